From an optimization exercise on the open Yosys and OpenROAD flow, aimed at small area; shortcuts taken in it are not production practice. RTL that was checked went through simulation tests only; none was proved equivalent to the original. Order is by start time. A run may have started before the one above it ended, and the first run may already hold edits. Some runs may be left out. An edit can pass the tests and still lose a function that they never use. The RTL of runs 1, 4 and 5 was laid out without a check of its function. Power is estimated from default activity; no workload was simulated.

==> design/flow/design.v <==
module DRAM32XN #(parameter data_width = 20)
                 (
                  DATA_IN,
                  ADDRESS,
                  ADDRESS_DP,
                  WRITE_EN,
                  CLK,
                  RST,
                  O_DATA_OUT,
                  O_DATA_OUT_DP);
input [data_width-1:0]DATA_IN;
input [3:0] ADDRESS;
input [3:0] ADDRESS_DP;
input WRITE_EN;
input CLK;
input RST;
output [data_width-1:0]O_DATA_OUT_DP;
output [data_width-1:0]O_DATA_OUT;
reg [data_width-1:0] mem [0:15];
integer i;
always @ (posedge CLK) begin
  if(RST) begin
    for(i = 0; i < 16; i = i + 1)
      mem[i] <= {data_width{1'b0}};
  end else if(WRITE_EN)
    mem[ADDRESS] <= DATA_IN;
end
assign O_DATA_OUT    = mem[ADDRESS];
assign O_DATA_OUT_DP = mem[ADDRESS_DP];
endmodule
`timescale 1 ns / 1ps
module chnlbond (
  input  wire       clk,
  input  wire       rst,
  input  wire [9:0] rawdata,
  input  wire       iamvld,
  input  wire       other_ch0_vld,
  input  wire       other_ch1_vld,
  input  wire       other_ch0_rdy,
  input  wire       other_ch1_rdy,
  output reg        iamrdy,
  output reg [9:0]  sdata
);
  localparam CTRLTOKEN0 = 10'b1101010100;
  localparam CTRLTOKEN1 = 10'b0010101011;
  localparam CTRLTOKEN2 = 10'b0101010100;
  localparam CTRLTOKEN3 = 10'b1010101011;
  wire rawdata_vld;
  assign rawdata_vld = other_ch0_vld & other_ch1_vld & iamvld;
  reg [3:0] wa, ra;
  reg we;
  always @ (posedge clk) begin
    we <= rawdata_vld;
  end
  always @ (posedge clk) begin
    if(rawdata_vld)
      wa <= wa + 1'b1;
    else
      wa <= 4'h0;
  end
  wire [9:0] dpfo_dout;
  DRAM32XN #(.data_width(10))
  cbfifo_i (
         .DATA_IN(rawdata),
         .ADDRESS(wa),
         .ADDRESS_DP(ra),
         .WRITE_EN(we),
         .CLK(clk),
         .RST(rst),
         .O_DATA_OUT(),
         .O_DATA_OUT_DP(dpfo_dout));
  always @ (posedge clk) begin
    sdata <= dpfo_dout;
  end
  reg rcvd_ctkn, rcvd_ctkn_q;  
  reg blnkbgn;  
  always @ (posedge clk) begin
    rcvd_ctkn <= ((sdata == CTRLTOKEN0) || (sdata == CTRLTOKEN1) || (sdata == CTRLTOKEN2) || (sdata == CTRLTOKEN3));
    rcvd_ctkn_q <= rcvd_ctkn;
    blnkbgn <= !rcvd_ctkn_q & rcvd_ctkn;
  end
  wire next_blnkbgn;
  reg skip_line;
  always @ (posedge clk) begin
    if(!rawdata_vld)
      skip_line <= 1'b0;
    else if(blnkbgn)
      skip_line <= 1'b1;
  end
  assign next_blnkbgn = skip_line & blnkbgn;
  always @ (posedge clk) begin
    if(!rawdata_vld)
      iamrdy <= 1'b0;
    else if(next_blnkbgn)
      iamrdy <= 1'b1;
  end
  reg rawdata_vld_q;
  reg rawdata_vld_rising;
  always @ (posedge clk) begin
    rawdata_vld_q <= rawdata_vld;
    rawdata_vld_rising <= rawdata_vld & !rawdata_vld_q;
  end
  reg ra_en;
  always @ (posedge clk) begin
    if(rst)
      ra_en <= 1'b0;
    else if(rawdata_vld_rising || (other_ch0_rdy & other_ch1_rdy & iamrdy))
      ra_en <= 1'b1;
    else if(next_blnkbgn && !(other_ch0_rdy & other_ch1_rdy & iamrdy))
      ra_en <= 1'b0;
  end
  always @ (posedge clk) begin
    if(!rawdata_vld)
      ra <= 4'h0;
    else if(ra_en)
      ra <= ra + 1'b1;
  end
endmodule
`timescale 1 ns / 1ps
module phasealign # (
   parameter CTKNCNTWD   = 4,     
   parameter SRCHTIMERWD = 23     
)
(
   input  wire       rst,
   input  wire       clk,
   input  wire [9:0] sdata,       
   input  wire       psdone,
   input  wire       dcm_ovflw,
   output reg        found_vld_openeye,
   output reg        psen,        
   output reg        psincdec,    
   output reg        psaligned,   
   output reg        psalgnerr
);  
  localparam CTRLTOKEN0 = 10'b1101010100;
  localparam CTRLTOKEN1 = 10'b0010101011;
  localparam CTRLTOKEN2 = 10'b0101010100;
  localparam CTRLTOKEN3 = 10'b1010101011;
  reg rcvd_ctkn, rcvd_ctkn_q;  
  reg blnkbgn;  
  reg [9:0] sdata_q;
  wire tkn0, tkn1, tkn2, tkn3;
  reg tkn0_q, tkn1_q, tkn2_q, tkn3_q;
  assign tkn0 = (sdata_q == CTRLTOKEN0) ? 1'b1 : 1'b0;
  assign tkn1 = (sdata_q == CTRLTOKEN1) ? 1'b1 : 1'b0;
  assign tkn2 = (sdata_q == CTRLTOKEN2) ? 1'b1 : 1'b0;
  assign tkn3 = (sdata_q == CTRLTOKEN3) ? 1'b1 : 1'b0;
  always @ (posedge clk) begin
   tkn0_q <= tkn0;
   tkn1_q <= tkn1;
   tkn2_q <= tkn2;
   tkn3_q <= tkn3;
  end
  always @ (posedge clk) begin
    sdata_q <= sdata;
    rcvd_ctkn <= (tkn0_q || tkn1_q || tkn2_q || tkn3_q);
    rcvd_ctkn_q <= rcvd_ctkn;
    blnkbgn <= !rcvd_ctkn_q & rcvd_ctkn;
  end
  reg [(SRCHTIMERWD-1):0] ctkn_srh_timer;
  reg ctkn_srh_rst;
  always @ (posedge clk) begin
    if (ctkn_srh_rst)
      ctkn_srh_timer <= {SRCHTIMERWD{1'b0}};
    else
      ctkn_srh_timer <= ctkn_srh_timer + 1'b1; 
  end
  reg ctkn_srh_tout;
  always @ (posedge clk) begin
    ctkn_srh_tout <= (ctkn_srh_timer == {SRCHTIMERWD{1'b1}});
  end
  reg [(CTKNCNTWD-1):0] ctkn_counter;
  reg ctkn_cnt_rst;
  always @ (posedge clk) begin
    if(ctkn_cnt_rst)
      ctkn_counter <= {CTKNCNTWD{1'b0}};
    else
      ctkn_counter <= ctkn_counter + 1'b1;
  end
  reg ctkn_cnt_tout;
  always @ (posedge clk) begin
    ctkn_cnt_tout <= (ctkn_counter == {CTKNCNTWD{1'b1}});
  end
  reg init_phs_done;  
  reg [9:0] ps_cnt;
  reg psinc_cnt_en, psdec_cnt_en;
  always @ (posedge clk) begin
    if(rst)
      ps_cnt <= 10'h0;
    else if(psen && psinc_cnt_en)
      ps_cnt <= ps_cnt + 1'b1;
    else if(psen && psdec_cnt_en && init_phs_done)
      ps_cnt <= ps_cnt - 1'b1;
  end
  reg ps_cnt_full;
  always @ (posedge clk) begin
    ps_cnt_full <= ps_cnt[9];
  end
  reg [9:0] openeye_bgn, jtrzone_bgn;
  reg psdec_cnt_end;
  always @ (posedge clk) begin
    psdec_cnt_end <= (ps_cnt == ((openeye_bgn + jtrzone_bgn) >> 1));
  end
  reg found_jtrzone;
  reg [3:0] openeye_counter;  
  localparam OPENEYE_CNTER_RST  = 4'b0000;
  localparam OPENEYE_CNTER_FULL = 4'b0100;
  reg [13:0] cstate;   
  reg [13:0] nstate;
  localparam INITDEC     = 14'b1 << 0;   
  localparam TESTDEC     = 14'b1 << 1;
  localparam INITDECDONE = 14'b1 << 2;  
  localparam IDLE        = 14'b1 << 3;  
  localparam PSINC       = 14'b1 << 4;   
  localparam PSINCDONE   = 14'b1 << 5;   
  localparam TESTOVFLW   = 14'b1 << 6;  
  localparam PSDEC       = 14'b1 << 7;   
  localparam PSDECDONE   = 14'b1 << 8;   
  localparam RCVDCTKN    = 14'b1 << 9;   
  localparam EYEOPENS    = 14'b1 << 10;   
  localparam JTRZONE     = 14'b1 << 11;   
  localparam PSALGND     = 14'b1 << 12;  
  localparam PSALGNERR   = 14'b1 << 13;  
  always @ (posedge clk) begin
    if (rst)
      cstate <= INITDEC; 
    else
      cstate <= nstate;
  end  
  always @ (*) begin
    case (cstate)
      INITDEC: begin
         nstate = TESTDEC;
      end
      TESTDEC: begin
         nstate = INITDECDONE;
      end
      INITDECDONE: begin
        if(psdone)
          nstate = (dcm_ovflw) ? IDLE : INITDEC;
        else
          nstate = INITDECDONE;
      end
      IDLE: begin
        if(blnkbgn)
          nstate = RCVDCTKN;
        else
          if(ctkn_srh_tout)
            nstate = JTRZONE;
          else
            nstate = (ps_cnt_full) ? PSALGNERR : IDLE;
      end
      RCVDCTKN: begin
        if(rcvd_ctkn)
          nstate = (ctkn_cnt_tout) ? EYEOPENS : RCVDCTKN;
        else
          nstate = IDLE;
      end
      EYEOPENS: begin
        nstate = PSINC;
      end 
      JTRZONE: begin
        if(!found_vld_openeye)
          nstate = PSINC;
        else
          nstate = PSDEC;
      end
      PSINC: begin  
        nstate = PSINCDONE;
      end
      PSINCDONE: begin  
        if(psdone)
          nstate = TESTOVFLW; 
        else
          nstate = PSINCDONE;
      end
      TESTOVFLW: begin
         nstate = (dcm_ovflw) ? PSALGNERR : IDLE;
      end
      PSDEC: begin
        nstate = PSDECDONE;
      end
      PSDECDONE: begin
        if(psdone)
          nstate = (psdec_cnt_end) ? PSALGND : PSDEC;
        else
          nstate = PSDECDONE;
      end
      PSALGND: begin   
        nstate = PSALGND;
      end
      PSALGNERR: begin  
        nstate = PSALGNERR;
      end
      default: begin
        nstate = INITDEC;
      end
    endcase
  end
  reg [9:0] last_openeye_pos;
  always @ (posedge clk) begin
    if(rst) begin
      psen               <= 1'b0;  
      psincdec           <= 1'b0;  
      init_phs_done      <= 1'b0;
      psinc_cnt_en       <= 1'b0;  
      psdec_cnt_en       <= 1'b0;  
      openeye_bgn        <= 10'h0;  
      jtrzone_bgn        <= 10'h0;  
      last_openeye_pos   <= 10'h0;
      found_vld_openeye  <= 1'b0;  
      found_jtrzone      <= 1'b0;  
      psalgnerr          <= 1'b0;  
      openeye_counter    <= OPENEYE_CNTER_RST;
      psaligned          <= 1'b0;  
      ctkn_srh_rst       <= 1'b1;  
      ctkn_cnt_rst       <= 1'b1;  
    end else begin
      case (cstate)
        INITDEC: begin
          if(!dcm_ovflw) begin
            psen               <= 1'b1;
            psincdec           <= 1'b0;
          end else begin
            psen               <= 1'b0;
            psincdec           <= 1'b0;
          end
          init_phs_done      <= 1'b0;
        end
        TESTDEC: begin
          psen               <= 1'b0;
          psincdec           <= 1'b0;
          init_phs_done      <= 1'b0;
        end
        INITDECDONE: begin
          psen               <= 1'b0;
          psincdec           <= 1'b0;
          init_phs_done      <= 1'b0;
        end
        IDLE: begin
          psen               <= 1'b0;
          psincdec           <= 1'b1;
          init_phs_done      <= 1'b1;
          psinc_cnt_en       <= 1'b0;  
          psdec_cnt_en       <= 1'b0;  
          psalgnerr          <= 1'b0;  
          psaligned          <= 1'b0;
          ctkn_srh_rst       <= 1'b0;
          ctkn_cnt_rst       <= 1'b1;
        end
        RCVDCTKN: begin
          psen               <= 1'b0;
          psincdec           <= 1'b1;
          psinc_cnt_en       <= 1'b0;  
          psdec_cnt_en       <= 1'b0;  
          psalgnerr          <= 1'b0;  
          psaligned          <= 1'b0;
          ctkn_srh_rst       <= 1'b0;
          ctkn_cnt_rst       <= 1'b0;
        end
        PSINC: begin
          psen               <= 1'b1;
          psincdec           <= 1'b1;
          psinc_cnt_en       <= 1'b1;  
          psdec_cnt_en       <= 1'b0;  
          psalgnerr          <= 1'b0;  
          psaligned          <= 1'b0;
          ctkn_srh_rst       <= 1'b1;
          ctkn_cnt_rst       <= 1'b1;
        end
        PSINCDONE: begin
          psen               <= 1'b0;
          psincdec           <= 1'b1;
          psinc_cnt_en       <= 1'b0;  
          psdec_cnt_en       <= 1'b0;  
          psalgnerr          <= 1'b0;  
          psaligned          <= 1'b0;
          ctkn_srh_rst       <= 1'b1;
          ctkn_cnt_rst       <= 1'b1;
        end
        TESTOVFLW: begin
          psen               <= 1'b0;
          psincdec           <= 1'b1;
          psinc_cnt_en       <= 1'b0;  
          psdec_cnt_en       <= 1'b0;  
          psalgnerr          <= 1'b0;  
          psaligned          <= 1'b0;
          ctkn_srh_rst       <= 1'b1;
          ctkn_cnt_rst       <= 1'b1;
        end
        EYEOPENS: begin
          psen               <= 1'b0;
          psincdec           <= 1'b1;
          psinc_cnt_en       <= 1'b0;  
          psdec_cnt_en       <= 1'b0;  
          if(found_jtrzone) begin
            if((ps_cnt - last_openeye_pos) == 10'b1) begin
              openeye_counter <= openeye_counter + 1'b1;
              if(openeye_counter == OPENEYE_CNTER_FULL)  
                found_vld_openeye <= 1'b1;
            end 
            else begin
              openeye_bgn     <= ps_cnt;
              openeye_counter <= OPENEYE_CNTER_RST;
            end
          end
          last_openeye_pos   <= ps_cnt;
          psalgnerr          <= 1'b0;  
          psaligned          <= 1'b0;
          ctkn_srh_rst       <= 1'b1;
          ctkn_cnt_rst       <= 1'b1;
        end 
        JTRZONE: begin
          psen               <= 1'b0;
          psincdec           <= 1'b1;
          psinc_cnt_en       <= 1'b0;  
          psdec_cnt_en       <= 1'b0;  
          jtrzone_bgn        <= ps_cnt;  
          psalgnerr          <= 1'b0;  
          psaligned          <= 1'b0;
          ctkn_srh_rst       <= 1'b1;
          ctkn_cnt_rst       <= 1'b1;
          found_jtrzone      <= 1'b1;
        end
        PSDEC: begin
          psen               <= 1'b1;
          psincdec           <= 1'b0;
          psinc_cnt_en       <= 1'b0;  
          psdec_cnt_en       <= 1'b1;  
          psalgnerr          <= 1'b0;  
          psaligned          <= 1'b0;
          ctkn_srh_rst       <= 1'b1;
          ctkn_cnt_rst       <= 1'b1;
        end
        PSDECDONE: begin
          psen               <= 1'b0;
          psincdec           <= 1'b0;
          psinc_cnt_en       <= 1'b0;  
          psdec_cnt_en       <= 1'b0;  
          psalgnerr          <= 1'b0;  
          psaligned          <= 1'b0;
          ctkn_srh_rst       <= 1'b1;
          ctkn_cnt_rst       <= 1'b1;
        end
        PSALGND: begin
          psaligned          <= 1'b1;
        end
        PSALGNERR: begin
          psalgnerr          <= 1'b1;  
        end
      endcase
    end 
  end
endmodule
`timescale 1ns / 1ps
module syncer (
  input  wire pclk_x1_in,
  input  wire [9:0] data_raw,       
  input  wire [4:0] idelay_cnt,     
  output wire ps_ce,                
  output wire ps_inc,               
  output reg  bitslip,              
  input  wire other_ch0_vld,  
  input  wire other_ch1_vld,  
  input  wire other_ch0_rdy,  
  input  wire other_ch1_rdy,  
  output wire iamvld,         
  output wire iamrdy,         
  output wire [9:0] vdout,    
  input  wire rst_fsm
);
assign iamvld  = phasealigned;
reg  searchdone_q;
reg  fStartCnt;
reg  [1:0] CntReset;
wire wIntReset;
wire wSearchDone, searchdone_pls;
wire pclk;
wire phasealigned;
wire [9:0] sdata;
wire ps_overflow;
wire psalgnerr;
wire found_vld_openeye;
assign pclk = pclk_x1_in;
assign ps_overflow = (idelay_cnt == 5'b11111) ? 1'b1 : 1'b0;
phasealign #(
  .CTKNCNTWD(4),
  .SRCHTIMERWD(10))
PhaseAlignment (
  .rst(rst_fsm || wIntReset),
  .clk(pclk),
  .sdata(data_raw),
  .psdone(1'b1),
  .dcm_ovflw(ps_overflow),
  .found_vld_openeye(found_vld_openeye),
  .psen(ps_ce),
  .psincdec(ps_inc),
  .psaligned(phasealigned),
  .psalgnerr(psalgnerr)
);
assign wSearchDone = ((ps_overflow == 1'b1) && (psalgnerr == 1'b1)) ? 1'b1 : 1'b0;
always @ (posedge pclk) begin
   searchdone_q <= wSearchDone;
end
assign searchdone_pls = !searchdone_q & wSearchDone;
always @ (posedge pclk) begin
   if(searchdone_pls)
      bitslip <= 1'b1;
   else
      bitslip <= 1'b0;
end
always @ (posedge pclk) begin
  if(searchdone_pls)
    fStartCnt <= 1'b1;
  else if(CntReset == 2'b10)
    fStartCnt <= 1'b0;
end
assign wIntReset = fStartCnt;
always @ (posedge pclk) begin
  if(fStartCnt)
    CntReset <= CntReset + 2'b01;
  else
    CntReset <= 2'b00;
end
chnlbond ChannelBond (
  .clk(pclk),
  .rst(rst_fsm),
  .rawdata(data_raw),
  .iamvld(phasealigned),
  .other_ch0_vld(other_ch0_vld),
  .other_ch1_vld(other_ch1_vld),
  .other_ch0_rdy(other_ch0_rdy),
  .other_ch1_rdy(other_ch1_rdy),
  .iamrdy(iamrdy),
  .sdata(sdata)
);
assign vdout = sdata;
endmodule
`timescale 1ns / 1ps
module decoder
(
  input  wire clk,
  input  wire [9:0] data_raw,
  input  wire data_ready,
  output reg  c0,
  output reg  c1,
  output reg  vde,
  output reg [7:0] vdout
);
localparam  BLANK_TOKEN = 10'b1101010100;
localparam  HSYNC_TOKEN = 10'b0010101011;
localparam  VSYNC_TOKEN = 10'b0101010100;
localparam VHSYNC_TOKEN = 10'b1010101011;  
wire [7:0] data;
assign data = (data_raw[9]) ? ~data_raw[7:0] : data_raw[7:0];
always @ (posedge clk) begin
  if(data_ready) begin
    case (data_raw)
      BLANK_TOKEN: begin
        c0 <= 1'b0;
        c1 <= 1'b0;
        vde <= 1'b0;
      end
      HSYNC_TOKEN: begin
        c0 <= 1'b1;
        c1 <= 1'b0;
        vde <= 1'b0;
      end
      VSYNC_TOKEN: begin
        c0 <= 1'b0;
        c1 <= 1'b1;
        vde <= 1'b0;
      end
      VHSYNC_TOKEN: begin
        c0 <= 1'b1;
        c1 <= 1'b1;
        vde <= 1'b0;
      end
      default: begin
        vdout[0] <= data[0];
        vdout[1] <= (data_raw[8]) ? (data[1] ^ data[0]) : (data[1] ~^ data[0]);
        vdout[2] <= (data_raw[8]) ? (data[2] ^ data[1]) : (data[2] ~^ data[1]);
        vdout[3] <= (data_raw[8]) ? (data[3] ^ data[2]) : (data[3] ~^ data[2]);
        vdout[4] <= (data_raw[8]) ? (data[4] ^ data[3]) : (data[4] ~^ data[3]);
        vdout[5] <= (data_raw[8]) ? (data[5] ^ data[4]) : (data[5] ~^ data[4]);
        vdout[6] <= (data_raw[8]) ? (data[6] ^ data[5]) : (data[6] ~^ data[5]);
        vdout[7] <= (data_raw[8]) ? (data[7] ^ data[6]) : (data[7] ~^ data[6]);
        vde <= 1'b1;
      end
    endcase
  end else begin
    c0 <= 1'b0;
    c1 <= 1'b0;
    vde <= 1'b0;
    vdout <= 8'b00000000;
  end
end
endmodule
`timescale 1ns / 1ps
module hdmi_rx (
  input  wire       clk,           
  input  wire       rst,           
  input  wire [9:0] raw0,          
  input  wire [9:0] raw1,
  input  wire [9:0] raw2,
  input  wire [4:0] dly_cnt0,      
  input  wire [4:0] dly_cnt1,
  input  wire [4:0] dly_cnt2,
  output wire [2:0] dly_ce,        
  output wire [2:0] dly_inc,       
  output wire [2:0] bitslip,       
  output wire [9:0] tmds_d0,       
  output wire [9:0] tmds_d1,
  output wire [9:0] tmds_d2,
  output wire       data_valid,    
  output wire       data_ready,    
  output wire       hsync,         
  output wire       vsync,
  output wire [2:0] vde,
  output wire [7:0] blue,
  output wire [7:0] green,
  output wire [7:0] red
);
wire blue_vld, green_vld, red_vld;
wire blue_rdy, green_rdy, red_rdy;
assign data_valid = blue_vld & green_vld & red_vld;
assign data_ready = blue_rdy & green_rdy & red_rdy;
syncer bluesyncer (
  .pclk_x1_in(clk), .data_raw(raw0), .idelay_cnt(dly_cnt0),
  .ps_ce(dly_ce[0]), .ps_inc(dly_inc[0]), .bitslip(bitslip[0]),
  .other_ch0_vld(green_vld), .other_ch1_vld(red_vld),
  .other_ch0_rdy(green_rdy), .other_ch1_rdy(red_rdy),
  .iamvld(blue_vld), .iamrdy(blue_rdy), .vdout(tmds_d0), .rst_fsm(rst));
syncer greensyncer (
  .pclk_x1_in(clk), .data_raw(raw1), .idelay_cnt(dly_cnt1),
  .ps_ce(dly_ce[1]), .ps_inc(dly_inc[1]), .bitslip(bitslip[1]),
  .other_ch0_vld(blue_vld), .other_ch1_vld(red_vld),
  .other_ch0_rdy(blue_rdy), .other_ch1_rdy(red_rdy),
  .iamvld(green_vld), .iamrdy(green_rdy), .vdout(tmds_d1), .rst_fsm(rst));
syncer redsyncer (
  .pclk_x1_in(clk), .data_raw(raw2), .idelay_cnt(dly_cnt2),
  .ps_ce(dly_ce[2]), .ps_inc(dly_inc[2]), .bitslip(bitslip[2]),
  .other_ch0_vld(blue_vld), .other_ch1_vld(green_vld),
  .other_ch0_rdy(blue_rdy), .other_ch1_rdy(green_rdy),
  .iamvld(red_vld), .iamrdy(red_rdy), .vdout(tmds_d2), .rst_fsm(rst));
wire unused_c0_g, unused_c1_g, unused_c0_r, unused_c1_r;
decoder bluedecoder (.clk(clk), .data_raw(tmds_d0), .data_ready(data_ready),
  .c0(hsync), .c1(vsync), .vde(vde[0]), .vdout(blue));
decoder greendecoder (.clk(clk), .data_raw(tmds_d1), .data_ready(data_ready),
  .c0(unused_c0_g), .c1(unused_c1_g), .vde(vde[1]), .vdout(green));
decoder reddecoder (.clk(clk), .data_raw(tmds_d2), .data_ready(data_ready),
  .c0(unused_c0_r), .c1(unused_c1_r), .vde(vde[2]), .vdout(red));
endmodule
==> design/flow/run.sh <==
#!/bin/bash
# synth_recipe.tcl (not shown) runs the flow's synth.tcl, then flattens the netlist and writes it again
# the make line also repeats each setting of config.mk as NAME=value (left out here)
make -C /OpenROAD-flow-scripts/flow DESIGN_CONFIG=/design/flow/config.mk WORK_HOME=/design/flow/orfs CLKGATE_MAP_FILE= SYNTH_SCRIPT=/design/flow/synth_recipe.tcl finish
==> design/flow/config.mk <==
export PLATFORM = sky130hd
export DESIGN_NAME = hdmi_rx
export DESIGN_NICKNAME = hdmi_rx
export VERILOG_FILES = /design/flow/design.v
export SDC_FILE = /design/flow/constraint.sdc
export NUM_CORES = 4
export LEC_CHECK = 0
export CAP_MARGIN = 20
export CORE_MARGIN = 2
export CORE_UTILIZATION = 40
export SLEW_MARGIN = 20
==> design/flow/constraint.sdc <==
create_clock -name core_clock -period 5.0 [get_ports {clk}]
set_input_delay 1.0000 -clock core_clock [delete_from_list [all_inputs] [get_ports {clk}]]
set_output_delay 1.0000 -clock core_clock [all_outputs]
set_load 0.01 [all_outputs]
==> summary.txt, run 1 <==
DR vias 27000; Synth top area share between 30% and 40%; Synth Flop Type edfxtp_1; Power Dens Cells about 340 mW/mm²; die area approximately 0.11 mm²; Max-slew headroom roughly a quarter; CTS root buf clkbuf_16; PortBufs around 120; Cell Rows 119; RSZ-0062 raised after global routing false; r2r startpoint greensyncer.PhaseAlignment.ps_cnt[0]; MaxCap Viol Count 0; CP Launch Type register; cells taking the most area after synthesis edfxtp_1 34%, dfxtp_1 21%, mux4_2 8.1%; largest net degree at the start of global routing between 40 and 50; worst hold path class reg2reg; CTS sink count about 910; syn_area_per_cell 11.5 µm²; setup ws final roughly 1.4 ns; max-slew violation count 0; total power between 15 and 20 mW; P_sw between 3 and 4 mW; HPWL reported at the end of detailed placement between 60 and 70 mm; Initial DRC Count about 1900; die width between 300 and 400 µm; CP Class reg2reg; CTS Buf Count 100; P_int roughly 13 mW; Synth Register Bits a little over 900; CP required roughly 5.6 ns; die height 329 µm; CTS tree yes; Arr. time, crit path ~4.2 ns; Filler Cell Count 9486; R2R cell count 10; final WL just under 100 mm; nets about 3900; min Tclk post-route around 3.6 ns; Via density 5.18; Final Setup Violations 0; worst vdd ir 0.000260 V; Antenna diodes 0; Post-DRT Antenna Nets 0; hold_buf cts 0; share of the clock period used by the worst path slightly above 70%; post-CTS setup buffer count 0; TNS Setup 0 ns; initial core utilization roughly 40%; CP endpoint kind register; Yosys top cell by area edfxtp_1; first-pass GRT wire length roughly 150 mm; Setup WS pre-CTS 1.40 ns; H-tree levels 3; hold wc startpoint greensyncer.ChannelBond.rcvd_ctkn; GRT Resource Usage Total 18.2%; Syn Inst Count between 3000 and 4000; First-pass DRT Iterations 5; Util after Layout roughly 46%; Comb pwr share under 10%; Hold Violations, Final 0; worst-skew pair later-pin latency 0.69 ns; layout cells sized above 1 between 10% and 20%; hold depth 0; share of power burned in registers between 50% and 60%; Lkg Pwr 17.5 nW; Max Root-Sink Buffers 3; Post-synth EDFFs between 400 and 500; crit path max fanout 12; clock group share of total power a little under half; Avg WL per Cell approximately 19 µm; global-route congestion overflow total 0; Ports about 120; final clock skew around 0.027 ns; clock slew at reported path FFs about 0.060 ns; core area between 0.1 and 0.15 mm²; number of global-route vias before repair ~26000; post-synthesis cell area about 0.042 mm²; Residual DRC 0; Ys Warns 5; Slew @ Worst Pin about 1.1 ns; Post-Synthesis Net Count 3854; run status no timing/DRC/antenna violations; sw frac between 20% and 30%; GP Congestion ~0.84; fmax 277 MHz; hold slack about 0.34 ns; CP Launch Point greensyncer.PhaseAlignment.ps_cnt[0]; Yosys cell types between 70 and 80; Async SR Flop Fraction 0%; Area growth syn-to-layout 13.8%; post-cts repair resize count 0; sequential area share after synthesis a little over half; initial antenna violation count 1
==> cells in the mapped netlist (88+ instances only) <==
cell type / number
and2_1: 522
edfxtp_1: 480
dfxtp_1: 434
nor2_1: 354
clkbuf_1: 173
nand2_1: 171
a21oi_1: 156
mux4_2: 151
inv_1: 122
ha_1: 119
nand3_1: 103
xnor2_1: 88
==> cells by family (layout without fill, tap and decap cells) <==
group           Yosys count  in the layout  synth area share [%]
mux                     207            207                  9.41
compound gates          376            376                  5.46
buf+inv                 337            468                  3.13
xor+xnor                166            166                  3.45
fa+ha+maj               128            128                  3.96
simple gates           1551           1551                  19.8
flops                   914            914                  54.8
==> layer usage <==
layer	global-route usage, %	wire (µm)	up-vias	part of all wire [%]
li1	-	-	13100	-
met1	25.8	46000	13200	47
met2	29.3	46000	504	47
met3	2.58	4260	121	4.3
met4	4.70	1760	0	1.8
met5	0	0	-	0
==> flip-flops by register name (all words and copies together), names as in the netlist, 14 cells and up <==
signal	count
greensyncer.PhaseAlignment.cstate	14
bluesyncer.ChannelBond.cbfifo_i.mem	160
redsyncer.ChannelBond.cbfifo_i.mem	160
bluesyncer.PhaseAlignment.cstate	14
greensyncer.ChannelBond.cbfifo_i.mem	160
redsyncer.PhaseAlignment.cstate	14
==> per-stage QoR <==
step,area (µm²),cells
2_1_floorplan,42100,3679
3_3_place_gp,44500,5012
3_5_place_dp,44500,5012
4_1_cts,47900,5201
5_1_grt,48000,5201
6_report,48000,5201
==> worst paths after layout <==
kind	end	slack [ns]
max	greensyncer.PhaseAlignment.openeye_bgn[7]	1.39
max reg2reg	greensyncer.PhaseAlignment.openeye_bgn[7]	1.39
min	greensyncer.ChannelBond.rcvd_ctkn_q	0.34
min reg2reg	greensyncer.ChannelBond.rcvd_ctkn_q	0.34
==> layout by cell type (no fill, tap or decap), types with 13 or more instances in the layout <==
master / synthesis / layout
nand2_1: 171 / 171
nand3_1: 103 / 101
a211oi_1: 13 / 13
nand2b_1: 33 / 33
a21oi_1: 156 / 156
or3_1: 17 / 17
or2_2: 60 / 60
nor2_1: 354 / 353
nand4_1: 50 / 50
o21ai_0: 76 / 76
clkdlybuf4s50_1: 0 / 115
nor4_1: 31 / 30
edfxtp_1: 480 / 480
inv_1: 122 / 122
ha_1: 119 / 119
clkbuf_8: 0 / 17
clkbuf_1: 173 / 19
nor3_1: 74 / 74
dfxtp_1: 434 / 428
or4_1: 14 / 14
clkbuf_16: 0 / 101
a21o_1: 13 / 13
xor2_1: 78 / 78
mux4_2: 151 / 151
and3_1: 49 / 49
clkinv_2: 0 / 17
mux2i_1: 53 / 53
and2_1: 522 / 522
buf_4: 12 / 41
a22oi_1: 22 / 22
xnor2_1: 88 / 88
nor2b_1: 31 / 31
==> area by class of cell <==
| cell class | count | area [µm²] | share of cell area (%) |
|---|---|---|---|
| clock buffer | 137 | 2830 | 5.91 |
| clock inverter | 52 | 604 | 1.26 |
| inverter | 122 | 458 | 0.955 |
| multi-input combinational | 2428 | 17700 | 37.0 |
| sequential | 914 | 23100 | 48.2 |
| tap | 1391 | 1740 | 3.63 |
| timing repair buffer | 157 | 1460 | 3.05 |
==> critical path, stage by stage, from the launching register on <==
cell,delay [ns]
dfxtp_1,0.48
inv_1,0.12
ha_1,0.24
fa_1,0.41
xnor2_1,0.14
a2111o_1,0.39
a2111oi_2,0.20
o311ai_1,0.21
a2111oi_2,0.97
o21ai_0,0.20
a21oi_1,0.18
==> power groups by stage <==
| stage | registers (mW) | clock network (mW) | logic, mW |
|---|---|---|---|
| after floorplan | 8.30 | 0 | 0.342 |
| after global placement | 8.34 | 0 | 0.573 |
| after detailed placement | 8.35 | 0 | 0.578 |
| after CTS | 8.19 | 7.79 | 0.579 |
| after global routing | 8.21 | 8.11 | 0.616 |
| final | 8.19 | 7.62 | 0.571 |
==> run 2, diff against run 1 <==
==> design/flow/design.v (replaced) <==
module DRAM32XN (
  input  wire       CLK,
  input  wire       RST,         
  input  wire       RST_Q,       
  input  wire [9:0] DATA_IN,
  input  wire       WE,          
  input  wire       WE_Q,        
  input  wire [3:0] WA,
  input  wire [3:0] RA,
  output wire [9:0] DATA_Q,      
  output wire [9:0] DOUT         
);
reg [9:0] hist [0:15];           
integer k;
always @ (posedge CLK) begin
  hist[1] <= DATA_IN;
  hist[2] <= hist[1] & {10{WE_Q}};
  for (k = 3; k < 16; k = k + 1)
    hist[k] <= hist[k-1];
  hist[0] <= hist[15];
end
assign DATA_Q = hist[1];
wire [3:0] age = WA - RA;
reg [9:0] pv;
reg [3:0] pa;
reg       pf;
wire      ld = RST_Q & WE & ~RST;
always @ (posedge CLK) begin
  if (ld) begin
    pv <= DATA_IN;
    pa <= WA;
  end
  if (RST)
    pf <= 1'b0;
  else if (ld)
    pf <= 1'b1;
  else if (WE && WA == pa)
    pf <= 1'b0;
end
assign DOUT = (pf && RA == pa) ? pv :
              (WE && WE_Q && !RST_Q) ? hist[age] : 10'd0;
endmodule
`timescale 1 ns / 1ps
module chnlbond (
  input  wire       clk,
  input  wire       rst,
  input  wire       rst_q,
  input  wire [9:0] rawdata,
  input  wire       iamvld,
  input  wire       other_ch0_vld,
  input  wire       other_ch1_vld,
  input  wire       other_ch0_rdy,
  input  wire       other_ch1_rdy,
  output reg        iamrdy,
  output reg [9:0]  sdata,
  output wire [9:0] rawdata_q
);
  localparam CTRLTOKEN0 = 10'b1101010100;
  localparam CTRLTOKEN1 = 10'b0010101011;
  localparam CTRLTOKEN2 = 10'b0101010100;
  localparam CTRLTOKEN3 = 10'b1010101011;
  wire rawdata_vld = other_ch0_vld & other_ch1_vld & iamvld;
  reg [3:0] wa, ra;
  reg we, we_q;
  always @ (posedge clk) begin
    we   <= rawdata_vld;
    we_q <= we;
  end
  always @ (posedge clk) begin
    if(rawdata_vld)
      wa <= wa + 1'b1;
    else
      wa <= 4'h0;
  end
  wire [9:0] dpfo_dout;
  DRAM32XN cbfifo_i (
    .CLK(clk), .RST(rst), .RST_Q(rst_q), .DATA_IN(rawdata),
    .WE(we), .WE_Q(we_q), .WA(wa), .RA(ra),
    .DATA_Q(rawdata_q), .DOUT(dpfo_dout));
  always @ (posedge clk) begin
    sdata <= dpfo_dout;
  end
  reg rcvd_ctkn, rcvd_ctkn_q;
  reg blnkbgn;
  always @ (posedge clk) begin
    rcvd_ctkn <= ((sdata == CTRLTOKEN0) || (sdata == CTRLTOKEN1) || (sdata == CTRLTOKEN2) || (sdata == CTRLTOKEN3));
    rcvd_ctkn_q <= rcvd_ctkn;
    blnkbgn <= !rcvd_ctkn_q & rcvd_ctkn;
  end
  wire next_blnkbgn;
  reg skip_line;
  always @ (posedge clk) begin
    if(!rawdata_vld)
      skip_line <= 1'b0;
    else if(blnkbgn)
      skip_line <= 1'b1;
  end
  assign next_blnkbgn = skip_line & blnkbgn;
  always @ (posedge clk) begin
    if(!rawdata_vld)
      iamrdy <= 1'b0;
    else if(next_blnkbgn)
      iamrdy <= 1'b1;
  end
  wire rawdata_vld_rising = we & !we_q;
  wire all_rdy = other_ch0_rdy & other_ch1_rdy & iamrdy;
  reg ra_en;
  always @ (posedge clk) begin
    if(rst)
      ra_en <= 1'b0;
    else if(rawdata_vld_rising || all_rdy)
      ra_en <= 1'b1;
    else if(next_blnkbgn)
      ra_en <= 1'b0;
  end
  always @ (posedge clk) begin
    if(!rawdata_vld)
      ra <= 4'h0;
    else if(ra_en)
      ra <= ra + 1'b1;
  end
endmodule
`timescale 1 ns / 1ps
module phasealign (
   input  wire       rst,
   input  wire       clk,
   input  wire [9:0] sdata_q,     
   input  wire       dcm_ovflw,
   output reg        psen,        
   output reg        psincdec,    
   output wire       psaligned,   
   output wire       psalgnerr
);
  localparam CTRLTOKEN0 = 10'b1101010100;
  localparam CTRLTOKEN1 = 10'b0010101011;
  localparam CTRLTOKEN2 = 10'b0101010100;
  localparam CTRLTOKEN3 = 10'b1010101011;
  reg tkn_q, rcvd_ctkn, rcvd_ctkn_q, blnkbgn;
  wire tkn = (sdata_q == CTRLTOKEN0) || (sdata_q == CTRLTOKEN1) ||
             (sdata_q == CTRLTOKEN2) || (sdata_q == CTRLTOKEN3);
  always @ (posedge clk) begin
    tkn_q       <= tkn;
    rcvd_ctkn   <= tkn_q;
    rcvd_ctkn_q <= rcvd_ctkn;
    blnkbgn     <= !rcvd_ctkn_q & rcvd_ctkn;
  end
  reg [9:0] ctkn_srh_timer;
  reg ctkn_srh_rst;
  reg ctkn_srh_tout;
  always @ (posedge clk) begin
    if (ctkn_srh_rst)
      ctkn_srh_timer <= 10'd0;
    else
      ctkn_srh_timer <= ctkn_srh_timer + 1'b1;
    ctkn_srh_tout <= &ctkn_srh_timer;
  end
  reg [3:0] ctkn_counter;
  reg ctkn_cnt_rst;
  reg ctkn_cnt_tout;
  always @ (posedge clk) begin
    if(ctkn_cnt_rst)
      ctkn_counter <= 4'd0;
    else
      ctkn_counter <= ctkn_counter + 1'b1;
    ctkn_cnt_tout <= &ctkn_counter;
  end
  localparam [3:0] INITDEC     = 4'd0;
  localparam [3:0] TESTDEC     = 4'd1;
  localparam [3:0] INITDECDONE = 4'd2;
  localparam [3:0] IDLE        = 4'd3;
  localparam [3:0] PSINC       = 4'd4;
  localparam [3:0] PSINCDONE   = 4'd5;
  localparam [3:0] TESTOVFLW   = 4'd6;
  localparam [3:0] PSDEC       = 4'd7;
  localparam [3:0] PSDECDONE   = 4'd8;
  localparam [3:0] RCVDCTKN    = 4'd9;
  localparam [3:0] EYEOPENS    = 4'd10;
  localparam [3:0] JTRZONE     = 4'd11;
  localparam [3:0] PSALGND1    = 4'd12;  
  localparam [3:0] PSALGND     = 4'd13;
  localparam [3:0] PSALGNERR1  = 4'd14;  
  localparam [3:0] PSALGNERR   = 4'd15;
  reg [3:0] cstate, nstate;
  reg [9:0] ps_cnt;
  always @ (posedge clk) begin
    if(rst)
      ps_cnt <= 10'h0;
    else if(cstate == PSINCDONE)
      ps_cnt <= ps_cnt + 1'b1;
    else if(cstate == PSDECDONE)
      ps_cnt <= ps_cnt - 1'b1;
  end
  reg ps_cnt_full;
  always @ (posedge clk) begin
    ps_cnt_full <= ps_cnt[9];
  end
  reg [9:0] openeye_bgn, jtrzone_bgn;
  wire [9:0] eye_sum = openeye_bgn + jtrzone_bgn;
  reg psdec_cnt_end;
  always @ (posedge clk) begin
    psdec_cnt_end <= (ps_cnt == {1'b0, eye_sum[9:1]});
  end
  reg found_jtrzone;
  reg [2:0] openeye_counter;   
  reg [1:0] inc_since_eye;     
  wire found_vld_openeye = (openeye_counter == 3'd5);
  always @ (posedge clk) begin
    if (rst)
      cstate <= INITDEC;
    else
      cstate <= nstate;
  end
  always @ (*) begin
    case (cstate)
      INITDEC:     nstate = TESTDEC;
      TESTDEC:     nstate = INITDECDONE;
      INITDECDONE: nstate = (dcm_ovflw) ? IDLE : INITDEC;
      IDLE: begin
        if(blnkbgn)
          nstate = RCVDCTKN;
        else if(ctkn_srh_tout)
          nstate = JTRZONE;
        else
          nstate = (ps_cnt_full) ? PSALGNERR1 : IDLE;
      end
      RCVDCTKN: begin
        if(rcvd_ctkn)
          nstate = (ctkn_cnt_tout) ? EYEOPENS : RCVDCTKN;
        else
          nstate = IDLE;
      end
      EYEOPENS:    nstate = PSINC;
      JTRZONE:     nstate = (found_vld_openeye) ? PSDEC : PSINC;
      PSINC:       nstate = PSINCDONE;
      PSINCDONE:   nstate = TESTOVFLW;
      TESTOVFLW:   nstate = (dcm_ovflw) ? PSALGNERR1 : IDLE;
      PSDEC:       nstate = PSDECDONE;
      PSDECDONE:   nstate = (psdec_cnt_end) ? PSALGND1 : PSDEC;
      PSALGND1:    nstate = PSALGND;
      PSALGND:     nstate = PSALGND;
      PSALGNERR1:  nstate = PSALGNERR;
      default:     nstate = PSALGNERR;
    endcase
  end
  assign psaligned = (cstate == PSALGND);
  assign psalgnerr = (cstate == PSALGNERR);
  always @ (posedge clk) begin
    if(rst) begin
      psen            <= 1'b0;
      psincdec        <= 1'b0;
      openeye_bgn     <= 10'h0;
      jtrzone_bgn     <= 10'h0;
      found_jtrzone   <= 1'b0;
      openeye_counter <= 3'd0;
      inc_since_eye   <= 2'd0;
      ctkn_srh_rst    <= 1'b1;
      ctkn_cnt_rst    <= 1'b1;
    end else begin
      psen <= ((cstate == INITDEC) && !dcm_ovflw) || (cstate == PSINC) || (cstate == PSDEC);
      psincdec <= (cstate == IDLE) || (cstate == RCVDCTKN) || (cstate == PSINC) ||
                  (cstate == PSINCDONE) || (cstate == TESTOVFLW) || (cstate == EYEOPENS) ||
                  (cstate == JTRZONE) || (cstate == PSALGNERR1) || (cstate == PSALGNERR);
      ctkn_srh_rst <= !((cstate == IDLE) || (cstate == RCVDCTKN));
      ctkn_cnt_rst <= !(cstate == RCVDCTKN);
      if (cstate == JTRZONE) begin
        jtrzone_bgn   <= ps_cnt;
        found_jtrzone <= 1'b1;
      end
      if (cstate == EYEOPENS) begin
        if (found_jtrzone) begin
          if (inc_since_eye == 2'd1) begin
            if (!found_vld_openeye)
              openeye_counter <= openeye_counter + 1'b1;
          end else begin
            openeye_bgn <= ps_cnt;
            if (!found_vld_openeye)
              openeye_counter <= 3'd0;
          end
        end
        inc_since_eye <= 2'd0;
      end else if (cstate == PSINCDONE && inc_since_eye != 2'd2) begin
        inc_since_eye <= inc_since_eye + 1'b1;
      end
    end
  end
endmodule
`timescale 1ns / 1ps
module syncer (
  input  wire pclk_x1_in,
  input  wire [9:0] data_raw,       
  input  wire [4:0] idelay_cnt,     
  output wire ps_ce,                
  output wire ps_inc,               
  output wire bitslip,              
  input  wire other_ch0_vld,  
  input  wire other_ch1_vld,  
  input  wire other_ch0_rdy,  
  input  wire other_ch1_rdy,  
  output wire iamvld,         
  output wire iamrdy,         
  output wire [9:0] vdout,    
  input  wire rst_fsm,
  input  wire rst_fsm_q       
);
wire pclk = pclk_x1_in;
wire phasealigned;
wire psalgnerr;
wire [9:0] data_q;
wire ps_overflow = &idelay_cnt;
reg [1:0] slipseq;
reg searchdone_q;
wire wSearchDone = ps_overflow & psalgnerr;
wire searchdone_pls = !searchdone_q & wSearchDone;
always @ (posedge pclk) begin
  searchdone_q <= wSearchDone;
  if (searchdone_pls)
    slipseq <= 2'd1;
  else if (slipseq != 2'd0)
    slipseq <= slipseq + 2'd1;
end
assign bitslip = (slipseq == 2'd1);
wire wIntReset = (slipseq != 2'd0);
phasealign PhaseAlignment (
  .rst(rst_fsm || wIntReset),
  .clk(pclk),
  .sdata_q(data_q),
  .dcm_ovflw(ps_overflow),
  .psen(ps_ce),
  .psincdec(ps_inc),
  .psaligned(phasealigned),
  .psalgnerr(psalgnerr)
);
assign iamvld = phasealigned;
chnlbond ChannelBond (
  .clk(pclk),
  .rst(rst_fsm),
  .rst_q(rst_fsm_q),
  .rawdata(data_raw),
  .iamvld(phasealigned),
  .other_ch0_vld(other_ch0_vld),
  .other_ch1_vld(other_ch1_vld),
  .other_ch0_rdy(other_ch0_rdy),
  .other_ch1_rdy(other_ch1_rdy),
  .iamrdy(iamrdy),
  .sdata(vdout),
  .rawdata_q(data_q)
);
endmodule
`timescale 1ns / 1ps
module decoder
(
  input  wire clk,
  input  wire [9:0] data_raw,
  input  wire data_ready,
  output reg  c0,
  output reg  c1,
  output reg  vde,
  output reg [7:0] vdout
);
localparam  BLANK_TOKEN = 10'b1101010100;
localparam  HSYNC_TOKEN = 10'b0010101011;
localparam  VSYNC_TOKEN = 10'b0101010100;
localparam VHSYNC_TOKEN = 10'b1010101011;  
wire [7:0] data;
assign data = (data_raw[9]) ? ~data_raw[7:0] : data_raw[7:0];
always @ (posedge clk) begin
  if(data_ready) begin
    case (data_raw)
      BLANK_TOKEN: begin
        c0 <= 1'b0;
        c1 <= 1'b0;
        vde <= 1'b0;
      end
      HSYNC_TOKEN: begin
        c0 <= 1'b1;
        c1 <= 1'b0;
        vde <= 1'b0;
      end
      VSYNC_TOKEN: begin
        c0 <= 1'b0;
        c1 <= 1'b1;
        vde <= 1'b0;
      end
      VHSYNC_TOKEN: begin
        c0 <= 1'b1;
        c1 <= 1'b1;
        vde <= 1'b0;
      end
      default: begin
        vdout[0] <= data[0];
        vdout[1] <= (data_raw[8]) ? (data[1] ^ data[0]) : (data[1] ~^ data[0]);
        vdout[2] <= (data_raw[8]) ? (data[2] ^ data[1]) : (data[2] ~^ data[1]);
        vdout[3] <= (data_raw[8]) ? (data[3] ^ data[2]) : (data[3] ~^ data[2]);
        vdout[4] <= (data_raw[8]) ? (data[4] ^ data[3]) : (data[4] ~^ data[3]);
        vdout[5] <= (data_raw[8]) ? (data[5] ^ data[4]) : (data[5] ~^ data[4]);
        vdout[6] <= (data_raw[8]) ? (data[6] ^ data[5]) : (data[6] ~^ data[5]);
        vdout[7] <= (data_raw[8]) ? (data[7] ^ data[6]) : (data[7] ~^ data[6]);
        vde <= 1'b1;
      end
    endcase
  end else begin
    c0 <= 1'b0;
    c1 <= 1'b0;
    vde <= 1'b0;
    vdout <= 8'b00000000;
  end
end
endmodule
`timescale 1ns / 1ps
module hdmi_rx (
  input  wire       clk,           
  input  wire       rst,           
  input  wire [9:0] raw0,          
  input  wire [9:0] raw1,
  input  wire [9:0] raw2,
  input  wire [4:0] dly_cnt0,      
  input  wire [4:0] dly_cnt1,
  input  wire [4:0] dly_cnt2,
  output wire [2:0] dly_ce,        
  output wire [2:0] dly_inc,       
  output wire [2:0] bitslip,       
  output wire [9:0] tmds_d0,       
  output wire [9:0] tmds_d1,
  output wire [9:0] tmds_d2,
  output wire       data_valid,    
  output wire       data_ready,    
  output wire       hsync,         
  output wire       vsync,
  output wire [2:0] vde,
  output wire [7:0] blue,
  output wire [7:0] green,
  output wire [7:0] red
);
wire blue_vld, green_vld, red_vld;
wire blue_rdy, green_rdy, red_rdy;
reg rst_q;
always @ (posedge clk) rst_q <= rst;
assign data_valid = blue_vld & green_vld & red_vld;
assign data_ready = blue_rdy & green_rdy & red_rdy;
syncer bluesyncer (
  .pclk_x1_in(clk), .data_raw(raw0), .idelay_cnt(dly_cnt0),
  .ps_ce(dly_ce[0]), .ps_inc(dly_inc[0]), .bitslip(bitslip[0]),
  .other_ch0_vld(green_vld), .other_ch1_vld(red_vld),
  .other_ch0_rdy(green_rdy), .other_ch1_rdy(red_rdy),
  .iamvld(blue_vld), .iamrdy(blue_rdy), .vdout(tmds_d0), .rst_fsm(rst), .rst_fsm_q(rst_q));
syncer greensyncer (
  .pclk_x1_in(clk), .data_raw(raw1), .idelay_cnt(dly_cnt1),
  .ps_ce(dly_ce[1]), .ps_inc(dly_inc[1]), .bitslip(bitslip[1]),
  .other_ch0_vld(blue_vld), .other_ch1_vld(red_vld),
  .other_ch0_rdy(blue_rdy), .other_ch1_rdy(red_rdy),
  .iamvld(green_vld), .iamrdy(green_rdy), .vdout(tmds_d1), .rst_fsm(rst), .rst_fsm_q(rst_q));
syncer redsyncer (
  .pclk_x1_in(clk), .data_raw(raw2), .idelay_cnt(dly_cnt2),
  .ps_ce(dly_ce[2]), .ps_inc(dly_inc[2]), .bitslip(bitslip[2]),
  .other_ch0_vld(blue_vld), .other_ch1_vld(green_vld),
  .other_ch0_rdy(blue_rdy), .other_ch1_rdy(green_rdy),
  .iamvld(red_vld), .iamrdy(red_rdy), .vdout(tmds_d2), .rst_fsm(rst), .rst_fsm_q(rst_q));
wire unused_c0_g, unused_c1_g, unused_c0_r, unused_c1_r;
decoder bluedecoder (.clk(clk), .data_raw(tmds_d0), .data_ready(data_ready),
  .c0(hsync), .c1(vsync), .vde(vde[0]), .vdout(blue));
decoder greendecoder (.clk(clk), .data_raw(tmds_d1), .data_ready(data_ready),
  .c0(unused_c0_g), .c1(unused_c1_g), .vde(vde[1]), .vdout(green));
decoder reddecoder (.clk(clk), .data_raw(tmds_d2), .data_ready(data_ready),
  .c0(unused_c0_r), .c1(unused_c1_r), .vde(vde[2]), .vdout(red));
endmodule
==> run 2 against run 1 <==
Clock skew grew 0.0065 ns. Synthesized cell count decreased by 18%. First-iteration DRC count down 29%. Global-route usage shrank 0.71 points. Total power is 15% lower. Core utilization increased by 1.3 points. Fmax is 11% lower. Non-clock buffer count is 7 lower. Clock power shrank 14%. Sequential share of layout area fell by 0.87 points. Critical path type is now reg2out. Critical endpoint is now data_valid. Largest power group unchanged.
==> summary.txt, run 2 <==
Residual DRC 0 (unchanged); Slew @ Worst Pin 0.998 ns (-0.105 ns); placed inst area 0.0334 mm² (-25%); Synth top area share 51.1% (+17 points); largest registers bluesyncer.ChannelBond.cbfifo_i.hist x160, greensyncer.ChannelBond.cbfifo_i.hist x160, redsyncer.ChannelBond.cbfifo_i.hist x160; sequential area share after synthesis 55.1% (+0.27 points); number of global-route vias before repair 22000 (-17%); CP Launch Type register; nets 3250 (-17%); Arr. time, crit path 3.04 ns (-1.19 ns); Area growth syn-to-layout 16.4%; core area 0.0775 mm² (-26%); MaxCap Viol Count 0 (unchanged); CP endpoint kind primary output; die area 0.0805 mm² (-25%); Post-Synthesis Net Count 3162 (-18%); largest net degree at the start of global routing 61 (+39%); CP required 4.00 ns (-1.62 ns); first-pass GRT wire length 116 mm (-25%); post-synthesis cell area 0.0313 mm² (-26%); worst-skew pair later-pin latency 0.64 ns (-0.05 ns); Final Setup Violations 0 (unchanged); cells taking the most area after synthesis dfxtp_1 51%, ha_1 4.2%, edfxtp_1 4.0%; final instance area 0.0364 mm² (-24%); Cell Rows 102 (-14%); share of the clock period used by the worst path 80.8% (+8.6 points); commonest non-fill, non-tap cell in the layout dfxtp_1; First-pass DRT Iterations 7 (+2); Reg2Reg Setup Slack 1.64 ns (+0.25 ns); worst vdd ir 0.000225 V (-14%); CTS tree yes; RSZ-0062 raised after global routing false; GRT Resource Usage Total 17.5% (-0.71 points); H-tree levels 3 (unchanged); Yosys cell types 83 (+7.8%); CP Class reg2out; hold_buf cts 0 (unchanged); DR vias 21800 (-19%); PortBufs 116 (unchanged); Synth Flop Type dfxtp_1; Via density 5.19 (+0.22%); Antenna diodes 0 (unchanged); Max-slew headroom 33.2% (+6.8 points); Post-synth EDFFs 42 (-91%); final WL 71.9 mm (-27%); final clock skew 0.0334 ns (+0.00654 ns); Power Dens Cells 382 mW/mm² (+12%); Async SR Flop Fraction 0% (unchanged); Max Root-Sink Buffers 3 (unchanged); most frequent cells in the layout 798 x dfxtp_1, 259 x nor2_1, 237 x nand2_1, 154 x a21oi_1, 130 x nand3_1; global-route congestion overflow total 0 (unchanged); min Tclk post-route 4.04 ns (+0.429 ns); crit path max fanout 30 (+18); HPWL reported at the end of detailed placement 48.6 mm (-26%); Initial DRC Count 1355 (-29%); Lkg Pwr 14.3 nW (-19%); layout cells sized above 1 8.48% (-3.0 points); Ports 117 (unchanged); r2r startpoint redsyncer.PhaseAlignment.cstate[0]; Yosys top cell by area dfxtp_1; hold wc startpoint redsyncer.ChannelBond.cbfifo_i.hist[15][4]; Ys Warns 7 (+2); post-CTS setup buffer count 0 (unchanged); CP Launch Point bluesyncer.PhaseAlignment.cstate[0]; die height 284 µm (-14%); CTS Buf Count 86 (-14%); Commonest cells post-synth 798 x dfxtp_1, 260 x nor2_1, 237 x nand2_1, 154 x a21oi_1, 131 x nand3_1; Avg WL per Cell 17.1 µm (-9.1%); CTS root buf clkbuf_16; clock slew at reported path FFs 0.07 ns (about the same); Hold Violations, Final 0 (unchanged); syn_area_per_cell 10.4 µm² (-9.0%); GP Congestion 0.818 (-2.1%); die width 284 µm (-14%); fmax 247 MHz (-11%); initial antenna violation count 1 (unchanged); Synth Register Bits 840 (-8.1%); post-cts repair resize count 0 (unchanged); most common cell in the netlist dfxtp_1; CTS sink count 840 (-8.1%); run status no timing/DRC/antenna violations; max-slew violation count 0 (unchanged); worst hold path class reg2reg; TNS Setup 0 ns (unchanged); Post-DRT Antenna Nets 0 (unchanged); initial core utilization 40.4% (+0.18 points); Syn Inst Count 3001 (-18%)
## run 2: worst max-delay path, stage by stage, from the launching register on
cell and delay (ns):
dfxtp_1 0.57, nor2b_1 0.31, nand3_1 0.13, nor3_1 0.25
nand3_1 0.15, buf_4 0.27, inv_1 0.16, clkdlybuf4s50_1 0.56
## run 2: kinds of logic after synthesis
group	synth area share [%]
compound gates	11.1
flops	55.1
fa+ha+maj	4.78
xor+xnor	5.29
buf+inv	3.14
mux	6.53
simple gates	14.1
## run 2: worst paths after layout
check	cells after the start	end
max	7	data_valid
min	0	redsyncer.ChannelBond.cbfifo_i.hist[0][4]
max reg2reg	9	redsyncer.PhaseAlignment.ps_cnt[9]
min reg2reg	0	redsyncer.ChannelBond.cbfifo_i.hist[0][4]
## run 2: final cells by class
type | count | area [µm²]
sequential | 840 | 17200
inverter | 83 | 312
fill | 7100 | 41000
multi-input combinational | 1928 | 13200
clock buffer | 115 | 2460
clock inverter | 43 | 518
tap | 1040 | 1300
timing repair buffer | 150 | 1420
## run 2: routing by layer
layer	vias to the layer above	global-route usage [%]	routed length [µm]
met5	-	0	0
met4	0	5.78	1630
met3	119	2.56	2790
met2	457	29.2	34300
met1	10500	23.2	33200
li1	10700	-	-
## run 2: power by group
| part | switching (mW) | total (mW) | internal, mW |
|---|---|---|---|
| registers | 0.0766 | 6.88 | 6.80 |
| clock network | 2.71 | 6.58 | 3.87 |
| logic | 0.259 | 0.448 | 0.189 |
## run 2: through the flow
stage / utilization, % / instances / total power, mW / setup slack, ns / hold WS, ns
final: 47.0 / 4199 / 13.9 / 0.960 / 0.327
after global routing: 47.0 / 4199 / 14.4 / 0.763 / 0.332
after CTS: 47.0 / 4199 / 14.1 / 0.912 / 0.329
after detailed placement: 43.2 / 4041 / 7.48 / 1.62 / 0.312
after global placement: 43.2 / 4041 / 7.46 / 1.70 / 0.316
after floorplan: - / 3001 / 7.31 / 2.12 / 0.310
==> run 3, diff against run 2 <==
--- a/design/flow/design.v
+++ b/design/flow/design.v
@@ -1,11 +1,12 @@
 module DRAM32XN (
   input  wire       CLK,
-  input  wire       RST,         
-  input  wire       RST_Q,       
   input  wire [9:0] DATA_IN,
-  input  wire       WE,          
   input  wire       WE_Q,        
   input  wire [3:0] WA,
   input  wire [3:0] RA,
+  input  wire       RD_HIST,     
+  input  wire       LD,          
+  input  wire [3:0] PA,
+  input  wire       PF,
   output wire [9:0] DATA_Q,      
   output wire [9:0] DOUT         
@@ -21,23 +22,11 @@
 end
 assign DATA_Q = hist[1];
-wire [3:0] age = WA - RA;
 reg [9:0] pv;
-reg [3:0] pa;
-reg       pf;
-wire      ld = RST_Q & WE & ~RST;
-always @ (posedge CLK) begin
-  if (ld) begin
+always @ (posedge CLK)
+  if (LD)
     pv <= DATA_IN;
-    pa <= WA;
-  end
-  if (RST)
-    pf <= 1'b0;
-  else if (ld)
-    pf <= 1'b1;
-  else if (WE && WA == pa)
-    pf <= 1'b0;
-end
-assign DOUT = (pf && RA == pa) ? pv :
-              (WE && WE_Q && !RST_Q) ? hist[age] : 10'd0;
+wire [3:0] age = WA - RA;
+assign DOUT = (PF && RA == PA) ? pv :
+              RD_HIST ? hist[age] : 10'd0;
 endmodule
 `timescale 1 ns / 1ps
@@ -45,14 +34,18 @@
   input  wire       clk,
   input  wire       rst,
-  input  wire       rst_q,
   input  wire [9:0] rawdata,
-  input  wire       iamvld,
-  input  wire       other_ch0_vld,
-  input  wire       other_ch1_vld,
+  input  wire       rawdata_vld,
   input  wire       other_ch0_rdy,
   input  wire       other_ch1_rdy,
   output reg        iamrdy,
   output reg [9:0]  sdata,
-  output wire [9:0] rawdata_q
+  output wire [9:0] rawdata_q,
+  input  wire [3:0] wa,
+  input  wire       we_q,
+  input  wire       rd_hist,
+  input  wire       vld_rising,
+  input  wire       ld,
+  input  wire [3:0] pa,
+  input  wire       pf
 );
   localparam CTRLTOKEN0 = 10'b1101010100;
@@ -60,21 +53,9 @@
   localparam CTRLTOKEN2 = 10'b0101010100;
   localparam CTRLTOKEN3 = 10'b1010101011;
-  wire rawdata_vld = other_ch0_vld & other_ch1_vld & iamvld;
-  reg [3:0] wa, ra;
-  reg we, we_q;
-  always @ (posedge clk) begin
-    we   <= rawdata_vld;
-    we_q <= we;
-  end
-  always @ (posedge clk) begin
-    if(rawdata_vld)
-      wa <= wa + 1'b1;
-    else
-      wa <= 4'h0;
-  end
+  reg [3:0] ra;
   wire [9:0] dpfo_dout;
   DRAM32XN cbfifo_i (
-    .CLK(clk), .RST(rst), .RST_Q(rst_q), .DATA_IN(rawdata),
-    .WE(we), .WE_Q(we_q), .WA(wa), .RA(ra),
+    .CLK(clk), .DATA_IN(rawdata), .WE_Q(we_q), .WA(wa), .RA(ra),
+    .RD_HIST(rd_hist), .LD(ld), .PA(pa), .PF(pf),
     .DATA_Q(rawdata_q), .DOUT(dpfo_dout));
   always @ (posedge clk) begin
@@ -103,5 +84,4 @@
       iamrdy <= 1'b1;
   end
-  wire rawdata_vld_rising = we & !we_q;
   wire all_rdy = other_ch0_rdy & other_ch1_rdy & iamrdy;
   reg ra_en;
@@ -109,5 +89,5 @@
     if(rst)
       ra_en <= 1'b0;
-    else if(rawdata_vld_rising || all_rdy)
+    else if(vld_rising || all_rdy)
       ra_en <= 1'b1;
     else if(next_blnkbgn)
@@ -183,11 +163,18 @@
   reg [3:0] cstate, nstate;
   reg [9:0] ps_cnt;
+  reg [9:0] openeye_bgn;
+  wire [9:0] eye_sum = openeye_bgn + ps_cnt;
+  wire [9:0] to_mid  = {1'b0, eye_sum[9:1]} - ps_cnt;
+  reg found_jtrzone;
+  reg [2:0] openeye_counter;   
+  reg [1:0] inc_since_eye;     
+  wire found_vld_openeye = (openeye_counter == 3'd5);
   always @ (posedge clk) begin
     if(rst)
       ps_cnt <= 10'h0;
-    else if(cstate == PSINCDONE)
+    else if(cstate == JTRZONE && found_vld_openeye)
+      ps_cnt <= to_mid;
+    else if(cstate == PSINCDONE || cstate == PSDECDONE)
       ps_cnt <= ps_cnt + 1'b1;
-    else if(cstate == PSDECDONE)
-      ps_cnt <= ps_cnt - 1'b1;
   end
   reg ps_cnt_full;
@@ -195,14 +182,8 @@
     ps_cnt_full <= ps_cnt[9];
   end
-  reg [9:0] openeye_bgn, jtrzone_bgn;
-  wire [9:0] eye_sum = openeye_bgn + jtrzone_bgn;
   reg psdec_cnt_end;
   always @ (posedge clk) begin
-    psdec_cnt_end <= (ps_cnt == {1'b0, eye_sum[9:1]});
+    psdec_cnt_end <= (ps_cnt == 10'd0);
   end
-  reg found_jtrzone;
-  reg [2:0] openeye_counter;   
-  reg [1:0] inc_since_eye;     
-  wire found_vld_openeye = (openeye_counter == 3'd5);
   always @ (posedge clk) begin
     if (rst)
@@ -250,5 +231,4 @@
       psincdec        <= 1'b0;
       openeye_bgn     <= 10'h0;
-      jtrzone_bgn     <= 10'h0;
       found_jtrzone   <= 1'b0;
       openeye_counter <= 3'd0;
@@ -264,5 +244,4 @@
       ctkn_cnt_rst <= !(cstate == RCVDCTKN);
       if (cstate == JTRZONE) begin
-        jtrzone_bgn   <= ps_cnt;
         found_jtrzone <= 1'b1;
       end
@@ -293,6 +272,5 @@
   output wire ps_inc,               
   output wire bitslip,              
-  input  wire other_ch0_vld,  
-  input  wire other_ch1_vld,  
+  input  wire all_vld,        
   input  wire other_ch0_rdy,  
   input  wire other_ch1_rdy,  
@@ -301,5 +279,11 @@
   output wire [9:0] vdout,    
   input  wire rst_fsm,
-  input  wire rst_fsm_q       
+  input  wire [3:0] wa,       
+  input  wire we_q,
+  input  wire rd_hist,
+  input  wire vld_rising,
+  input  wire ld,
+  input  wire [3:0] pa,
+  input  wire pf
 );
 wire pclk = pclk_x1_in;
@@ -335,14 +319,13 @@
   .clk(pclk),
   .rst(rst_fsm),
-  .rst_q(rst_fsm_q),
   .rawdata(data_raw),
-  .iamvld(phasealigned),
-  .other_ch0_vld(other_ch0_vld),
-  .other_ch1_vld(other_ch1_vld),
+  .rawdata_vld(all_vld),
   .other_ch0_rdy(other_ch0_rdy),
   .other_ch1_rdy(other_ch1_rdy),
   .iamrdy(iamrdy),
   .sdata(vdout),
-  .rawdata_q(data_q)
+  .rawdata_q(data_q),
+  .wa(wa), .we_q(we_q), .rd_hist(rd_hist), .vld_rising(vld_rising),
+  .ld(ld), .pa(pa), .pf(pf)
 );
 endmodule
@@ -434,26 +417,52 @@
 wire blue_vld, green_vld, red_vld;
 wire blue_rdy, green_rdy, red_rdy;
-reg rst_q;
-always @ (posedge clk) rst_q <= rst;
 assign data_valid = blue_vld & green_vld & red_vld;
 assign data_ready = blue_rdy & green_rdy & red_rdy;
+reg       rst_q;       
+reg       we, we_q;    
+reg [3:0] wa;          
+reg [3:0] pa;          
+reg       pf;          
+wire      ld = rst_q & we & ~rst;
+always @ (posedge clk) begin
+  rst_q <= rst;
+  we    <= data_valid;
+  we_q  <= we;
+  if (data_valid)
+    wa <= wa + 1'b1;
+  else
+    wa <= 4'h0;
+  if (ld)
+    pa <= wa;
+  if (rst)
+    pf <= 1'b0;
+  else if (ld)
+    pf <= 1'b1;
+  else if (we && wa == pa)
+    pf <= 1'b0;
+end
+wire rd_hist = we & we_q & ~rst_q;    
+wire vld_rising = we & ~we_q;         
 syncer bluesyncer (
   .pclk_x1_in(clk), .data_raw(raw0), .idelay_cnt(dly_cnt0),
   .ps_ce(dly_ce[0]), .ps_inc(dly_inc[0]), .bitslip(bitslip[0]),
-  .other_ch0_vld(green_vld), .other_ch1_vld(red_vld),
-  .other_ch0_rdy(green_rdy), .other_ch1_rdy(red_rdy),
-  .iamvld(blue_vld), .iamrdy(blue_rdy), .vdout(tmds_d0), .rst_fsm(rst), .rst_fsm_q(rst_q));
+  .all_vld(data_valid), .other_ch0_rdy(green_rdy), .other_ch1_rdy(red_rdy),
+  .iamvld(blue_vld), .iamrdy(blue_rdy), .vdout(tmds_d0), .rst_fsm(rst),
+  .wa(wa), .we_q(we_q), .rd_hist(rd_hist), .vld_rising(vld_rising),
+  .ld(ld), .pa(pa), .pf(pf));
 syncer greensyncer (
   .pclk_x1_in(clk), .data_raw(raw1), .idelay_cnt(dly_cnt1),
   .ps_ce(dly_ce[1]), .ps_inc(dly_inc[1]), .bitslip(bitslip[1]),
-  .other_ch0_vld(blue_vld), .other_ch1_vld(red_vld),
-  .other_ch0_rdy(blue_rdy), .other_ch1_rdy(red_rdy),
-  .iamvld(green_vld), .iamrdy(green_rdy), .vdout(tmds_d1), .rst_fsm(rst), .rst_fsm_q(rst_q));
+  .all_vld(data_valid), .other_ch0_rdy(blue_rdy), .other_ch1_rdy(red_rdy),
+  .iamvld(green_vld), .iamrdy(green_rdy), .vdout(tmds_d1), .rst_fsm(rst),
+  .wa(wa), .we_q(we_q), .rd_hist(rd_hist), .vld_rising(vld_rising),
+  .ld(ld), .pa(pa), .pf(pf));
 syncer redsyncer (
   .pclk_x1_in(clk), .data_raw(raw2), .idelay_cnt(dly_cnt2),
   .ps_ce(dly_ce[2]), .ps_inc(dly_inc[2]), .bitslip(bitslip[2]),
-  .other_ch0_vld(blue_vld), .other_ch1_vld(green_vld),
-  .other_ch0_rdy(blue_rdy), .other_ch1_rdy(green_rdy),
-  .iamvld(red_vld), .iamrdy(red_rdy), .vdout(tmds_d2), .rst_fsm(rst), .rst_fsm_q(rst_q));
+  .all_vld(data_valid), .other_ch0_rdy(blue_rdy), .other_ch1_rdy(green_rdy),
+  .iamvld(red_vld), .iamrdy(red_rdy), .vdout(tmds_d2), .rst_fsm(rst),
+  .wa(wa), .we_q(we_q), .rd_hist(rd_hist), .vld_rising(vld_rising),
+  .ld(ld), .pa(pa), .pf(pf));
 wire unused_c0_g, unused_c1_g, unused_c0_r, unused_c1_r;
 decoder bluedecoder (.clk(clk), .data_raw(tmds_d0), .data_ready(data_ready),
==> run 3 against run 2 <==
Still clean. Setup slack lost 0.034 ns. Clock skew shrank 0.0045 ns. Synthesized cell count shrank 3.2%. Global-route usage grew 0.87 points. Critical path depth is the same. Worst hold slack is essentially flat. Critical path type unchanged. Critical endpoint unchanged. Largest cell class unchanged.
==> summary.txt, run 3 <==
Post-Synthesis Net Count 3074 (-2.8%); FF/Latch Area 0.0161 mm² (-6.5%); nets 3149 (-3.1%); dpl cells 3865 (-4.4%); hold wc startpoint greensyncer.PhaseAlignment.tkn_q; hold endpoint greensyncer.PhaseAlignment.rcvd_ctkn; core area 0.0741 mm² (-4.4%); gr busiest metal met2; met1 Resource Use GR 24.0% (+0.75 points); crit path max fanout 22 (-27%); largest net degree at the start of global routing 51 (-16%); die area 0.0767 mm² (-4.6%); number of global-route vias before repair 21600 (-1.8%); hold slack 0.327 ns (+0.000467 ns); R2R cell count 10 (+1); First-pass DRT Iterations 7 (unchanged); Antenna diodes 0 (unchanged); RSZ-0062 raised after global routing false; placed inst area 0.0319 mm² (-4.7%); Avg WL per Cell 17.7 µm (+3.2%); min Tclk post-route 4.07 ns (+0.0340 ns); Synth Flop Type dfxtp_1; Post-synth EDFFs 34 (-19%); CTS tree yes; Post-DRT Antenna Nets 0 (unchanged); Lkg Pwr 13.2 nW (-7.5%); Syn Inst Count 2906 (-3.2%); Initial DRC Count 1528 (+13%); Power Dens Cells 379 mW/mm² (-0.63%); r2r startpoint wa[0]; MaxCap Viol Count 0 (unchanged); Commonest cells post-synth 754 x dfxtp_1, 267 x nor2_1, 182 x nand2_1, 146 x a21oi_1, 145 x o21ai_0; sequential area share after synthesis 54.1% (-1.0 points); Hold Violations, Final 0 (unchanged); Yosys top cell by area dfxtp_1; Ports 117 (unchanged); first-pass GRT wire length 115 mm (-0.48%); CP endpoint kind primary output; hold depth 0 (unchanged); global-route congestion overflow total 0 (unchanged); hold_buf cts 0 (unchanged); most frequent cells in the layout 754 x dfxtp_1, 266 x nor2_1, 182 x nand2_1, 146 x a21oi_1, 145 x o21ai_0; M2 GR Usage 30.7% (+1.5 points); share of the clock period used by the worst path 81.5% (+0.68 points); HPWL reported at the end of detailed placement 48.2 mm (-0.81%); Ys Warns 7 (unchanged); worst vdd ir 0.000232 V (+3.4%); non-filler cells, final 4015 (-4.4%); Cell Rows 100 (-2.0%); layout cells sized above 1 8.63% (+0.15 points); CP Launch Type register; CP Class reg2out; Synth Register Bits 788 (-6.2%); worst-skew pair later-pin latency 0.64 ns (about the same); Multi-input gate area 0.0127 mm² (-3.3%); TNS Setup 0 ns (unchanged); final clock skew 0.0288 ns (-0.00455 ns); Via density 5.34 (+2.7%); Residual DRC 0 (unchanged); fmax 245 MHz (-0.83%); clock slew at reported path FFs 0.06 ns (about the same); post-cts repair resize count 0 (unchanged); CP required 4.00 ns (about the same); initial core utilization 40.2% (-0.13 points); final WL 71.0 mm (-1.3%); run status no timing/DRC/antenna violations; max-slew violation count 0 (unchanged); initial antenna violation count 0 (-1); Synth top area share 50.6% (-0.44 points); Arr. time, crit path 3.07 ns (+0.03 ns); die width 277 µm (-2.3%); Yosys cell types 78 (-6.0%); die height 277 µm (-2.3%); Async SR Flop Fraction 0% (unchanged); RR Endpoint bluesyncer.ChannelBond.sdata[2]; cells taking the most area after synthesis dfxtp_1 51%, ha_1 4.7%, edfxtp_1 3.4%; Max Root-Sink Buffers 3 (unchanged); Slew @ Worst Pin 1.14 ns (+0.145 ns); met3 Use GR 2.93% (+0.37 points); Final Setup Violations 0 (unchanged); CTS sink count 788 (-6.2%); syn_area_per_cell 10.3 µm² (-1.6%); post-CTS setup buffer count 0 (unchanged); CTS root buf clkbuf_16; Filler Cell Count 6864 (-3.3%); H-tree levels 3 (unchanged); Max-slew headroom 23.5% (-9.7 points); CTS Buf Count 83 (-3.5%); worst hold path class reg2reg; commonest non-fill, non-tap cell in the layout dfxtp_1; final instance area 0.0347 mm² (-4.7%); PortBufs 116 (unchanged); total power 13.2 mW (-5.3%); GRT Resource Usage Total 18.4% (+0.87 points); largest registers bluesyncer.ChannelBond.cbfifo_i.hist x160, greensyncer.ChannelBond.cbfifo_i.hist x160, redsyncer.ChannelBond.cbfifo_i.hist x160; most common cell in the netlist dfxtp_1; DR vias 21400 (-1.8%); GP Congestion 0.852 (+4.1%); post-synthesis cell area 0.0298 mm² (-4.7%); Area growth syn-to-layout 16.5% (about the same); Reg2Reg Setup Slack 1.21 ns (-0.43 ns)
-- run 3: cells by family (layout without fill, tap and decap cells) --
family | after synthesis | count (layout) | share of synthesized area [%]
buffers and inverters | 262 | 402 | 3.63
DFF | 788 | 788 | 54.1
xor gates and xnor gates | 149 | 149 | 4.43
muxes | 131 | 131 | 5.73
adders and majority gates | 121 | 121 | 5.31
AOI/OAI and AO/OA | 584 | 584 | 12.7
and+or+nand+nor | 871 | 871 | 14.2
-- run 3: report_power, final --
group / total, mW / internal (mW) / switching (mW) / leakage, nW
logic: 0.446 / 0.188 / 0.258 / 5.44
registers: 6.46 / 6.38 / 0.0816 / 6.40
clock network: 6.26 / 3.70 / 2.57 / 1.38
-- run 3: critical path: stages (launching register included) --
cell and delay (ns):
dfxtp_1 0.67, nor2b_1 0.33, nand3_1 0.11, nor3_1 0.16, nand4_1 0.16, buf_4 0.28
inv_1 0.10, clkdlybuf4s50_1 0.62
-- run 3: how the worst max path moves through the flow --
stage	endpoint	slack (ns)	depth (start not counted)	startpoint
5_1_grt	data_valid	0.67	7	redsyncer.PhaseAlignment.cstate[0]
4_1_cts	data_valid	0.89	7	redsyncer.PhaseAlignment.cstate[0]
6_report	data_valid	0.93	7	redsyncer.PhaseAlignment.cstate[0]
2_1_floorplan	redsyncer.PhaseAlignment.ps_cnt[9]	1.91	15	redsyncer.PhaseAlignment.ps_cnt[0]
3_5_place_dp	bluesyncer.ChannelBond.sdata[4]	1.24	11	wa[0]
3_3_place_gp	bluesyncer.ChannelBond.sdata[4]	1.31	11	wa[0]
-- run 3: per-layer routing --
metal	vias up	share of wire, %
li1	10500	-
met4	0	2.7
met3	126	4.7
met2	492	47
met1	10300	46
met5	-	0
-- run 3: layout make-up --
| cell class | count | area share, % |
|---|---|---|
| Clock buffer | 112 | 6.88 |
| Clock inverter | 38 | 1.33 |
| Inverter | 102 | 1.10 |
| Multi-Input combinational cell | 1856 | 36.7 |
| Sequential cell | 788 | 46.4 |
| Tap cell | 969 | 3.49 |
| Timing Repair Buffer | 150 | 4.08 |
-- run 3: through the flow --
step	utilization, %	setup WS [ns]
3_3_place_gp	43.0	1.31
3_5_place_dp	43.0	1.24
6_report	46.9	0.926
4_1_cts	46.9	0.885
2_1_floorplan	-	1.91
5_1_grt	46.9	0.672
==> run 4, diff against run 3 <==
--- a/design/flow/design.v
+++ b/design/flow/design.v
@@ -178,12 +178,6 @@
       ps_cnt <= ps_cnt + 1'b1;
   end
-  reg ps_cnt_full;
-  always @ (posedge clk) begin
-    ps_cnt_full <= ps_cnt[9];
-  end
-  reg psdec_cnt_end;
-  always @ (posedge clk) begin
-    psdec_cnt_end <= (ps_cnt == 10'd0);
-  end
+  wire ps_cnt_full   = ps_cnt[9];
+  wire psdec_cnt_end = (ps_cnt == 10'd0);
   always @ (posedge clk) begin
     if (rst)
--- a/design/flow/config.mk
+++ b/design/flow/config.mk
@@ -9,3 +9,4 @@
 export CORE_MARGIN = 2
 export CORE_UTILIZATION = 40
+export CTS_BUF_LIST = sky130_fd_sc_hd__clkbuf_4
 export SLEW_MARGIN = 20
==> run 4 against run 3 <==
Sequential power is 0.6% lower. Synthesized cell count down 0.45%. Final cell count rose by 4.3%. Setup slack worse by 0.39 ns. Sequential cell count down 6. Largest power group unchanged.
==> summary.txt, run 4 <==
hold_buf cts 0 (unchanged); DR vias 22000 (+2.6%); Async SR Flop Fraction 0% (unchanged); most frequent cells in the layout 748 x dfxtp_1, 290 x clkbuf_4, 271 x nor2_1, 165 x nand2_1, 155 x a21oi_1; GRT Resource Usage Total 18.3% (-0.078 points); cells taking the most area after synthesis dfxtp_1 50%, ha_1 4.7%, edfxtp_1 3.4%; cell at the slowest stage of the critical path dfxtp_1; Initial DRC Count 1487 (-2.7%); largest registers bluesyncer.ChannelBond.cbfifo_i.hist x160, greensyncer.ChannelBond.cbfifo_i.hist x160, redsyncer.ChannelBond.cbfifo_i.hist x160; worst vdd ir 0.000175 V (-25%); Hold Violations, Final 0 (unchanged); die height 276 µm (-0.26%); Slew @ Worst Pin 1.04 ns (-0.105 ns); layout cells sized above 1 12.9% (+4.3 points); final instance area 0.0341 mm² (-1.7%); CTS tree yes; crit path max fanout 22 (unchanged); clock slew at reported path FFs 0.07 ns (about the same); nets 3249 (+3.2%); Post-synth EDFFs 34 (unchanged); most common cell in the netlist dfxtp_1; worst-skew pair later-pin latency 1.03 ns (+0.39 ns); die area 0.0763 mm² (-0.51%); Synth Flop Type dfxtp_1; non-filler cells, final 4189 (+4.3%); Arr. time, crit path 3.46 ns (+0.39 ns); sequential area share after synthesis 53.9% (-0.12 points); First-pass DRT Iterations 5 (-2); Yosys top cell by area dfxtp_1; RSZ-0062 raised after global routing false; Ys Warns 7 (unchanged); CTS Buf Count 195 (+130%); final WL 69.6 mm (-2.0%); HPWL reported at the end of detailed placement 46.3 mm (-4.0%); die width 276 µm (-0.26%); initial antenna violation count 2 (+2); post-cts repair resize count 0 (unchanged); Lkg Pwr 13.4 nW (+1.2%); Yosys cell types 83 (+6.4%); dpl cells 3842 (-0.60%); PortBufs 116 (unchanged); Cell Rows 99 (-1.0%); CTS root buf clkbuf_4; min Tclk post-route 4.46 ns (+0.387 ns); first-pass GRT wire length 115 mm (-0.59%); CP endpoint kind primary output; CTS sink count 782 (-0.76%); H-tree levels 4 (+1); Post-Synthesis Net Count 3061 (-0.42%); run status no timing/DRC/antenna violations; Crit path largest cell delay 0.72 ns (+0.05 ns); hold depth 0 (unchanged); syn_area_per_cell 10.3 µm² (about the same); Area growth syn-to-layout 15.1%; Via density 5.25 (-1.7%); hold wc startpoint bluesyncer.ChannelBond.cbfifo_i.hist[9][8]; Synth Register Bits 782 (-0.76%); worst path cell trace nand2_1 -> nor4_1 -> nand4_1 -> buf_4 -> inv_1 -> clkdlybuf4s50_1; CP Launch Type register; Final Setup Violations 0 (unchanged); core area 0.0732 mm² (-1.2%); fmax 224 MHz (-8.7%); GP Congestion 0.865 (+1.5%); final clock skew 0.0590 ns (+0.0302 ns); Avg WL per Cell 16.6 µm (-6.1%); max-slew violation count 0 (unchanged); placed inst area 0.0316 mm² (-0.71%); post-synthesis cell area 0.0297 mm² (-0.52%); hold endpoint bluesyncer.ChannelBond.cbfifo_i.hist[10][8]; CP Class reg2out; Power Dens Cells 356 mW/mm² (-6.2%); share of the clock period used by the worst path 89.2% (+7.7 points); MaxCap Viol Count 0 (unchanged); largest net degree at the start of global routing 52 (+2.0%); Reg2Reg Setup Slack 1.56 ns (+0.35 ns); Max Root-Sink Buffers 3 (unchanged); post-CTS setup buffer count 0 (unchanged); TNS Setup 0 ns (unchanged); R2R cell count 7 (-3); RR Endpoint bluesyncer.ChannelBond.sdata[3]; Residual DRC 0 (unchanged); initial core utilization 40.5% (+0.26 points); number of global-route vias before repair 22300 (+3.6%); Commonest cells post-synth 748 x dfxtp_1, 271 x nor2_1, 165 x nand2_1, 155 x a21oi_1, 135 x nand3_1; CP required 4.00 ns (about the same); Syn Inst Count 2893 (-0.45%); Synth top area share 50.5% (-0.14 points); Post-DRT Antenna Nets 0 (unchanged); r2r startpoint wa[2]; commonest non-fill, non-tap cell in the layout dfxtp_1; global-route congestion overflow total 0 (unchanged); Max-slew headroom 30.5% (+7.0 points); Ports 117 (unchanged); worst hold path class reg2reg
## run 4: worst max-delay path by stage
| stage | from | to | slack (ns) | cells after the start |
|---|---|---|---|---|
| floorplan | bluesyncer.PhaseAlignment.ps_cnt[0] | bluesyncer.PhaseAlignment.ps_cnt[9] | 1.85 | 13 |
| global placement | bluesyncer.PhaseAlignment.ps_cnt[0] | bluesyncer.PhaseAlignment.ps_cnt[9] | 1.57 | 13 |
| detailed placement | greensyncer.PhaseAlignment.cstate[3] | data_valid | 1.52 | 6 |
| CTS | greensyncer.PhaseAlignment.cstate[3] | data_valid | 0.36 | 6 |
| global route | greensyncer.PhaseAlignment.cstate[3] | data_valid | 0.20 | 6 |
| finish | greensyncer.PhaseAlignment.cstate[3] | data_valid | 0.54 | 6 |
## run 4: critical path: cells and delay by family, from the launching register on
kind          cells  cell delay [ns]
buf+inv           3             1.00
simple gates      3             0.73
flops             1             0.72
## run 4: logic make-up after synthesis
| group | synth area share [%] |
|---|---|
| AOI/OAI and AO/OA | 12.7 |
| buffers and inverters | 3.64 |
| DFF | 53.9 |
| muxes | 5.63 |
| and+or+nand+nor | 14.4 |
| xor gates and xnor gates | 4.32 |
| adders and majority gates | 5.33 |
## run 4: power breakdown
group          switching (mW)  internal, mW  leakage (nW)
Clock                    2.51          2.75          1.47
Combinational           0.272         0.199          5.56
Sequential             0.0867          6.33          6.35
## run 4: final cells by class
| cell class | count | area [µm²] |
|---|---|---|
| multi-input combinational | 1853 | 12700 |
| inverter | 100 | 375 |
| fill | 6807 | 39100 |
| timing repair buffer | 149 | 1430 |
| clock inverter | 55 | 295 |
| clock buffer | 290 | 2180 |
| antenna | 1 | 2.50 |
| tap | 959 | 1200 |
| sequential | 782 | 16000 |
## run 4: per-layer routing
layer / vias to the layer above / wire [µm] / track usage (%)
li1: 10800 / - / -
met1: 10500 / 31500 / 23.2
met2: 571 / 32600 / 29.7
met3: 130 / 3760 / 4.28
met4: 0 / 1700 / 7.92
met5: - / 0 / 0
## run 4: metrics by stage
step           hold WS [ns]  worst slack, ns  util [%]  power [mW]
6_report              0.316            0.539      46.6        12.2
5_1_grt               0.319            0.204      46.6        12.7
4_1_cts               0.308            0.355      46.6        12.4
3_5_place_dp          0.317             1.52      43.2        7.03
3_3_place_gp          0.314             1.57      43.2        7.01
2_1_floorplan         0.310             1.85         -        6.85
==> run 5, diff against run 4 <==
--- a/design/flow/design.v
+++ b/design/flow/design.v
@@ -41,4 +41,5 @@
   output reg [9:0]  sdata,
   output wire [9:0] rawdata_q,
+  output wire       sdata_tkn,    
   input  wire [3:0] wa,
   input  wire       we_q,
@@ -62,8 +63,9 @@
     sdata <= dpfo_dout;
   end
+  assign sdata_tkn = ((sdata == CTRLTOKEN0) || (sdata == CTRLTOKEN1) || (sdata == CTRLTOKEN2) || (sdata == CTRLTOKEN3));
   reg rcvd_ctkn, rcvd_ctkn_q;
   reg blnkbgn;
   always @ (posedge clk) begin
-    rcvd_ctkn <= ((sdata == CTRLTOKEN0) || (sdata == CTRLTOKEN1) || (sdata == CTRLTOKEN2) || (sdata == CTRLTOKEN3));
+    rcvd_ctkn <= sdata_tkn;
     rcvd_ctkn_q <= rcvd_ctkn;
     blnkbgn <= !rcvd_ctkn_q & rcvd_ctkn;
@@ -272,4 +274,5 @@
   output wire iamrdy,         
   output wire [9:0] vdout,    
+  output wire vdout_tkn,      
   input  wire rst_fsm,
   input  wire [3:0] wa,       
@@ -320,4 +323,5 @@
   .sdata(vdout),
   .rawdata_q(data_q),
+  .sdata_tkn(vdout_tkn),
   .wa(wa), .we_q(we_q), .rd_hist(rd_hist), .vld_rising(vld_rising),
   .ld(ld), .pa(pa), .pf(pf)
@@ -329,4 +333,5 @@
   input  wire clk,
   input  wire [9:0] data_raw,
+  input  wire is_token,
   input  wire data_ready,
   output reg  c0,
@@ -335,45 +340,15 @@
   output reg [7:0] vdout
 );
-localparam  BLANK_TOKEN = 10'b1101010100;
-localparam  HSYNC_TOKEN = 10'b0010101011;
-localparam  VSYNC_TOKEN = 10'b0101010100;
-localparam VHSYNC_TOKEN = 10'b1010101011;  
-wire [7:0] data;
-assign data = (data_raw[9]) ? ~data_raw[7:0] : data_raw[7:0];
+wire [7:0] data_dec = {data_raw[7:1] ^ data_raw[6:0] ^ {7{~data_raw[8]}},
+                       data_raw[0] ^ data_raw[9]};
 always @ (posedge clk) begin
   if(data_ready) begin
-    case (data_raw)
-      BLANK_TOKEN: begin
-        c0 <= 1'b0;
-        c1 <= 1'b0;
-        vde <= 1'b0;
-      end
-      HSYNC_TOKEN: begin
-        c0 <= 1'b1;
-        c1 <= 1'b0;
-        vde <= 1'b0;
-      end
-      VSYNC_TOKEN: begin
-        c0 <= 1'b0;
-        c1 <= 1'b1;
-        vde <= 1'b0;
-      end
-      VHSYNC_TOKEN: begin
-        c0 <= 1'b1;
-        c1 <= 1'b1;
-        vde <= 1'b0;
-      end
-      default: begin
-        vdout[0] <= data[0];
-        vdout[1] <= (data_raw[8]) ? (data[1] ^ data[0]) : (data[1] ~^ data[0]);
-        vdout[2] <= (data_raw[8]) ? (data[2] ^ data[1]) : (data[2] ~^ data[1]);
-        vdout[3] <= (data_raw[8]) ? (data[3] ^ data[2]) : (data[3] ~^ data[2]);
-        vdout[4] <= (data_raw[8]) ? (data[4] ^ data[3]) : (data[4] ~^ data[3]);
-        vdout[5] <= (data_raw[8]) ? (data[5] ^ data[4]) : (data[5] ~^ data[4]);
-        vdout[6] <= (data_raw[8]) ? (data[6] ^ data[5]) : (data[6] ~^ data[5]);
-        vdout[7] <= (data_raw[8]) ? (data[7] ^ data[6]) : (data[7] ~^ data[6]);
-        vde <= 1'b1;
-      end
-    endcase
+    if(is_token) begin
+      c0 <= data_raw[0];
+      c1 <= data_raw[9] ^ data_raw[8];
+    end else begin
+      vdout <= data_dec;
+    end
+    vde <= !is_token;
   end else begin
     c0 <= 1'b0;
@@ -438,9 +413,10 @@
 wire rd_hist = we & we_q & ~rst_q;    
 wire vld_rising = we & ~we_q;         
+wire tkn0, tkn1, tkn2;                
 syncer bluesyncer (
   .pclk_x1_in(clk), .data_raw(raw0), .idelay_cnt(dly_cnt0),
   .ps_ce(dly_ce[0]), .ps_inc(dly_inc[0]), .bitslip(bitslip[0]),
   .all_vld(data_valid), .other_ch0_rdy(green_rdy), .other_ch1_rdy(red_rdy),
-  .iamvld(blue_vld), .iamrdy(blue_rdy), .vdout(tmds_d0), .rst_fsm(rst),
+  .iamvld(blue_vld), .iamrdy(blue_rdy), .vdout(tmds_d0), .vdout_tkn(tkn0), .rst_fsm(rst),
   .wa(wa), .we_q(we_q), .rd_hist(rd_hist), .vld_rising(vld_rising),
   .ld(ld), .pa(pa), .pf(pf));
@@ -449,5 +425,5 @@
   .ps_ce(dly_ce[1]), .ps_inc(dly_inc[1]), .bitslip(bitslip[1]),
   .all_vld(data_valid), .other_ch0_rdy(blue_rdy), .other_ch1_rdy(red_rdy),
-  .iamvld(green_vld), .iamrdy(green_rdy), .vdout(tmds_d1), .rst_fsm(rst),
+  .iamvld(green_vld), .iamrdy(green_rdy), .vdout(tmds_d1), .vdout_tkn(tkn1), .rst_fsm(rst),
   .wa(wa), .we_q(we_q), .rd_hist(rd_hist), .vld_rising(vld_rising),
   .ld(ld), .pa(pa), .pf(pf));
@@ -456,13 +432,13 @@
   .ps_ce(dly_ce[2]), .ps_inc(dly_inc[2]), .bitslip(bitslip[2]),
   .all_vld(data_valid), .other_ch0_rdy(blue_rdy), .other_ch1_rdy(green_rdy),
-  .iamvld(red_vld), .iamrdy(red_rdy), .vdout(tmds_d2), .rst_fsm(rst),
+  .iamvld(red_vld), .iamrdy(red_rdy), .vdout(tmds_d2), .vdout_tkn(tkn2), .rst_fsm(rst),
   .wa(wa), .we_q(we_q), .rd_hist(rd_hist), .vld_rising(vld_rising),
   .ld(ld), .pa(pa), .pf(pf));
 wire unused_c0_g, unused_c1_g, unused_c0_r, unused_c1_r;
-decoder bluedecoder (.clk(clk), .data_raw(tmds_d0), .data_ready(data_ready),
+decoder bluedecoder (.clk(clk), .data_raw(tmds_d0), .is_token(tkn0), .data_ready(data_ready),
   .c0(hsync), .c1(vsync), .vde(vde[0]), .vdout(blue));
-decoder greendecoder (.clk(clk), .data_raw(tmds_d1), .data_ready(data_ready),
+decoder greendecoder (.clk(clk), .data_raw(tmds_d1), .is_token(tkn1), .data_ready(data_ready),
   .c0(unused_c0_g), .c1(unused_c1_g), .vde(vde[1]), .vdout(green));
-decoder reddecoder (.clk(clk), .data_raw(tmds_d2), .data_ready(data_ready),
+decoder reddecoder (.clk(clk), .data_raw(tmds_d2), .is_token(tkn2), .data_ready(data_ready),
   .c0(unused_c0_r), .c1(unused_c1_r), .vde(vde[2]), .vdout(red));
 endmodule
--- a/design/flow/config.mk
+++ b/design/flow/config.mk
@@ -9,4 +9,6 @@
 export CORE_MARGIN = 2
 export CORE_UTILIZATION = 40
-export CTS_BUF_LIST = sky130_fd_sc_hd__clkbuf_4
+export CTS_BUF_LIST = sky130_fd_sc_hd__clkbuf_8 sky130_fd_sc_hd__clkbuf_16
+export CTS_CLUSTER_DIAMETER = 100
+export CTS_CLUSTER_SIZE = 30
 export SLEW_MARGIN = 20
==> run 5 against run 4 <==
Fmax fell by 0.30%. Clock-buffer cell count is 253 lower. Register-to-register slack got worse by 0.03 ns. Global-route usage fell by 0.65 points. Synthesized area rose by 0.70%. Core utilization fell by 2.2 points. Via count down 4.8%. Non-clock buffer count is 2 lower. Critical endpoint unchanged. Largest power group unchanged.
==> summary.txt, run 5 <==
CP bufs+invs 2 (-1); syn_area_per_cell 10.3 µm² (+0.53%); CP endpoint kind primary output; placed inst area 0.0318 mm² (+0.54%); cell at the slowest stage of the critical path or4_1; layout cells sized above 1 5.58% (-7.3 points); PortBufs 116 (unchanged); post-cts repair resize count 0 (unchanged); GP Congestion 0.881 (+1.8%); hold depth 0 (unchanged); share of power burned in registers 62.6% (+9.8 points); Post-Synthesis Net Count 3076 (+0.49%); total power 10.1 mW (-17%); CTS sink count 782 (unchanged); max-slew violation count 0 (unchanged); Post-DRT Antenna Nets 0 (unchanged); number of global-route vias before repair 20900 (-6.3%); non-filler cells, final 3926 (-6.3%); CP Launch Type register; Final Setup Violations 0 (unchanged); initial antenna violation count 0 (-2); largest net degree at the start of global routing 59 (+13%); Synth Flop Type dfxtp_1; Util after Layout 44.5% (-2.2 points); die width 277 µm (+0.35%); CTS tree yes; Yosys cell types 87 (+4.8%); Ports 117 (unchanged); First-pass DRT Iterations 5 (unchanged); CP required 4.00 ns (about the same); most common cell in the netlist dfxtp_1; post-CTS setup buffer count 0 (unchanged); Post-synth EDFFs 34 (unchanged); Area growth syn-to-layout 10.5%; CP top delay family simple AND/OR/NAND/NOR gates; Arr. time, crit path 3.47 ns (about the same); first-pass GRT wire length 111 mm (-3.0%); Async SR Flop Fraction 0% (unchanged); P_sw 2.22 mW (-23%); CP Class reg2out; DR vias 20900 (-4.8%); Reg2Reg Setup Slack 1.53 ns (-0.03 ns); Max Root-Sink Buffers 3 (unchanged); worst-skew pair later-pin latency 0.59 ns (-0.44 ns); HPWL reported at the end of detailed placement 47.5 mm (+2.6%); Avg WL per Cell 17.5 µm (+5.6%); P_int 7.93 mW (-15%); Synth top area share 50.1% (-0.35 points); Ys Warns 7 (unchanged); min Tclk post-route 4.47 ns (+0.0134 ns); crit path max fanout 22 (unchanged); die height 277 µm (+0.35%); CTS Buf Count 35 (-82%); run status no timing/DRC/antenna violations; clock slew at reported path FFs 0.11 ns (+0.04 ns); initial core utilization 40.2% (-0.26 points); post-synthesis cell area 0.0299 mm² (+0.70%); global-route congestion overflow total 0 (unchanged); Lkg Pwr 12.7 nW (-5.2%); Max-slew headroom 28.4% (-2.1 points); sw frac 21.8% (-1.8 points); hold endpoint bluesyncer.ChannelBond.cbfifo_i.hist[13][7]; Slew @ Worst Pin 1.07 ns (+0.0338 ns); final WL 68.8 mm (-1.1%); MaxCap Viol Count 0 (unchanged); Synth Register Bits 782 (unchanged); Setup WS pre-CTS 1.11 ns (-0.417 ns); Filler Cell Count 6975 (+2.5%); hold wc startpoint bluesyncer.ChannelBond.cbfifo_i.hist[12][7]; Comb pwr share 2.2% (-1.7 points); Via density 5.33 (+1.6%); Power Dens Cells 307 mW/mm² (-14%); hold slack 0.335 ns (+0.0186 ns); clock group share of total power 35.1% (-8.2 points); die area 0.0769 mm² (+0.69%); CTS root buf clkbuf_16; setup ws final 0.526 ns (-0.0134 ns); Commonest cells post-synth 748 x dfxtp_1, 264 x nor2_1, 185 x nand2_1, 166 x a21oi_1, 126 x o21ai_0; hold_buf cts 0 (unchanged); GRT Resource Usage Total 17.6% (-0.65 points); R2R cell count 8 (+1); worst hold path class reg2reg; Crit path largest cell delay 0.88 ns (+0.16 ns); worst vdd ir 0.000207 V (+19%); sequential area share after synthesis 53.6% (-0.38 points); nets 3115 (-4.1%); Cell Rows 100 (+1.0%); r2r startpoint wa[0]; TNS Setup 0 ns (unchanged); most frequent cells in the layout 748 x dfxtp_1, 264 x nor2_1, 185 x nand2_1, 166 x a21oi_1, 126 x o21ai_0; fmax 223 MHz (-0.30%); core area 0.0742 mm² (+1.4%); final instance area 0.0330 mm² (-3.3%); Antenna diodes 0 (-1); dpl cells 3868 (+0.68%); cells taking the most area after synthesis dfxtp_1 50%, ha_1 5.1%, edfxtp_1 3.4%; H-tree levels 2 (-2); final clock skew 0.0280 ns (-0.0310 ns); Yosys top cell by area dfxtp_1; RR Endpoint redsyncer.ChannelBond.sdata[4]; Syn Inst Count 2898 (+0.17%); RSZ-0062 raised after global routing false; Initial DRC Count 1448 (-2.6%); largest registers bluesyncer.ChannelBond.cbfifo_i.hist x160, greensyncer.ChannelBond.cbfifo_i.hist x160, redsyncer.ChannelBond.cbfifo_i.hist x160; share of the clock period used by the worst path 89.5% (+0.27 points); Hold Violations, Final 0 (unchanged); commonest non-fill, non-tap cell in the layout dfxtp_1; worst path cell trace nor2b_1 -> nand2_1 -> or4_1 -> inv_1 -> clkdlybuf4s50_1; Residual DRC 0 (unchanged)
-- run 5: changes by cell type after synthesis, moves of 13 or more --
cell	change
a31oi_1	-13
nand3_1	-21
o21ai_0	+16
mux2i_1	+19
nand2_1	+20
o21ai_1	-17
clkbuf_1	-29
-- run 5: logic make-up after synthesis --
family / count (synthesis) / synth area share, %
flops: 782 / 53.6
simple gates: 866 / 14.0
xor+xnor: 145 / 4.38
buf+inv: 258 / 3.87
compound gates: 571 / 12.1
fa+ha+maj: 131 / 5.71
mux: 145 / 6.34
-- run 5: power groups by stage --
| stage | Clock [mW] | Sequential [mW] | Combinational [mW] |
|---|---|---|---|
| finish | 3.56 | 6.35 | 0.227 |
| global route | 3.89 | 6.36 | 0.251 |
| global placement | 0 | 6.49 | 0.221 |
| CTS | 3.69 | 6.35 | 0.230 |
| detailed placement | 0 | 6.49 | 0.229 |
| floorplan | 0 | 6.47 | 0.154 |
-- run 5: metal layers --
metal | GRT usage [%] | vias to the layer above | share of wire [%]
met5 | 0 | - | 0
met4 | 4.43 | 0 | 2.0
met3 | 2.22 | 84 | 3.3
met2 | 31.1 | 379 | 49
met1 | 22.8 | 10200 | 46
li1 | - | 10200 | -
-- run 5: worst max path at each step --
stage / start / endpoint / slack [ns] / cells after the start
global route: bluesyncer.PhaseAlignment.cstate[0] / data_valid / 0.22 / 5
CTS: bluesyncer.PhaseAlignment.cstate[0] / data_valid / 0.45 / 5
global placement: bluesyncer.PhaseAlignment.cstate[0] / data_valid / 1.13 / 5
floorplan: greensyncer.PhaseAlignment.ps_cnt[0] / greensyncer.PhaseAlignment.ps_cnt[9] / 1.99 / 13
finish: bluesyncer.PhaseAlignment.cstate[0] / data_valid / 0.53 / 5
detailed placement: bluesyncer.PhaseAlignment.cstate[0] / data_valid / 1.11 / 5
-- run 5: area by class of cell --
class	count	area, µm²	area share (%)
clock buffers	37	926	2.81
clock inverters	20	243	0.736
inverters	113	424	1.29
multi-input cells	1858	12800	38.8
flip-flops and latches	782	16000	48.5
well taps	969	1210	3.67
repair buffers	147	1390	4.22
==> run 6, diff against run 5 <==
--- a/design/flow/design.v
+++ b/design/flow/design.v
@@ -3,9 +3,8 @@
   input  wire [9:0] DATA_IN,
   input  wire       WE_Q,        
-  input  wire [3:0] WA,
-  input  wire [3:0] RA,
+  input  wire [3:0] AGE,        
   input  wire       RD_HIST,     
   input  wire       LD,          
-  input  wire [3:0] PA,
+  input  wire [3:0] PDIFF,      
   input  wire       PF,
   output wire [9:0] DATA_Q,      
@@ -26,7 +25,6 @@
   if (LD)
     pv <= DATA_IN;
-wire [3:0] age = WA - RA;
-assign DOUT = (PF && RA == PA) ? pv :
-              RD_HIST ? hist[age] : 10'd0;
+assign DOUT = (PF && AGE == PDIFF) ? pv :
+              RD_HIST ? hist[AGE] : 10'd0;
 endmodule
 `timescale 1 ns / 1ps
@@ -42,10 +40,9 @@
   output wire [9:0] rawdata_q,
   output wire       sdata_tkn,    
-  input  wire [3:0] wa,
   input  wire       we_q,
   input  wire       rd_hist,
   input  wire       vld_rising,
   input  wire       ld,
-  input  wire [3:0] pa,
+  input  wire [3:0] pdiff,
   input  wire       pf
 );
@@ -54,9 +51,9 @@
   localparam CTRLTOKEN2 = 10'b0101010100;
   localparam CTRLTOKEN3 = 10'b1010101011;
-  reg [3:0] ra;
+  reg [3:0] age;
   wire [9:0] dpfo_dout;
   DRAM32XN cbfifo_i (
-    .CLK(clk), .DATA_IN(rawdata), .WE_Q(we_q), .WA(wa), .RA(ra),
-    .RD_HIST(rd_hist), .LD(ld), .PA(pa), .PF(pf),
+    .CLK(clk), .DATA_IN(rawdata), .WE_Q(we_q), .AGE(age),
+    .RD_HIST(rd_hist), .LD(ld), .PDIFF(pdiff), .PF(pf),
     .DATA_Q(rawdata_q), .DOUT(dpfo_dout));
   always @ (posedge clk) begin
@@ -98,7 +95,7 @@
   always @ (posedge clk) begin
     if(!rawdata_vld)
-      ra <= 4'h0;
-    else if(ra_en)
-      ra <= ra + 1'b1;
+      age <= 4'h0;
+    else if(!ra_en)
+      age <= age + 1'b1;
   end
 endmodule
@@ -130,20 +127,22 @@
   reg ctkn_srh_rst;
   reg ctkn_srh_tout;
+  wire srh_fb = ctkn_srh_timer[9] ^ ctkn_srh_timer[6] ^ ~|ctkn_srh_timer[8:0];
   always @ (posedge clk) begin
     if (ctkn_srh_rst)
       ctkn_srh_timer <= 10'd0;
     else
-      ctkn_srh_timer <= ctkn_srh_timer + 1'b1;
-    ctkn_srh_tout <= &ctkn_srh_timer;
+      ctkn_srh_timer <= {ctkn_srh_timer[8:0], srh_fb};
+    ctkn_srh_tout <= (ctkn_srh_timer == 10'b1000000000);
   end
   reg [3:0] ctkn_counter;
   reg ctkn_cnt_rst;
   reg ctkn_cnt_tout;
+  wire cnt_fb = ctkn_counter[3] ^ ctkn_counter[2] ^ ~|ctkn_counter[2:0];
   always @ (posedge clk) begin
     if(ctkn_cnt_rst)
       ctkn_counter <= 4'd0;
     else
-      ctkn_counter <= ctkn_counter + 1'b1;
-    ctkn_cnt_tout <= &ctkn_counter;
+      ctkn_counter <= {ctkn_counter[2:0], cnt_fb};
+    ctkn_cnt_tout <= (ctkn_counter == 4'b1000);
   end
   localparam [3:0] INITDEC     = 4'd0;
@@ -276,10 +275,9 @@
   output wire vdout_tkn,      
   input  wire rst_fsm,
-  input  wire [3:0] wa,       
   input  wire we_q,
   input  wire rd_hist,
   input  wire vld_rising,
   input  wire ld,
-  input  wire [3:0] pa,
+  input  wire [3:0] pdiff,    
   input  wire pf
 );
@@ -324,6 +322,6 @@
   .rawdata_q(data_q),
   .sdata_tkn(vdout_tkn),
-  .wa(wa), .we_q(we_q), .rd_hist(rd_hist), .vld_rising(vld_rising),
-  .ld(ld), .pa(pa), .pf(pf)
+  .we_q(we_q), .rd_hist(rd_hist), .vld_rising(vld_rising),
+  .ld(ld), .pdiff(pdiff), .pf(pf)
 );
 endmodule
@@ -412,4 +410,5 @@
 end
 wire rd_hist = we & we_q & ~rst_q;    
+wire [3:0] pdiff = wa - pa;
 wire vld_rising = we & ~we_q;         
 wire tkn0, tkn1, tkn2;                
@@ -419,6 +418,6 @@
   .all_vld(data_valid), .other_ch0_rdy(green_rdy), .other_ch1_rdy(red_rdy),
   .iamvld(blue_vld), .iamrdy(blue_rdy), .vdout(tmds_d0), .vdout_tkn(tkn0), .rst_fsm(rst),
-  .wa(wa), .we_q(we_q), .rd_hist(rd_hist), .vld_rising(vld_rising),
-  .ld(ld), .pa(pa), .pf(pf));
+  .we_q(we_q), .rd_hist(rd_hist), .vld_rising(vld_rising),
+  .ld(ld), .pdiff(pdiff), .pf(pf));
 syncer greensyncer (
   .pclk_x1_in(clk), .data_raw(raw1), .idelay_cnt(dly_cnt1),
@@ -426,6 +425,6 @@
   .all_vld(data_valid), .other_ch0_rdy(blue_rdy), .other_ch1_rdy(red_rdy),
   .iamvld(green_vld), .iamrdy(green_rdy), .vdout(tmds_d1), .vdout_tkn(tkn1), .rst_fsm(rst),
-  .wa(wa), .we_q(we_q), .rd_hist(rd_hist), .vld_rising(vld_rising),
-  .ld(ld), .pa(pa), .pf(pf));
+  .we_q(we_q), .rd_hist(rd_hist), .vld_rising(vld_rising),
+  .ld(ld), .pdiff(pdiff), .pf(pf));
 syncer redsyncer (
   .pclk_x1_in(clk), .data_raw(raw2), .idelay_cnt(dly_cnt2),
@@ -433,6 +432,6 @@
   .all_vld(data_valid), .other_ch0_rdy(blue_rdy), .other_ch1_rdy(green_rdy),
   .iamvld(red_vld), .iamrdy(red_rdy), .vdout(tmds_d2), .vdout_tkn(tkn2), .rst_fsm(rst),
-  .wa(wa), .we_q(we_q), .rd_hist(rd_hist), .vld_rising(vld_rising),
-  .ld(ld), .pa(pa), .pf(pf));
+  .we_q(we_q), .rd_hist(rd_hist), .vld_rising(vld_rising),
+  .ld(ld), .pdiff(pdiff), .pf(pf));
 wire unused_c0_g, unused_c1_g, unused_c0_r, unused_c1_r;
 decoder bluedecoder (.clk(clk), .data_raw(tmds_d0), .is_token(tkn0), .data_ready(data_ready),
--- a/design/flow/config.mk
+++ b/design/flow/config.mk
@@ -9,6 +9,6 @@
 export CORE_MARGIN = 2
 export CORE_UTILIZATION = 40
-export CTS_BUF_LIST = sky130_fd_sc_hd__clkbuf_8 sky130_fd_sc_hd__clkbuf_16
+export CTS_BUF_LIST = sky130_fd_sc_hd__clkbuf_16
 export CTS_CLUSTER_DIAMETER = 100
-export CTS_CLUSTER_SIZE = 30
+export CTS_CLUSTER_SIZE = 25
 export SLEW_MARGIN = 20
==> run 6 against run 5 <==
Core utilization is 0.31 points higher. Routed wire length fell by 6.5%. Global-route usage is 0.38 points lower. Total power is 0.39% lower. Synthesized area down 4.8%. Cell area is 4.8% lower. Sequential share of layout area up 2.4 points. Clock skew is 0.00086 ns lower. Critical path type unchanged. Largest power group unchanged.
==> summary.txt, run 6 <==
layout cells sized above 1 4.24% (-1.3 points); sw frac 21.6% (-0.20 points); most common cell in the netlist dfxtp_1; initial antenna violation count 1 (+1); fmax 225 MHz (+0.85%); Comb pwr share 3.2% (+1.0 points); post-synthesis cell area 0.0284 mm² (-4.8%); Synth Flop Type dfxtp_1; crit path max fanout 22 (unchanged); Initial DRC Count 1531 (+5.7%); GRT Resource Usage Total 17.2% (-0.38 points); CP endpoint kind primary output; Ys Warns 7 (unchanged); min Tclk post-route 4.44 ns (-0.0376 ns); global-route congestion overflow total 0 (unchanged); setup ws final 0.563 ns (+0.0376 ns); CTS sink count 782 (unchanged); DR vias 19800 (-5.6%); non-filler cells, final 3678 (-6.3%); nets 2896 (-7.0%); cells taking the most area after synthesis dfxtp_1 53%, ha_1 5.4%, edfxtp_1 3.6%; die area 0.0732 mm² (-4.7%); share of power burned in registers 63.1% (+0.5 points); die width 271 µm (-2.4%); max-slew violation count 0 (unchanged); Antenna diodes 0 (unchanged); Lkg Pwr 11.6 nW (-8.8%); Final Setup Violations 0 (unchanged); Yosys top cell by area dfxtp_1; MaxCap Viol Count 0 (unchanged); Filler Cell Count 6690 (-4.1%); dpl cells 3620 (-6.4%); RSZ-0062 raised after global routing false; Slew @ Worst Pin 1.02 ns (-0.0504 ns); PortBufs 116 (unchanged); post-CTS setup buffer count 0 (unchanged); most frequent cells in the layout 746 x dfxtp_1, 227 x nor2_1, 164 x a21oi_1, 141 x nand2_1, 126 x inv_1; TNS Setup 0 ns (unchanged); Avg WL per Cell 17.5 µm (-0.16%); CTS tree yes; run status no timing/DRC/antenna violations; core area 0.0701 mm² (-5.5%); Util after Layout 44.8% (+0.31 points); syn_area_per_cell 10.6 µm² (+2.4%); Syn Inst Count 2693 (-7.1%); Ports 117 (unchanged); CP Class reg2out; Power Dens Cells 322 mW/mm² (+4.6%); Yosys cell types 83 (-4.6%); final WL 64.4 mm (-6.5%); largest net degree at the start of global routing 46 (-22%); Residual DRC 0 (unchanged); hold_buf cts 0 (unchanged); largest registers bluesyncer.ChannelBond.cbfifo_i.hist x160, greensyncer.ChannelBond.cbfifo_i.hist x160, redsyncer.ChannelBond.cbfifo_i.hist x160; final clock skew 0.0271 ns (-0.000861 ns); sequential area share after synthesis 56.3% (+2.7 points); GP Congestion 0.827 (-6.2%); Synth Register Bits 782 (unchanged); initial core utilization 40.5% (+0.27 points); Synth top area share 52.7% (+2.5 points); P_sw 2.19 mW (-1.3%); CP Launch Type register; Arr. time, crit path 3.44 ns (-0.03 ns); worst-skew pair later-pin latency 0.61 ns (+0.02 ns); P_int 7.92 mW (-0.13%); Max-slew headroom 31.8% (+3.4 points); H-tree levels 2 (unchanged); CP required 4.00 ns (about the same); share of the clock period used by the worst path 88.7% (-0.75 points); worst hold path class reg2reg; First-pass DRT Iterations 6 (+1); CTS Buf Count 37 (+5.7%); Post-Synthesis Net Count 2869 (-6.7%); number of global-route vias before repair 19600 (-6.3%); worst vdd ir 0.000238 V (+15%); Hold Violations, Final 0 (unchanged); commonest non-fill, non-tap cell in the layout dfxtp_1; Max Root-Sink Buffers 3 (unchanged); clock slew at reported path FFs 0.10 ns (about the same); first-pass GRT wire length 104 mm (-6.2%); post-cts repair resize count 0 (unchanged); CTS root buf clkbuf_16; Cell Rows 97 (-3.0%); Area growth syn-to-layout 10.5% (about the same); Via density 5.37 (+0.77%); Post-synth EDFFs 34 (unchanged); Commonest cells post-synth 748 x dfxtp_1, 228 x nor2_1, 164 x a21oi_1, 141 x nand2_1, 122 x ha_1; Post-DRT Antenna Nets 0 (unchanged); clock group share of total power 33.7% (-1.4 points); Async SR Flop Fraction 0% (unchanged); HPWL reported at the end of detailed placement 43.3 mm (-8.9%); die height 271 µm (-2.4%); Setup WS pre-CTS 1.15 ns (+0.0395 ns)
## run 6: final timing paths
check	start	to	slack [ns]	cells after the start
worst max register to register	bluesyncer.PhaseAlignment.ps_cnt[0]	bluesyncer.PhaseAlignment.ps_cnt[9]	1.28	14
worst max-delay path	redsyncer.PhaseAlignment.cstate[0]	data_valid	0.56	5
worst min register to register	redsyncer.ChannelBond.cbfifo_i.hist[3][4]	redsyncer.ChannelBond.cbfifo_i.hist[4][4]	0.34	0
worst min-delay path	redsyncer.ChannelBond.cbfifo_i.hist[3][4]	redsyncer.ChannelBond.cbfifo_i.hist[4][4]	0.34	0
## run 6: per-layer routing
| metal | wire length (µm) | vias up | GRT usage (%) | share of wire [%] |
|---|---|---|---|---|
| met4 | 961 | 0 | 4.11 | 1.5 |
| met5 | 0 | - | 0 | 0 |
| met1 | 30500 | 9656 | 23.7 | 47 |
| li1 | - | 9628 | - | - |
| met2 | 30100 | 421 | 28.8 | 47 |
| met3 | 2770 | 54 | 2.15 | 4.3 |
## run 6: worst max-delay path, stage by stage (launching register included)
cell and delay, ns:
dfxtp_1 0.66, nor2b_1 0.33, nand3_1 0.11, or4_1 0.88
inv_1 0.22, clkdlybuf4s50_1 0.64
## run 6: kinds of logic (layout without fill, tap and decap cells)
| kind of cell | after synthesis | count (layout) | share of synthesized area, % |
|---|---|---|---|
| buffers and inverters | 261 | 306 | 3.70 |
| xor gates and xnor gates | 123 | 123 | 3.96 |
| adders and majority gates | 129 | 129 | 5.86 |
| and+or+nand+nor | 716 | 716 | 12.7 |
| muxes | 38 | 38 | 1.77 |
| DFF | 782 | 782 | 56.3 |
| AOI/OAI and AO/OA | 644 | 644 | 15.8 |
## run 6: final cells by class
class / instances / area (µm²) / share of cell area [%]
Clock inverter: 19 / 135 / 0.430
Tap cell: 940 / 1180 / 3.74
Multi-Input combinational cell: 1650 / 11400 / 36.3
Sequential cell: 782 / 16000 / 50.9
Inverter: 113 / 424 / 1.35
Clock buffer: 38 / 951 / 3.03
Timing Repair Buffer: 136 / 1310 / 4.17
## run 6: power by group through the flow
stage	Combinational (mW)	Sequential [mW]	Clock, mW
3_5_place_dp	0.323	6.52	0
6_report	0.320	6.37	3.41
4_1_cts	0.325	6.37	3.53
3_3_place_gp	0.311	6.52	0
5_1_grt	0.353	6.39	3.76
2_1_floorplan	0.233	6.48	0
## run 6: through the flow
stage,total power [mW],instance area (µm²),hold WS (ns)
finish,10.1,31400,0.342
global route,10.5,31400,0.353
CTS,10.2,31400,0.346
detailed placement,6.84,30300,0.332
global placement,6.83,30300,0.328
floorplan,6.71,28400,0.310

==> port drivers added, routing unchanged <==
How much do the figures lean on ideal ports? The routed layouts below were timed once more, with nothing changed but the port constraints.
Step 1: set_driving_cell puts a clkbuf_16 on clk and a buf_2 on each other input, an assumption about the parent block.
Step 2 also shifts input and output timing later by t, the mid clock arrival at the registers, as if the neighbouring blocks saw the same clock.
Slacks: no drivers / after step 1 / after step 2; pairs: no drivers / after step 1.
| run | t (ns) | setup WS [ns] | hold slack, ns | latest minus earliest clock arrival (ns) |
|---|---|---|---|---|
| run 1 | 0.738 | 1.388 / 1.388 / 1.388 | 0.344 / 0.344 / 0.344 | 0.031 / 0.031 |
| run 2 | 0.691 | 0.960 / 0.895 / 1.586 | 0.327 / 0.327 / 0.327 | 0.036 / 0.036 |
| run 3 | 0.686 | 0.926 / 0.860 / 1.209 | 0.327 / 0.327 / 0.327 | 0.032 / 0.032 |
| run 4 | 1.051 | 0.539 / 0.480 / 1.532 | 0.316 / 0.316 / 0.316 | 0.071 / 0.071 |
| run 5 | 0.639 | 0.526 / 0.461 / 1.099 | 0.335 / 0.335 / 0.335 | 0.029 / 0.029 |
| run 6 | 0.653 | 0.563 / 0.500 / 1.153 | 0.342 / 0.342 / 0.342 | 0.030 / 0.030 |
After both steps setup and hold are still met in every run listed.
